This is an optimization exercise on Yosys and OpenROAD, whose aim is small area, not a production implementation.
At most, simulation tests tie the RTL to the original design; equivalence was not proved.
The runs stand in the order in which they began. Some may have run side by side, so a run need not build on the results above it, and the first need not be the original design.
Not every run is shown, and edits may drop behaviour that the tests do not exercise.
Only the layout flow was run in runs 3 to 5; the RTL was not checked for function there.
Power is estimated from default activity; no workload was simulated.

==> flow/design.v <==
module AND_gate(A, B, Out);  
  input logic [31:0] A;
  input logic [31:0] B;
  output logic [31:0] Out;
  assign Out = (A & B);
endmodule
module OR_gate(A, B, Out);  
  input logic [31:0] A;
  input logic [31:0] B;
  output logic [31:0] Out;
  assign Out = (A | B);
endmodule
module XOR_gate(A, B, Out);  
  input logic [31:0] A;
  input logic [31:0] B;
  output logic [31:0] Out;
  assign Out = (A ^ B);
endmodule
module NOT_gate(A, Out);  
  input logic [31:0] A;
  output logic [31:0] Out;
  assign Out = ~A;
endmodule
module NAND_gate(A, B, Out);  
  input logic [31:0] A;
  input logic [31:0] B;
  output logic [31:0] Out;
  assign Out = ~(A & B);
endmodule
module NOR_gate(A, B, Out);  
  input logic [31:0] A;
  input logic [31:0] B;
  output logic [31:0] Out;
  assign Out = ~(A | B);
endmodule
module XNOR_gate(A, B, Out);  
  input logic [31:0] A;
  input logic [31:0] B;
  output logic [31:0] Out;
  assign Out = ~(A ^ B);
endmodule
module ADD_er(A, B, SUM, Cout);  
  input logic [31:0] A;
  input logic [31:0] B;
  output logic Cout;
  output logic [31:0] SUM;
  logic [32:0] SUM_local;
  always @(*) begin
    SUM_local = A + B;
  end
  assign SUM = SUM_local[31:0];  
  assign Cout = SUM_local[32];   
endmodule
module SUB_er(A, B, Out);  
  input logic [31:0] A;
  input logic [31:0] B;
  output logic [31:0] Out;
  logic [31:0] SUB_local;
  always @(*) begin
    SUB_local = A - B;
  end
  assign Out = SUB_local[31:0];
endmodule
module MUL_er(A, B, Out);  
  input logic [31:0] A;
  input logic [31:0] B;
  output logic [31:0] Out;
  logic [31:0] MUL_local;
  always @(*) begin
    MUL_local = A * B;
  end
  assign Out = MUL_local[31:0];
endmodule
module DIV_er(A, B, Out, Remainder);  
  input logic [31:0] A;
  input logic [31:0] B;
  output logic [31:0] Out;
  output logic [31:0] Remainder;
  logic [31:0] DIV_local;
  logic [31:0] REMAIN_local;
  always @(*) begin
    if (B == 32'b0) begin  
      DIV_local = 32'hFFFFFFFF;
      REMAIN_local = A;
    end else begin
      DIV_local = A / B;
      REMAIN_local = A % B;
    end
  end
  assign Out = DIV_local[31:0];
  assign Remainder = REMAIN_local[31:0];
endmodule
module SHL_Logic(A, Out);  
  input logic [31:0] A;
  output logic [31:0] Out;
  logic [31:0] SHL_local;
  always @(*) begin
    SHL_local = (A << 1);
  end
  assign Out = SHL_local[31:0];
endmodule
module SHR_Logic(A, Out);  
  input logic [31:0] A;
  output logic [31:0] Out;
  logic [31:0] SHR_local;
  always @(*) begin
    SHR_local = (A >> 1);
  end
  assign Out = SHR_local[31:0];
endmodule
module DFF(input logic clk, input logic inputA, output logic Out);  
  always @(posedge clk) begin
    Out = inputA;
  end
endmodule
module DFF_register(input logic clk, input logic reset, input logic [31:0] inputA, output logic [31:0] Out);  
  logic [31:0] rst;
  always @(posedge clk) begin
    if (reset == 1) begin
      rst = 0;
    end else begin
      rst = inputA;
    end
  end
  assign Out = rst;
endmodule
module ERROR_Check(input logic clk, input logic rst, input logic add_of, output logic LED);  
  wire Overflow_ERR;
  assign Overflow_ERR = add_of;
  wire ERROR_wire;
  logic ERROR_value;
  DFF ERROR_CHECKER(clk, Overflow_ERR, ERROR_wire);
  always @(*) begin
    ERROR_value = ERROR_wire;
    if (rst == 0) begin
      ERROR_value = 0;
    end
  end
  assign LED = ERROR_wire;
endmodule
module MUX(input logic [511:0] channels, input logic [3:0] select, output logic [31:0] Out);  
  assign Out = channels[select*32 +: 32];
endmodule
module breadboard(input logic clk, input logic reset, input logic [31:0] A, input logic [31:0] B, input logic [3:0] opcode, output logic [31:0] C, output logic ERR_out);  
  logic [31:0] curA;
  logic [31:0] curB;
  logic [31:0] curC;
  logic curERROR;
  logic [31:0] nextA;
  logic [31:0] nextB;
  logic [31:0] nextC;
  logic nextERROR;
  logic [31:0] zeros_wire;
  assign zeros_wire = 32'b0;
  logic [31:0] ADD_out_wire;
  logic carry_error_wire;
  logic [31:0] SUB_out_wire;
  logic [31:0] MUL_out_wire;
  logic [31:0] DIV_out_wire;
  logic [31:0] remainder_wire;
  logic [31:0] AND_out_wire;
  logic [31:0] OR_out_wire;
  logic [31:0] XOR_out_wire;
  logic [31:0] NOT_out_wire;
  logic [31:0] NAND_out_wire;
  logic [31:0] NOR_out_wire;
  logic [31:0] XNOR_out_wire;
  logic [31:0] SHL_out_wire;
  logic [31:0] SHR_out_wire;
  logic [511:0] MUX_channels;
  assign MUX_channels[0*32 +: 32] = curC;
  assign MUX_channels[1*32 +: 32] = ADD_out_wire;
  assign MUX_channels[2*32 +: 32] = SUB_out_wire;
  assign MUX_channels[3*32 +: 32] = MUL_out_wire;
  assign MUX_channels[4*32 +: 32] = DIV_out_wire;
  assign MUX_channels[5*32 +: 32] = remainder_wire;
  assign MUX_channels[6*32 +: 32] = AND_out_wire;
  assign MUX_channels[7*32 +: 32] = OR_out_wire;
  assign MUX_channels[8*32 +: 32] = XOR_out_wire;
  assign MUX_channels[9*32 +: 32] = NOT_out_wire;
  assign MUX_channels[10*32 +: 32] = NAND_out_wire;
  assign MUX_channels[11*32 +: 32] = NOR_out_wire;
  assign MUX_channels[12*32 +: 32] = XNOR_out_wire;
  assign MUX_channels[13*32 +: 32] = SHL_out_wire;
  assign MUX_channels[14*32 +: 32] = SHR_out_wire;
  assign MUX_channels[15*32 +: 32] = zeros_wire;
  logic [31:0] MUX_out_wire;
  logic ERROR_result;
  ADD_er ADD1(A, B, ADD_out_wire, carry_error_wire);
  SUB_er SUB1(A, B, SUB_out_wire);
  MUL_er MUL1(A, B, MUL_out_wire);
  DIV_er DIV1(A, B, DIV_out_wire, remainder_wire);
  AND_gate AND1(A, B, AND_out_wire);
  OR_gate OR1(A, B, OR_out_wire);
  XOR_gate XOR1(A, B, XOR_out_wire);
  NOT_gate NOT1(B, NOT_out_wire);   
  NAND_gate NAND1(A, B, NAND_out_wire);
  NOR_gate NOR1(A, B, NOR_out_wire);
  XNOR_gate XNOR1(A, B, XNOR_out_wire);
  SHL_Logic SHL1(A, SHL_out_wire);
  SHR_Logic SHR1(A, SHR_out_wire);
  MUX MUX1(MUX_channels, opcode, MUX_out_wire);
  DFF_register DFF_ACC(clk, reset, MUX_out_wire, curC);
  ERROR_Check ERR1(clk, reset, carry_error_wire, ERROR_result);
  always @(*) begin
    nextA = A;
    nextB = B;
    nextC = MUX_out_wire;
    nextERROR = carry_error_wire;
  end
  assign C = curC;
  assign ERR_out = ERROR_result;
endmodule
==> flow/run.sh <==
#!/bin/bash
# synth_recipe.tcl (not shown) runs the flow's synth.tcl, then flattens the netlist and writes it again
# the make line also repeats each setting of config.mk as NAME=value (left out here)
make -C /OpenROAD-flow-scripts/flow DESIGN_CONFIG=/design/flow/config.mk WORK_HOME=/design/flow/orfs CLKGATE_MAP_FILE= SYNTH_SCRIPT=/design/flow/synth_recipe.tcl finish
==> flow/config.mk <==
export PLATFORM = sky130hd
export DESIGN_NAME = breadboard
export DESIGN_NICKNAME = breadboard
export VERILOG_FILES = /design/flow/design.v
export SDC_FILE = /design/flow/constraint.sdc
export NUM_CORES = 4
export LEC_CHECK = 0
export CAP_MARGIN = 20
export CORE_MARGIN = 2
export CORE_UTILIZATION = 40
export SLEW_MARGIN = 20
==> flow/constraint.sdc <==
create_clock -name core_clock -period 150.0 [get_ports {clk}]
set_input_delay 30.0000 -clock core_clock [delete_from_list [all_inputs] [get_ports {clk}]]
set_output_delay 30.0000 -clock core_clock [all_outputs]
set_load 0.01 [all_outputs]
==> results.cfg, run 1 <==
[run_status]
status = no timing/DRC/antenna violations

[power]
share_seq_of_total_power = 0.015
p_leak_nw = 27.4
p_sw_uw = 701
p_per_area_nw_per_um2 = 19.7
power.share.clock = 0.011
p_comb_frac = 0.973
switching_share = 0.601
ir_worst_vdd_uv = 60.7
p_int_uw = 465

[clock_network]
clock_latency_ns = 0.30
cts_hold_buf = 0
htreeDepth = 2
post_cts_resized = 0
cts.reportedPaths.clkPinSlew_ns = 0.06
clockBufferDepth = 2
clock_sinks = 33
cts_tree = built
root_buffer = clkbuf_16
cts_inserted_buffers = 5
cts_setup_buffers = 0

[synth]
synth-edff-count = 0
ys_top_cells_by_count = 1027 x nand2_1, 749 x ha_1, 732 x nor2_1
synth_compound_area_frac = 0.285
ys.flop_type = dfxtp_1
yosysTopAreaCellShare = 0.169
ys_seq_elements = 33
ys_types = 98
synthesis.area_um2 = 55600
ys_top_cells_by_area = ha_1 17%, fa_1 15%, nand2_1 6.9%
async_reset_ff_frac = 0
synthMuxAreaShare = 0.0215
synth_xor_area_frac = 0.0698
synth_simple_gate_area_frac = 0.219
avgSynthCellArea_um2 = 7.00
synth_top_family_by_area = adder cells
ys_warn_count = 10
synthAdderAreaFrac = 0.317
synth_largest_area_cell = ha_1
ys_seq_area_frac = 0.0119
yosysMostFrequentCell = nand2_1
syn_inst = 7943

[route]
first_iter_violations = 8972
drtAntennaViolNets = 0
wirelength_um = 288000
drt_pass1_iterations = 9
drc = 0
vias_per_cell = 6.62
avgRoutedWirePerCell_um = 29.8
vias = 63982

[cells_and_area]
fillCellCount = 14408
stdcell_count = 9658
seqCellArea_um2 = 661
postLayoutCoreUtil = 0.429
nets = 9084
layout-drive-gt1-share = 0.0554
areaGrowthSynthToFinish_pct = 6.21
multi_input_area_um2 = 50800

[setup_path]
required_ns = 150.18
crit_path_max_incr_delay_ns = 0.86
reg2regPathDepth = 4
critPathBufInv = 20
path_max_fanout = 36
cp.arrival_ns = 118.95
critPathTopFamily = compound AO/OA/AOI/OAI gates
slowest_stage = a2111oi_0
worstSetupPathType = input pin to register
rrSetupSlack_ns = 147.86
critPathCaptureType = register
crit_path_frequent_cell = ha_1
path_depth = 278
start_kind = input pin

[hold_path]
min_path_type = register to register
hold_depth = 2

[floorplan]
dieWidth_um = 377
start_util = 0.404
num_io_pins = 103
die_y_um = 377
num_rows = 136
dieArea_um2 = 142000
coreArea_um2 = 138000

[sta]
period_share = 0.792
slew-limit-headroom = 0.175
rsz0062_at_grt = no
finalSetupViolations = 0
fin_ws_ns = 31.23
slew_viol_final = 0
worst_pin_slew_ns = 1.23
final-hold-violation-count = 0
fmax_ghz = 0.00842
period_needed_ns = 118.77
fin_skew_ns = 0
setup_tns_ns = 0
whs_ns = 0.525

[global_route]
antenna_found_initial = 20
grt_max_degree = 77
grt_pass1_wl_um = 412000
grt_pass1_vias = 59937
grt_overflow_total = 0
grt_usage = 0.391

[placement]
hpwlAfterDp_um = 228000
place_inst = 9641
gp_congestion = 1.09
dp_slack_ns = 34.14
port_buffers = 102

[job]
maxCapViolCount = 0
==> per-stage QoR <==
step | power [mW] | instance area (µm²)
after floorplan | 0.795 | 55600
after detailed placement | 1.11 | 58800
after CTS | 1.13 | 59000
final | 1.17 | 59000
after global placement | 1.11 | 58800
after global routing | 1.27 | 59000
==> tightest hold or removal path: stages (launching register included) <==
cell and delay [ns]:
dfxtp_1 0.32, nor2_1 0.10, a311oi_1 0.06
==> logic make-up after synthesis <==
| kind of cell | Yosys count |
|---|---|
| muxes | 109 |
| DFF | 33 |
| xor gates and xnor gates | 443 |
| and+or+nand+nor | 2678 |
| AOI/OAI and AO/OA | 2398 |
| buffers and inverters | 1122 |
| adders and majority gates | 1160 |
==> per-layer routing <==
metal	part of all wire	track usage
met1	0.39	0.512
met2	0.41	0.574
met3	0.12	0.0957
met4	0.076	0.242
met5	0.00078	0.00515
==> cell type report <==
cell class,count,area share
Multi-Input combinational cell,6788,0.861
Inverter,735,0.0468
Timing Repair Buffer,291,0.0401
Tap cell,1794,0.0380
Sequential cell,33,0.0112
Clock buffer,7,0.00242
Clock inverter,1,0.000509
Antenna cell,9,0.000382
==> how the worst max path moves through the flow <==
stage,end,start
floorplan,register,B[0]
global placement,register,B[26]
detailed placement,register,B[26]
CTS,register,B[26]
global route,register,B[26]
finish,register,B[26]
==> placed cells by master (no fill, tap or decap), drive strengths merged, types with 29 or more instances in the layout <==
cell type | synthesis | layout
a21boi | 45 | 45
xor2 | 173 | 173
o221ai | 39 | 39
or3 | 65 | 65
xnor2 | 270 | 270
nor2 | 732 | 732
o21bai | 63 | 63
a22oi | 32 | 32
a211oi | 114 | 114
nor4 | 41 | 41
and2 | 71 | 71
a21o | 196 | 196
a31oi | 128 | 128
o21a | 140 | 140
mux2 | 61 | 61
a221o | 33 | 33
a211o | 29 | 29
nor2b | 45 | 45
clkdlybuf4s50 | 0 | 86
o211ai | 90 | 90
nand3 | 176 | 176
fa | 411 | 411
buf | 78 | 205
o31ai | 58 | 58
a21oi | 573 | 573
o22ai | 36 | 36
a221oi | 36 | 36
dfxtp | 33 | 33
inv | 729 | 727
nand2b | 79 | 79
nand4 | 77 | 77
o21ai | 503 | 503
mux2i | 46 | 46
nor3 | 168 | 168
or2 | 51 | 51
ha | 749 | 749
nand2 | 1027 | 1027
and3 | 51 | 51
==> power groups by stage <==
stage                     Clock, mW  Sequential, mW  Combinational [mW]
final                        0.0133          0.0178                1.13
after global routing         0.0136          0.0172                1.24
after CTS                    0.0132          0.0170                1.10
after detailed placement          0          0.0171                1.09
after global placement            0          0.0173                1.09
after floorplan                   0          0.0140               0.781
==> run 2: changes to the inputs <==
==> flow/design.v (replaced) <==
module g_nand2(input logic a, input logic b, output logic y);
  assign y = ~(a & b);
endmodule
module g_nor2(input logic a, input logic b, output logic y);
  assign y = ~(a | b);
endmodule
module g_xor2(input logic a, input logic b, output logic y);
  assign y = a ^ b;
endmodule
module g_xnor2(input logic a, input logic b, output logic y);
  assign y = ~(a ^ b);
endmodule
module g_aoi21(input logic a1, input logic a2, input logic b1, output logic y);
  assign y = ~((a1 & a2) | b1);
endmodule
module g_oai21(input logic a1, input logic a2, input logic b1, output logic y);
  assign y = ~((a1 | a2) & b1);
endmodule
module cell_p(input logic xn, input logic yn, input logic c, input logic sel,
              output logic nco, output logic m);
  logic g, p, h, u;
  g_nor2  u_g(.a(xn), .b(yn), .y(g));             
  g_nand2 u_p(.a(xn), .b(yn), .y(p));             
  g_aoi21 u_c(.a1(p), .a2(c), .b1(g), .y(nco));   
  g_xnor2 u_h(.a(yn), .b(c), .y(h));              
  g_nand2 u_u(.a(sel), .b(h), .y(u));
  g_xor2  u_m(.a(xn), .b(u), .y(m));              
endmodule
module cell_n(input logic x, input logic y, input logic nc, input logic sel,
              output logic co, output logic mn);
  logic gn, pn, h, u;
  g_nand2 u_g(.a(x), .b(y), .y(gn));              
  g_nor2  u_p(.a(x), .b(y), .y(pn));              
  g_oai21 u_c(.a1(pn), .a2(nc), .b1(gn), .y(co));  
  g_xnor2 u_h(.a(y), .b(nc), .y(h));              
  g_nand2 u_u(.a(sel), .b(h), .y(u));
  g_xor2  u_m(.a(x), .b(u), .y(mn));              
endmodule
module breadboard(input logic clk, input logic reset, input logic [31:0] A, input logic [31:0] B,
                  input logic [3:0] opcode, output logic [31:0] C, output logic ERR_out);
  logic op_hold, op_add, op_sub, op_mul, op_quo, op_rem, op_div, op_shl, op_shr;
  assign op_hold = opcode == 4'h0;
  assign op_add  = opcode == 4'h1;
  assign op_sub  = opcode == 4'h2;
  assign op_mul  = opcode == 4'h3;
  assign op_quo  = opcode == 4'h4;
  assign op_rem  = opcode == 4'h5;
  assign op_div  = op_quo | op_rem;
  assign op_shl  = opcode == 4'hD;
  assign op_shr  = opcode == 4'hE;
  logic [3:0] tt;   
  always_comb begin
    case (opcode)
      4'h1, 4'h2, 4'h4, 4'h5, 4'hD: tt = 4'b1100;  
      4'h6: tt = 4'b1000;   
      4'h7: tt = 4'b1110;   
      4'h8: tt = 4'b0110;   
      4'h9: tt = 4'b0101;   
      4'hA: tt = 4'b0111;   
      4'hB: tt = 4'b0001;   
      4'hC: tt = 4'b1001;   
      default: tt = 4'b0000;
    endcase
  end
  logic [31:0] A_hi;
  assign A_hi = {1'b0, A[31:1]};
  logic [31:0] x0n;
  always_comb begin
    for (int i = 0; i < 32; i++)
      x0n[i] = ~(tt[{A[i], B[i]}] | (op_shr & A_hi[i]) | (op_hold & C[i]));
  end
  logic [31:0] Y, Yv;
  logic cin;
  assign Y   = (op_mul | op_shl) ? A : (B ^ {32{op_div | op_sub}});
  assign Yv  = Y ^ 32'h55555555;
  assign cin = op_div | op_sub;
  logic [31:0] bz;
  assign bz[0] = 1'b1;
  genvar k, i;
  generate
    for (k = 1; k < 32; k++) begin : g_bz
      assign bz[k] = bz[k-1] & ~B[32-k];
    end
  endgenerate
  logic [31:0] r [0:32];
  logic [31:0] sel;
  assign r[32] = x0n;
  generate
    for (k = 31; k >= 0; k--) begin : g_row
      localparam int W = 32 - k;
      logic [W:0] c;      
      logic co;
      assign c[0] = cin;
      for (i = 0; i < W; i++) begin : g_bit
        if (i % 2 == 0) begin : g_e
          cell_p u(.xn(r[k+1][k+i]), .yn(Yv[i]), .c(c[i]), .sel(sel[k]), .nco(c[i+1]), .m(r[k][k+i]));
        end else begin : g_o
          cell_n u(.x(r[k+1][k+i]), .y(Yv[i]), .nc(c[i]), .sel(sel[k]), .co(c[i+1]), .mn(r[k][k+i]));
        end
      end
      if (W % 2 == 0) begin : g_ce
        assign co = c[W];
      end else begin : g_co
        assign co = ~c[W];
      end
      if (k == 0) begin : g_last
        assign sel[k] = (op_mul & B[k]) | (op_div & co) | op_add | op_sub | op_shl;
      end else begin : g_mid
        assign sel[k] = (op_mul & B[k]) | (op_div & bz[k] & co);
      end
      if (k > 0) begin : g_low
        assign r[k][k-1:0] = r[k+1][k-1:0];
      end
    end
  endgenerate
  logic [31:0] rem;
  assign rem = r[0] ^ 32'hAAAAAAAA;
  logic [31:0] result;
  assign result = op_quo ? sel : rem;
  logic [32:0] ec;
  assign ec[0] = 1'b0;
  generate
    for (i = 0; i < 32; i++) begin : g_err
      assign ec[i+1] = (A[i] & B[i]) | (A[i] & ec[i]) | (B[i] & ec[i]);
    end
  endgenerate
  always_ff @(posedge clk) begin
    if (reset) C <= 32'b0;
    else       C <= result;
    ERR_out <= ec[32];
  end
endmodule
--- a/flow/config.mk
+++ b/flow/config.mk
@@ -10,2 +10,3 @@
 export CORE_UTILIZATION = 40
 export SLEW_MARGIN = 20
+export SYNTH_HIERARCHICAL = 1
==> run 2 against run 1 <==
Die area is 57% lower; hold slack better by 0.36 ns; sequential share of layout area is 1.2 points higher; clock skew is 0.0067 ns higher; sequential power is 7% lower; critical path depth is 387 higher; critical path type unchanged; largest cell class unchanged; largest power group unchanged; highest routed layer unchanged.
==> results.cfg, run 2 <==
[run_status]
status = no timing/DRC/antenna violations

[global_route]
antenna_found_initial = 3
grt_overflow_total = 0
grt_usage = 0.244
grt_pass1_vias = 21984
grt_pass1_wl_um = 120000
grt_max_degree = 85

[setup_path]
reg2regPathDepth = 658
critPathLaunch = opcode[0]
cp.arrival_ns = 139.39
crit_path_max_incr_delay_ns = 0.47
start_kind = input pin
rrSetupSlack_ns = 41.81
slowest_stage = clkdlybuf4s50_1
rr_startpoint = C[31]
required_ns = 150.14
critPathBufInv = 15
critPathCaptureType = register
worstReg2RegEnd = C[16]
critPathTopFamily = compound AO/OA/AOI/OAI gates
crit_path_frequent_cell = a21oi_2
path_depth = 665
cp-endpoint = C[16]
worstSetupPathType = input pin to register
path_max_fanout = 33

[placement]
place_area_um2 = 27000
place_inst = 4720
port_buffers = 102
hpwlAfterDp_um = 57000
dp_slack_ns = 1.59
gp_congestion = 0.860

[power]
power.share.clock = 0.026
p_comb_frac = 0.938
p_int_uw = 205
p_per_area_nw_per_um2 = 16.5
p_leak_nw = 8.81
p_seq_uw = 16.6
p_comb_uw = 432
powerClk_uw = 12.1
power.total_uw = 460
power_leader = combinational logic
p_sw_uw = 255
switching_share = 0.554
ir_worst_vdd_uv = 6.51
share_seq_of_total_power = 0.036

[synth]
ys.flop_type = dfxtp_1
ys_top_cells_by_count = 1110 x nand2_1, 576 x nor2_1, 560 x xnor2_1
synthesis.area_um2 = 23500
async_reset_ff_frac = 0
syn_inst = 3727
avgSynthCellArea_um2 = 6.30
yosysTopAreaCellShare = 0.209
ys_seq_area_frac = 0.0281
ys_seq_elements = 33
ys_types = 71
ys_warn_count = 9
yosysMostFrequentCell = nand2_1
synth_largest_area_cell = xnor2_1
synth-edff-count = 0
ys_top_cells_by_area = xnor2_1 21%, xor2_1 20%, nand2_1 18%

[route]
wirelength_um = 75700
avgRoutedWirePerCell_um = 16.0
vias_per_cell = 5.21
first_iter_violations = 1586
drtAntennaViolNets = 0
drc = 0
drt_pass1_iterations = 8
vias = 24691

[cells_and_area]
largest_register_ffs = 32
fin_area_um2 = 27900
top_regs = C x32, ERR_out x1
fillCellCount = 6093
stdcell_count = 4743
multi_input_area_um2 = 23300
layout-drive-gt1-share = 0.181
nets = 4051
seqCellArea_um2 = 661
top_register = C
postLayoutCoreUtil = 0.482
areaGrowthSynthToFinish_pct = 18.8
final_common_cell = nand2_1
layout_common_cells = 1107 x nand2_1, 574 x nor2_1, 560 x xnor2_1

[clock_network]
clock_sinks = 33
cts_tree = built
clockBufferDepth = 2
cts_hold_buf = 0
clock_latency_ns = 0.30
cts_inserted_buffers = 5
root_buffer = clkbuf_16
htreeDepth = 2
cts.reportedPaths.clkPinSlew_ns = 0.06

[sta]
fmax_ghz = 0.00718
whs_ns = 0.883
finalSetupViolations = 0
fin_ws_ns = 10.75
slew-limit-headroom = 0.254
period_share = 0.928
slew_viol_final = 0
period_needed_ns = 139.25
setup_tns_ns = 0
fin_skew_ns = 0.00668
worst_pin_slew_ns = 1.12
final-hold-violation-count = 0

[hold_path]
holdCritStartpoint = C[0]
hold_depth = 4
min_path_type = register to register
holdPathEnd = C[0]

[floorplan]
die_y_um = 246
coreArea_um2 = 57900
num_io_pins = 103
start_util = 0.406
dieArea_um2 = 60700
num_rows = 88
dieWidth_um = 246

[job]
maxCapViolCount = 0
==> run 2: cell count changes after synthesis, moves of 156 or more <==
| cell | delta |
|---|---|
| a21o_1 | -191 |
| a21oi_1 | -535 |
| a21oi_2 | +272 |
| clkbuf_1 | -270 |
| fa_1 | -411 |
| ha_1 | -744 |
| inv_1 | -722 |
| nand3_1 | -167 |
| nor2_1 | -156 |
| o21ai_0 | -458 |
| o21ai_1 | +243 |
| xnor2_1 | +290 |
| xor2_1 | +355 |
==> run 2: kinds of logic after synthesis <==
| kind of cell | synth area share |
|---|---|
| XOR/XNOR | 0.406 |
| buffers and inverters | 0.0169 |
| AO/OA/AOI/OAI | 0.223 |
| flip-flops | 0.0281 |
| AND/OR/NAND/NOR | 0.292 |
| adder cells (fa/ha/maj) | 0.00309 |
| multiplexers | 0.0314 |
==> run 2: repair_timing <==
| item | CTS | global route |
|---|---|---|
| setup buffers | 0 | 12 |
| resized for setup | 0 | 142 |
| endpoints found under the setup margin | 0 | 32 |
==> run 2: layout make-up <==
| cell class | instances | share of cell area |
|---|---|---|
| repair buffers | 317 | 0.0995 |
| diodes | 1 | 0.0000897 |
| multi-input cells | 3611 | 0.836 |
| flip-flops and latches | 33 | 0.0237 |
| clock buffers | 7 | 0.00547 |
| inverters | 8 | 0.00108 |
| clock inverters | 1 | 0.000179 |
| well taps | 765 | 0.0343 |
==> run 2: Yosys stat by module, one instance, submodules excluded, a selection <==
module,flops+latches,cells,times used
g_nor2,0,1,528
g_xor2,0,1,528
breadboard,33,559,1
g_nand2,0,1,1056
g_aoi21,0,1,272
g_xnor2,0,1,528
g_oai21,0,1,256
==> run 2: per-layer routing <==
layer | vias up | share of wire | track usage
met5 | - | 0.00040 | 0
met4 | 4 | 0.017 | 0.0432
met3 | 90 | 0.059 | 0.0297
met2 | 596 | 0.47 | 0.418
met1 | 11310 | 0.46 | 0.330
li1 | 12691 | - | -
==> run 3: changes to the inputs <==
--- a/flow/design.v
+++ b/flow/design.v
@@ -11,7 +11,4 @@
   assign y = ~(a ^ b);
 endmodule
-module g_aoi21(input logic a1, input logic a2, input logic b1, output logic y);
-  assign y = ~((a1 & a2) | b1);
-endmodule
 module g_oai21(input logic a1, input logic a2, input logic b1, output logic y);
   assign y = ~((a1 | a2) & b1);
@@ -22,5 +19,5 @@
   g_nor2  u_g(.a(xn), .b(yn), .y(g));             
   g_nand2 u_p(.a(xn), .b(yn), .y(p));             
-  g_aoi21 u_c(.a1(p), .a2(c), .b1(g), .y(nco));   
+  g_oai21 u_c(.a1(c), .a2(g), .b1(p), .y(nco));   
   g_xnor2 u_h(.a(yn), .b(c), .y(h));              
   g_nand2 u_u(.a(sel), .b(h), .y(u));
==> run 3 against run 2 <==
First-iteration DRC count is essentially flat; synthesized cell count did not move; setup slack got worse by 0.11 ns; critical path type unchanged; hold slack lost 0.062 ns; highest routed layer unchanged; still clean; wire length shrank 3.5%; critical endpoint is now C[29]; clock-buffer cell count increased by 1; final cell count decreased by 2.2%; global-route usage is 0.13 points lower; register-to-register slack got worse by 0.10 ns; non-clock buffer count decreased by 85; synthesized area shrank 4.3%.
==> results.cfg, run 3 <==
[power]
p_seq_uw = 16.5
p_leak_nw = 8.42
switching_share = 0.566
p_comb_uw = 390
power_leader = combinational logic
share_seq_of_total_power = 0.039
ir_worst_vdd_uv = 5.90
p_int_uw = 181
powerClk_uw = 11.0
p_comb_frac = 0.934
power.total_uw = 418
p_sw_uw = 237
p_per_area_nw_per_um2 = 15.7
power.share.clock = 0.026

[cells_and_area]
final_common_cell = nand2_1
top_register = C
fillCellCount = 5803
largest_register_ffs = 32
areaGrowthSynthToFinish_pct = 18.8
antenna_cells = 0
fin_area_um2 = 26700
nets = 3966
layout-drive-gt1-share = 0.114
top_regs = C x32, ERR_out x1
layout_common_cells = 1107 x nand2_1, 574 x nor2_1, 560 x xnor2_1

[setup_path]
critPathTopFamily = compound AO/OA/AOI/OAI gates
slowest_stage = clkdlybuf4s50_1
worstSetupPathType = input pin to register
path_depth = 663
worstReg2RegEnd = C[29]
critPathBufInv = 18
start_kind = input pin
path_max_fanout = 32
rr_startpoint = C[31]
rrSetupSlack_ns = 41.71
crit_path_frequent_cell = o21ai_1
required_ns = 150.18
cp.arrival_ns = 139.54
reg2regPathDepth = 657
cp-endpoint = C[29]
critPathCaptureType = register
critPathLaunch = opcode[0]
crit_path_max_incr_delay_ns = 0.51

[floorplan]
coreArea_um2 = 55300
num_io_pins = 103
dieWidth_um = 241
die_y_um = 241
dieArea_um2 = 58100
start_util = 0.406
num_rows = 86

[clock_network]
cts_inserted_buffers = 5
clock_sinks = 33
clockBufferDepth = 2
htreeDepth = 2
clock_latency_ns = 0.30
cts_tree = built
cts.reportedPaths.clkPinSlew_ns = 0.06
root_buffer = clkbuf_16
cts_hold_buf = 0

[hold_path]
holdCritStartpoint = C[0]
hold_depth = 4
holdPathEnd = C[0]
min_path_type = register to register

[sta]
fin_skew_ns = 0.00442
finalSetupViolations = 0
slew-limit-headroom = 0.201
fmax_ghz = 0.00718
period_share = 0.929
period_needed_ns = 139.36
fin_ws_ns = 10.64
slew_viol_final = 0
final-hold-violation-count = 0
setup_tns_ns = 0
worst_pin_slew_ns = 1.20

[placement]
port_buffers = 102
place_area_um2 = 25200
dp_slack_ns = 1.50
hpwlAfterDp_um = 54200
gp_congestion = 0.862

[global_route]
grt_usage = 0.243
grt_max_degree = 97
grt_pass1_vias = 20846
grt_overflow_total = 0
grt_pass1_wl_um = 114000
antenna_found_initial = 2

[run_status]
status = no timing/DRC/antenna violations

[synth]
syn_inst = 3727
synthesis.area_um2 = 22500
ys_warn_count = 9
ys_seq_area_frac = 0.0294
ys_top_cells_by_area = xnor2_1 22%, xor2_1 21%, nand2_1 19%
ys_seq_elements = 33
yosysMostFrequentCell = nand2_1
yosysTopAreaCellShare = 0.218
ys_top_cells_by_count = 1110 x nand2_1, 576 x nor2_1, 560 x xnor2_1
synth-edff-count = 0
async_reset_ff_frac = 0
avgSynthCellArea_um2 = 6.03
synth_largest_area_cell = xnor2_1
ys_types = 71
ys.flop_type = dfxtp_1

[route]
wirelength_um = 73100
drt_pass1_iterations = 6
vias_per_cell = 5.21
first_iter_violations = 1585
drc = 0
avgRoutedWirePerCell_um = 15.7
vias = 24182
drtAntennaViolNets = 0

[job]
maxCapViolCount = 0
[run 3: changes by cell type in the layout (fill, tap and decap cells not counted), moves of 3 or more]
cell      change
a21oi_2     -274
buf_16        +3
buf_4        -92
clkbuf_1      +3
o21ai_1     +208
o21ai_2      +65
xor2_1       -15
xor2_2       +15
[run 3: area by class of cell]
class	instances	area (µm²)	area share
multi-input combinational	3611	22700	0.850
timing repair buffer	232	2240	0.0838
tap	748	936	0.0351
sequential	33	661	0.0247
clock buffer	8	136	0.00511
inverter	8	30.0	0.00112
[run 3: per-layer routing]
metal / vias to the layer above / track usage / wire length [µm]
met5: - / 0 / 30
met4: 4 / 0.0518 / 1290
met3: 76 / 0.0225 / 3560
met2: 535 / 0.415 / 34100
met1: 11017 / 0.330 / 34100
li1: 12550 / - / -
[run 3: stage by stage]
| stage | instances | hold WS (ns) | util |
|---|---|---|---|
| 6_report | 4640 | 0.821 | 0.483 |
| 5_1_grt | 4640 | 0.890 | 0.483 |
| 4_1_cts | 4602 | 0.805 | 0.457 |
| 3_5_place_dp | 4594 | 0.783 | 0.455 |
| 3_3_place_gp | 4594 | 0.800 | 0.455 |
| 2_1_floorplan | 3727 | 0.801 | - |
[run 3: what timing repair did]
item / in CTS / in global routing
resized for setup: 0 / 224
setup buffers: 0 / 30
hold endpoints to repair: 0 / 0
setup endpoints to repair: 0 / 32
[run 3: modules after synthesis (local to each module, per instance), excerpt]
module      flops+latches  cells inside  copies in the design
breadboard             33           559                     1
g_nand2                 0             1                  1056
g_nor2                  0             1                   528
g_oai21                 0             1                   528
g_xnor2                 0             1                   528
g_xor2                  0             1                   528
[run 3: cells by family after synthesis]
family,Yosys count,synth area share
compound gates,723,0.187
xor+xnor,1088,0.424
fa+ha+maj,6,0.00323
buf+inv,83,0.0177
flops,33,0.0294
mux,34,0.0329
simple gates,1760,0.305
==> run 4: changes to the inputs <==
--- a/flow/design.v
+++ b/flow/design.v
@@ -34,4 +34,25 @@
   g_xor2  u_m(.a(x), .b(u), .y(mn));              
 endmodule
+module col_x0(input logic a, input logic b, input logic a1, input logic c, input logic [3:0] t,
+              input logic shr, input logic hold, output logic xn);
+  assign xn = ~(t[{a, b}] | (shr & a1) | (hold & c));
+endmodule
+module col_y(input logic a, input logic b, input logic ma, input logic mb, input logic mnb,
+             output logic y);
+  assign y = (ma & a) | (mb & b) | (mnb & ~b);
+endmodule
+module col_yn(input logic a, input logic b, input logic ma, input logic mb, input logic mnb,
+              output logic yn);
+  assign yn = ~((ma & a) | (mb & b) | (mnb & ~b));
+endmodule
+module row_sel(input logic mb, input logic dz, input logic co, output logic sel);
+  assign sel = mb | (dz & co);
+endmodule
+module out_d(input logic q, input logic r, input logic qs, input logic rs, output logic d);
+  assign d = (qs & q) | (rs & r);
+endmodule
+module g_maj3(input logic a, input logic b, input logic c, output logic y);
+  assign y = (a & b) | (c & (a | b));
+endmodule
 module breadboard(input logic clk, input logic reset, input logic [31:0] A, input logic [31:0] B,
                   input logic [3:0] opcode, output logic [31:0] C, output logic ERR_out);
@@ -63,16 +84,28 @@
   assign A_hi = {1'b0, A[31:1]};
   logic [31:0] x0n;
-  always_comb begin
-    for (int i = 0; i < 32; i++)
-      x0n[i] = ~(tt[{A[i], B[i]}] | (op_shr & A_hi[i]) | (op_hold & C[i]));
-  end
-  logic [31:0] Y, Yv;
-  logic cin;
-  assign Y   = (op_mul | op_shl) ? A : (B ^ {32{op_div | op_sub}});
-  assign Yv  = Y ^ 32'h55555555;
-  assign cin = op_div | op_sub;
+  genvar k, i;
+  generate
+    for (i = 0; i < 32; i++) begin : g_x0
+      col_x0 u(.a(A[i]), .b(B[i]), .a1(A_hi[i]), .c(C[i]), .t(tt), .shr(op_shr), .hold(op_hold),
+               .xn(x0n[i]));
+    end
+  endgenerate
+  logic [31:0] Yv;
+  logic cin, y_a, y_b, y_nb;
+  assign y_a  = op_mul | op_shl;
+  assign y_nb = op_div | op_sub;
+  assign y_b  = ~y_a & ~y_nb;
+  assign cin  = y_nb;
+  generate
+    for (i = 0; i < 32; i++) begin : g_y
+      if (i % 2 == 0) begin : g_e
+        col_yn u(.a(A[i]), .b(B[i]), .ma(y_a), .mb(y_b), .mnb(y_nb), .yn(Yv[i]));
+      end else begin : g_o
+        col_y  u(.a(A[i]), .b(B[i]), .ma(y_a), .mb(y_b), .mnb(y_nb), .y(Yv[i]));
+      end
+    end
+  endgenerate
   logic [31:0] bz;
   assign bz[0] = 1'b1;
-  genvar k, i;
   generate
     for (k = 1; k < 32; k++) begin : g_bz
@@ -102,7 +135,7 @@
       end
       if (k == 0) begin : g_last
-        assign sel[k] = (op_mul & B[k]) | (op_div & co) | op_add | op_sub | op_shl;
+        row_sel u_sel(.mb((op_mul & B[k]) | op_add | op_sub | op_shl), .dz(op_div), .co(co), .sel(sel[k]));
       end else begin : g_mid
-        assign sel[k] = (op_mul & B[k]) | (op_div & bz[k] & co);
+        row_sel u_sel(.mb(op_mul & B[k]), .dz(op_div & bz[k]), .co(co), .sel(sel[k]));
       end
       if (k > 0) begin : g_low
@@ -113,16 +146,22 @@
   logic [31:0] rem;
   assign rem = r[0] ^ 32'hAAAAAAAA;
-  logic [31:0] result;
-  assign result = op_quo ? sel : rem;
+  logic [31:0] d;
+  logic q_s, r_s;
+  assign q_s = op_quo & ~reset;
+  assign r_s = ~op_quo & ~reset;
+  generate
+    for (i = 0; i < 32; i++) begin : g_d
+      out_d u(.q(sel[i]), .r(rem[i]), .qs(q_s), .rs(r_s), .d(d[i]));
+    end
+  endgenerate
   logic [32:0] ec;
   assign ec[0] = 1'b0;
   generate
     for (i = 0; i < 32; i++) begin : g_err
-      assign ec[i+1] = (A[i] & B[i]) | (A[i] & ec[i]) | (B[i] & ec[i]);
+      g_maj3 u(.a(A[i]), .b(B[i]), .c(ec[i]), .y(ec[i+1]));
     end
   endgenerate
   always_ff @(posedge clk) begin
-    if (reset) C <= 32'b0;
-    else       C <= result;
+    C <= d;
     ERR_out <= ec[32];
   end
==> run 4 against run 3 <==
Combinational power fell by 17%; via count fell by 4.0%; synthesized area fell by 1.1%; critical endpoint is now C[15]; largest power group unchanged.
==> results.cfg, run 4 <==
[run_status]
status = no timing/DRC/antenna violations

[power]
p_sw_uw = 195
switching_share = 0.555
p_seq_uw = 15.9
p_leak_nw = 8.35
powerClk_uw = 10.8
p_comb_uw = 325
p_comb_frac = 0.924
power.share.clock = 0.031
p_per_area_nw_per_um2 = 13.6
power_leader = combinational logic
ir_worst_vdd_uv = 5.43
p_int_uw = 156
share_seq_of_total_power = 0.045

[synth]
ys_top_cells_by_area = xnor2_1 21%, xor2_1 21%, nand2_1 18%
syn_inst = 3593
synthesis.area_um2 = 22200
yosysTopAreaCellShare = 0.208
avgSynthCellArea_um2 = 6.19
ys.flop_type = dfxtp_1
ys_warn_count = 9
ys_types = 46
synth_largest_area_cell = xnor2_1
yosysMostFrequentCell = nand2_1
ys_seq_area_frac = 0.0297
synth-edff-count = 0
ys_top_cells_by_count = 1061 x nand2_1, 541 x nor2_1, 528 x o21ai_1, 528 x xnor2_1, 528 x xor2_1
async_reset_ff_frac = 0
ys_seq_elements = 33

[cells_and_area]
nets = 3873
final_common_cell = nand2_1
stdcell_count = 4545
postLayoutCoreUtil = 0.470
areaGrowthSynthToFinish_pct = 16.3
top_register = C
layout-drive-gt1-share = 0.0906
top_regs = C x32, ERR_out x1
largest_register_ffs = 32
layout_common_cells = 1060 x nand2_1, 540 x nor2_1, 528 x xnor2_1
fin_area_um2 = 25800

[global_route]
grt_usage = 0.237
grt_pass1_wl_um = 112000
antenna_found_initial = 0
grt_overflow_total = 0
grt_pass1_vias = 20388
grt_max_degree = 79

[clock_network]
htreeDepth = 2
cts_inserted_buffers = 5
clock_latency_ns = 0.30
clockBufferDepth = 2
cts_tree = built
clock_sinks = 33
root_buffer = clkbuf_16
cts.reportedPaths.clkPinSlew_ns = 0.06

[sta]
final-hold-violation-count = 0
fin_skew_ns = 0.0112
finalSetupViolations = 0
slew-limit-headroom = 0.326
worst_pin_slew_ns = 1.01
fin_ws_ns = 12.03
period_share = 0.920
fmax_ghz = 0.00725
period_needed_ns = 137.97
slew_viol_final = 0
whs_ns = 0.748

[setup_path]
worstSetupPathType = input pin to register
critPathLaunch = opcode[0]
crit_path_max_incr_delay_ns = 0.55
critPathBufInv = 28
cp-endpoint = C[15]
worstReg2RegEnd = C[15]
cp.arrival_ns = 138.16
path_max_fanout = 32
start_kind = input pin
rrSetupSlack_ns = 43.59
required_ns = 150.19
slowest_stage = clkdlybuf4s50_1
path_depth = 658
critPathCaptureType = register
critPathTopFamily = compound AO/OA/AOI/OAI gates
reg2regPathDepth = 650
crit_path_frequent_cell = o21ai_1
rr_startpoint = C[31]

[floorplan]
num_io_pins = 103
start_util = 0.404
dieArea_um2 = 57500
num_rows = 86
die_y_um = 240
coreArea_um2 = 55000
dieWidth_um = 240

[route]
first_iter_violations = 1414
avgRoutedWirePerCell_um = 15.3
wirelength_um = 69700
vias = 23223
vias_per_cell = 5.11
drtAntennaViolNets = 0
drc = 0
drt_pass1_iterations = 5

[job]
maxCapViolCount = 0

[hold_path]
holdCritStartpoint = C[0]
holdPathEnd = C[0]
min_path_type = register to register
hold_depth = 3

[placement]
place_inst = 4536
place_area_um2 = 25200
dp_slack_ns = 6.17
gp_congestion = 0.877
hpwlAfterDp_um = 52400
port_buffers = 102
run 4: cell count changes in the layout (fill, tap and decap cells not counted), moves of 23 or more:
cell and delta:
o21ai_1 +95, maj3_2 +32, nor2_1 -34, inv_1 +31, nor2b_1 +31, xnor2_1 -32, a22o_1 +27, o21ai_2 -100
a21oi_1 -23, nand2_1 -47, and2_1 +31
run 4: cell type report:
cell class	count	area, µm²
fillers	5683	29100
flip-flops and latches	33	661
clock inverters	1	5.00
well taps	748	936
clock buffers	5	125
diodes	1	2.50
multi-input cells	3514	22100
repair buffers	206	1870
inverters	37	139
run 4: through the flow:
step | TNS [ns] | total power [mW]
global placement | 0 | 0.331
floorplan | 0 | 0.266
finish | 0 | 0.351
global route | -6.40 | 0.390
detailed placement | 0 | 0.332
CTS | 0 | 0.345
run 4: kinds of logic (layout without fill, tap and decap cells):
logic type / Yosys count / in the layout / share of synthesized area
xor gates and xnor gates: 1056 / 1056 / 0.416
other: 1 / 3 / 0.000169
buffers and inverters: 47 / 249 / 0.00833
DFF: 33 / 33 / 0.0297
muxes: 33 / 33 / 0.0329
adders and majority gates: 38 / 38 / 0.0196
and+or+nand+nor: 1718 / 1718 / 0.308
AOI/OAI and AO/OA: 667 / 667 / 0.185
run 4: modules after synthesis (local to each module, per instance), excerpt:
module / flip-flops and latches / copies in the design / cells inside
row_sel: 0 / 32 / 1
col_x0: 0 / 32 / 2
g_xor2: 0 / 528 / 1
g_nand2: 0 / 1056 / 1
col_y: 0 / 16 / 2
g_nor2: 0 / 528 / 1
g_oai21: 0 / 528 / 1
breadboard: 33 / 1 / 201
col_yn: 0 / 16 / 2
g_xnor2: 0 / 528 / 1
run 4: timing repair:
action / CTS / global route
endpoints found under the setup margin: 0 / 32
hold buffers: 0 / 0
resized for setup: 0 / 110
setup buffers: 0 / 1
run 4: per-layer routing:
layer	track usage	vias to the layer above	share of wire
li1	-	12227	-
met1	0.326	10480	0.48
met2	0.402	447	0.46
met3	0.0179	69	0.046
met4	0.0491	0	0.020
met5	0	-	0
==> run 5: changes to the inputs <==
--- a/flow/config.mk
+++ b/flow/config.mk
@@ -8,5 +8,6 @@
 export CAP_MARGIN = 20
 export CORE_MARGIN = 2
-export CORE_UTILIZATION = 40
+export CORE_UTILIZATION = 65
+export PLACE_DENSITY = 0.75
 export SLEW_MARGIN = 20
 export SYNTH_HIERARCHICAL = 1
==> run 5 against run 4 <==
Synthesized area is the same; combinational power grew 4%; cell area grew 0.65%; first-iteration DRC count grew 65%; flip-flop and latch count is the same; clock power grew 5%; critical endpoint is now C[18]; largest cell class unchanged; highest routed layer unchanged.
==> results.cfg, run 5 <==
[setup_path]
worstReg2RegEnd = C[18]
rrSetupSlack_ns = 41.03
reg2regPathDepth = 651
crit_path_max_incr_delay_ns = 0.58
critPathLaunch = opcode[1]
required_ns = 150.24
cp-endpoint = C[18]
critPathTopFamily = compound AO/OA/AOI/OAI gates
critPathBufInv = 28
path_depth = 659
path_max_fanout = 32
worstSetupPathType = input pin to register
slowest_stage = clkdlybuf4s50_1
crit_path_frequent_cell = o21ai_1
critPathCaptureType = register
rr_startpoint = C[31]
cp.arrival_ns = 140.87
start_kind = input pin

[power]
ir_worst_vdd_uv = 7.83
p_int_uw = 162
p_comb_frac = 0.928
p_per_area_nw_per_um2 = 14.0
share_seq_of_total_power = 0.041
p_leak_nw = 8.64
p_sw_uw = 202
p_comb_uw = 338
switching_share = 0.555
powerClk_uw = 11.3
power_leader = combinational logic
p_seq_uw = 15.0
power.share.clock = 0.031

[synth]
synth-edff-count = 0
yosysTopAreaCellShare = 0.208
ys_seq_elements = 33
ys_top_cells_by_area = xnor2_1 21%, xor2_1 21%, nand2_1 18%
syn_inst = 3593
ys_seq_area_frac = 0.0297
synthesis.area_um2 = 22200
avgSynthCellArea_um2 = 6.19
synth_largest_area_cell = xnor2_1
ys_types = 46
ys.flop_type = dfxtp_1
ys_warn_count = 9
async_reset_ff_frac = 0
yosysMostFrequentCell = nand2_1
ys_top_cells_by_count = 1061 x nand2_1, 541 x nor2_1, 528 x o21ai_1, 528 x xnor2_1, 528 x xor2_1

[placement]
place_area_um2 = 25000
hpwlAfterDp_um = 53700
gp_congestion = 0.996
port_buffers = 102
dp_slack_ns = 1.75

[sta]
worst_pin_slew_ns = 1.04
period_needed_ns = 140.63
final-hold-violation-count = 0
fin_ws_ns = 9.37
fin_skew_ns = 0.00589
slew-limit-headroom = 0.310
fmax_ghz = 0.00711
setup_tns_ns = 0
whs_ns = 0.725
finalSetupViolations = 0
slew_viol_final = 0
period_share = 0.938

[global_route]
grt_max_degree = 55
grt_pass1_wl_um = 114000
antenna_found_initial = 0
grt_usage = 0.387
grt_overflow_total = 0
grt_pass1_vias = 23285

[floorplan]
num_io_pins = 103
dieArea_um2 = 35700
dieWidth_um = 189
die_y_um = 189
coreArea_um2 = 33600
num_rows = 67
start_util = 0.661

[cells_and_area]
seqCellArea_um2 = 661
multi_input_area_um2 = 22300
largest_register_ffs = 32
top_regs = C x32, ERR_out x1
antenna_cells = 0
layout_common_cells = 1060 x nand2_1, 540 x nor2_1, 528 x xnor2_1
nets = 3917
fillCellCount = 2541
fin_area_um2 = 26000
areaGrowthSynthToFinish_pct = 17.0
final_common_cell = nand2_1
top_register = C
layout-drive-gt1-share = 0.115

[hold_path]
holdPathEnd = C[0]
holdCritStartpoint = C[0]
hold_depth = 3
min_path_type = register to register

[clock_network]
cts.reportedPaths.clkPinSlew_ns = 0.06
clock_sinks = 33
cts_inserted_buffers = 5
htreeDepth = 2
root_buffer = clkbuf_16
cts_hold_buf = 0
clockBufferDepth = 2
cts_tree = built
clock_latency_ns = 0.30

[route]
first_iter_violations = 2337
drc = 0
vias = 25456
drt_pass1_iterations = 6
drtAntennaViolNets = 0
wirelength_um = 73300
vias_per_cell = 5.94
avgRoutedWirePerCell_um = 17.1

[run_status]
status = no timing/DRC/antenna violations

[job]
maxCapViolCount = 0
run 5: cell type report:
type / instances / area share
sequential: 33 / 0.0254
multi-input combinational: 3517 / 0.858
timing repair buffer: 247 / 0.0841
clock buffer: 7 / 0.00548
inverter: 37 / 0.00534
tap: 448 / 0.0215
run 5: stage by stage:
step                total power [mW]  utilization  std cells
floorplan                      0.266            -       3594
global placement               0.326        0.743       4264
detailed placement             0.337        0.743       4264
CTS                            0.350        0.747       4271
global route                   0.398        0.774       4289
finish                         0.364        0.774       4289
run 5: kinds of logic after synthesis:
kind of cell               after synthesis  share of synthesized area
muxes                                   33                     0.0329
other                                    1                   0.000169
AOI/OAI and AO/OA                      667                      0.185
xor gates and xnor gates              1056                      0.416
and+or+nand+nor                       1718                      0.308
buffers and inverters                   47                    0.00833
DFF                                     33                     0.0297
adders and majority gates               38                     0.0196
run 5: timing repair:
item	in CTS	in global routing
setup buffers	0	15
endpoints found under the setup margin	0	32
gates resized for setup	0	174
run 5: modules after synthesis, one instance, submodules excluded, excerpt:
| module | flops+latches | times used | cell area, µm² |
|---|---|---|---|
| col_x0 | 0 | 32 | 37.5 |
| g_xor2 | 0 | 528 | 8.76 |
| breadboard | 33 | 1 | 1710 |
| g_nand2 | 0 | 1056 | 3.75 |
| row_sel | 0 | 32 | 7.51 |
| g_maj3 | 0 | 32 | 11.3 |
| out_d | 0 | 32 | 8.76 |
| col_y | 0 | 16 | 16.3 |
| col_yn | 0 | 16 | 21.3 |
| g_xnor2 | 0 | 528 | 8.76 |
| g_oai21 | 0 | 528 | 5.00 |
| g_nor2 | 0 | 528 | 3.75 |
run 5: layer usage:
metal	up-vias	GRT usage	part of all wire
li1	12289	-	-
met1	11832	0.462	0.40
met2	1121	0.669	0.46
met4	0	0.202	0.055
met5	-	0	0
met3	214	0.0575	0.087
==> run 6: changes to the inputs <==
--- a/flow/design.v
+++ b/flow/design.v
@@ -34,18 +34,30 @@
   g_xor2  u_m(.a(x), .b(u), .y(mn));              
 endmodule
-module col_x0(input logic a, input logic b, input logic a1, input logic c, input logic [3:0] t,
-              input logic shr, input logic hold, output logic xn);
-  assign xn = ~(t[{a, b}] | (shr & a1) | (hold & c));
+module col_x0(input logic a, input logic b, input logic [3:0] tn, output logic xn);
+  assign xn = tn[{a, b}];
 endmodule
-module col_y(input logic a, input logic b, input logic ma, input logic mb, input logic mnb,
-             output logic y);
-  assign y = (ma & a) | (mb & b) | (mnb & ~b);
+module col_y(input logic a, input logic a1, input logic b, input logic c, input logic ma,
+             input logic ms, input logic mc, input logic mnbn, output logic y);
+  logic h1, h2;
+  assign h1 = ~((ma & a) | (ms & a1));
+  assign h2 = ~((mc & c) | (~b & ~mnbn));
+  assign y  = ~(h1 & h2);
 endmodule
-module col_yn(input logic a, input logic b, input logic ma, input logic mb, input logic mnb,
-              output logic yn);
-  assign yn = ~((ma & a) | (mb & b) | (mnb & ~b));
+module col_yn(input logic a, input logic a1, input logic b, input logic c, input logic ma,
+              input logic ms, input logic mc, input logic mnbn, output logic yn);
+  logic q1, q2, q3;
+  g_a22o u_1(.a1(ma), .a2(a), .b1(ms), .b2(a1), .y(q1));
+  g_a21o u_2(.a1(mc), .a2(c), .b1(q1), .y(q2));
+  g_nor2 u_3(.a(mnbn), .b(b), .y(q3));             
+  g_nor2 u_4(.a(q2), .b(q3), .y(yn));
 endmodule
-module row_sel(input logic mb, input logic dz, input logic co, output logic sel);
-  assign sel = mb | (dz & co);
+module g_a22o(input logic a1, input logic a2, input logic b1, input logic b2, output logic y);
+  assign y = (a1 & a2) | (b1 & b2);
+endmodule
+module g_a21o(input logic a1, input logic a2, input logic b1, output logic y);
+  assign y = (a1 & a2) | b1;
+endmodule
+module row_sel_p(input logic m, input logic b, input logic dz, input logic co, output logic sel);
+  assign sel = (m & b) | (dz & co);
 endmodule
 module out_d(input logic q, input logic r, input logic qs, input logic rs, output logic d);
@@ -67,8 +79,11 @@
   assign op_shl  = opcode == 4'hD;
   assign op_shr  = opcode == 4'hE;
-  logic [3:0] tt;   
+  logic op_ass;   
+  assign op_ass  = op_add | op_sub | op_shl | op_hold | op_shr;
+  logic [3:0] tt, tn;   
   always_comb begin
     case (opcode)
-      4'h1, 4'h2, 4'h4, 4'h5, 4'hD: tt = 4'b1100;  
+      4'h2, 4'h4, 4'h5, 4'hD: tt = 4'b1100;  
+      4'h1: tt = 4'b1010;   
       4'h6: tt = 4'b1000;   
       4'h7: tt = 4'b1110;   
@@ -81,34 +96,37 @@
     endcase
   end
-  logic [31:0] A_hi;
-  assign A_hi = {1'b0, A[31:1]};
+  assign tn = ~tt;
   logic [31:0] x0n;
   genvar k, i;
   generate
     for (i = 0; i < 32; i++) begin : g_x0
-      col_x0 u(.a(A[i]), .b(B[i]), .a1(A_hi[i]), .c(C[i]), .t(tt), .shr(op_shr), .hold(op_hold),
-               .xn(x0n[i]));
+      col_x0 u(.a(A[i]), .b(B[i]), .tn(tn), .xn(x0n[i]));
     end
   endgenerate
+  logic [31:0] A_hi;
+  assign A_hi = {1'b0, A[31:1]};
   logic [31:0] Yv;
-  logic cin, y_a, y_b, y_nb;
-  assign y_a  = op_mul | op_shl;
+  logic cin, y_a, y_nb, y_c, y_s;
+  assign y_a  = op_mul | op_add | op_shl;
   assign y_nb = op_div | op_sub;
-  assign y_b  = ~y_a & ~y_nb;
+  assign y_c  = op_hold;
+  assign y_s  = op_shr;
   assign cin  = y_nb;
   generate
     for (i = 0; i < 32; i++) begin : g_y
       if (i % 2 == 0) begin : g_e
-        col_yn u(.a(A[i]), .b(B[i]), .ma(y_a), .mb(y_b), .mnb(y_nb), .yn(Yv[i]));
+        col_yn u(.a(A[i]), .a1(A_hi[i]), .b(B[i]), .c(C[i]), .ma(y_a), .ms(y_s), .mc(y_c),
+                 .mnbn(~y_nb), .yn(Yv[i]));
       end else begin : g_o
-        col_y  u(.a(A[i]), .b(B[i]), .ma(y_a), .mb(y_b), .mnb(y_nb), .y(Yv[i]));
+        col_y  u(.a(A[i]), .a1(A_hi[i]), .b(B[i]), .c(C[i]), .ma(y_a), .ms(y_s), .mc(y_c),
+                 .mnbn(~y_nb), .y(Yv[i]));
       end
     end
   endgenerate
-  logic [31:0] bz;
-  assign bz[0] = 1'b1;
+  logic [31:0] dz;
+  assign dz[0] = op_div;
   generate
-    for (k = 1; k < 32; k++) begin : g_bz
-      assign bz[k] = bz[k-1] & ~B[32-k];
+    for (k = 1; k < 32; k++) begin : g_dz
+      assign dz[k] = dz[k-1] & ~B[32-k];
     end
   endgenerate
@@ -120,5 +138,4 @@
       localparam int W = 32 - k;
       logic [W:0] c;      
-      logic co;
       assign c[0] = cin;
       for (i = 0; i < W; i++) begin : g_bit
@@ -130,12 +147,13 @@
       end
       if (W % 2 == 0) begin : g_ce
-        assign co = c[W];
+        if (k == 0) begin : g_last
+          row_sel_p u_sel(.m(op_mul | op_ass), .b(B[k] | op_ass), .dz(dz[k]), .co(c[W]), .sel(sel[k]));
+        end else begin : g_mid
+          row_sel_p u_sel(.m(op_mul), .b(B[k]), .dz(dz[k]), .co(c[W]), .sel(sel[k]));
+        end
       end else begin : g_co
-        assign co = ~c[W];
-      end
-      if (k == 0) begin : g_last
-        row_sel u_sel(.mb((op_mul & B[k]) | op_add | op_sub | op_shl), .dz(op_div), .co(co), .sel(sel[k]));
-      end else begin : g_mid
-        row_sel u_sel(.mb(op_mul & B[k]), .dz(op_div & bz[k]), .co(co), .sel(sel[k]));
+        logic co;
+        g_nor2 u_co(.a(~dz[k]), .b(c[W]), .y(co));      
+        g_a21o u_sel(.a1(op_mul), .a2(B[k]), .b1(co), .y(sel[k]));
       end
       if (k > 0) begin : g_low
@@ -144,6 +162,4 @@
     end
   endgenerate
-  logic [31:0] rem;
-  assign rem = r[0] ^ 32'hAAAAAAAA;
   logic [31:0] d;
   logic q_s, r_s;
@@ -152,5 +168,11 @@
   generate
     for (i = 0; i < 32; i++) begin : g_d
-      out_d u(.q(sel[i]), .r(rem[i]), .qs(q_s), .rs(r_s), .d(d[i]));
+      if (i % 2 == 0) begin : g_e
+        out_d  u(.q(sel[i]), .r(r[0][i]), .qs(q_s), .rs(r_s), .d(d[i]));
+      end else begin : g_o
+        logic rs;
+        g_nor2 u_r(.a(~r_s), .b(r[0][i]), .y(rs));
+        g_a21o u(.a1(q_s), .a2(sel[i]), .b1(rs), .y(d[i]));
+      end
     end
   endgenerate
--- a/flow/config.mk
+++ b/flow/config.mk
@@ -8,6 +8,5 @@
 export CAP_MARGIN = 20
 export CORE_MARGIN = 2
-export CORE_UTILIZATION = 65
-export PLACE_DENSITY = 0.75
+export CORE_UTILIZATION = 40
 export SLEW_MARGIN = 20
 export SYNTH_HIERARCHICAL = 1
==> run 6 against run 5 <==
Utilization is 30 points lower; setup slack better by 2.4 ns; combinational power is 47% lower; critical path type unchanged; synthesized cell count is 0.19% lower; largest power group unchanged; still clean on timing, DRC and antenna; cell area is 1.8% lower; sequential share of layout area hardly changed; largest cell class unchanged; via count is 7.4% lower; flip-flop and latch count stayed put; final cell count is 5.2% higher; sequential power is 13% lower.
==> results.cfg, run 6 <==
[synth]
ys_top_cells_by_area = xnor2_1 21%, xor2_1 21%, nand2_1 19%
ys_seq_area_frac = 0.0306
yosysMostFrequentCell = nand2_1
synthesis.area_um2 = 21600
async_reset_ff_frac = 0
yosysTopAreaCellShare = 0.214
synth_largest_area_cell = xnor2_1
avgSynthCellArea_um2 = 6.01
ys_top_cells_by_count = 1081 x nand2_1, 608 x nor2_1, 528 x o21ai_1, 528 x xnor2_1, 528 x xor2_1
ys_warn_count = 9
syn_inst = 3586
ys_types = 40
synth-edff-count = 0
ys.flop_type = dfxtp_1
ys_seq_elements = 33

[clock_network]
cts.reportedPaths.clkPinSlew_ns = 0.06
clock_sinks = 33
cts_inserted_buffers = 5
clock_latency_ns = 0.29
clockBufferDepth = 2
root_buffer = clkbuf_16
cts_hold_buf = 0
cts_tree = built
htreeDepth = 2

[sta]
finalSetupViolations = 0
period_needed_ns = 138.21
worst_pin_slew_ns = 1.36
final-hold-violation-count = 0
slew_viol_final = 0
fin_skew_ns = 0.00589
slew-limit-headroom = 0.0874
whs_ns = 1.00
fmax_ghz = 0.00724
period_share = 0.921

[placement]
gp_congestion = 0.919
port_buffers = 102
place_area_um2 = 24400
hpwlAfterDp_um = 53500

[setup_path]
critPathCaptureType = register
slowest_stage = clkdlybuf4s50_1
worstReg2RegEnd = C[3]
crit_path_frequent_cell = o21ai_1
path_depth = 658
start_kind = input pin
required_ns = 150.19
cp-endpoint = C[3]
path_max_fanout = 32
reg2regPathDepth = 651
critPathBufInv = 9
worstSetupPathType = input pin to register
cp.arrival_ns = 138.40
rr_startpoint = C[0]
crit_path_max_incr_delay_ns = 0.58
critPathLaunch = opcode[1]
critPathTopFamily = compound AO/OA/AOI/OAI gates
rrSetupSlack_ns = 42.98

[cells_and_area]
top_register = C
layout-drive-gt1-share = 0.0994
largest_register_ffs = 32
layout_common_cells = 1081 x nand2_1, 590 x nor2_1, 528 x xnor2_1
antenna_cells = 0
fin_area_um2 = 25500
areaGrowthSynthToFinish_pct = 18.4
postLayoutCoreUtil = 0.476
final_common_cell = nand2_1
top_regs = C x32, ERR_out x1
nets = 3888

[power]
p_leak_nw = 8.19
powerClk_uw = 11.0
p_comb_uw = 180
power_leader = combinational logic
ir_worst_vdd_uv = 4.55
p_sw_uw = 115
share_seq_of_total_power = 0.064
power.share.clock = 0.054
p_comb_frac = 0.882
power.total_uw = 204
switching_share = 0.565
p_per_area_nw_per_um2 = 7.98
p_seq_uw = 13.1
p_int_uw = 88.6

[hold_path]
min_path_type = register to register
holdPathEnd = C[31]
holdCritStartpoint = C[31]
hold_depth = 7

[global_route]
grt_overflow_total = 0
grt_pass1_wl_um = 113000
grt_max_degree = 80
antenna_found_initial = 1
grt_pass1_vias = 20767
grt_usage = 0.245

[route]
drt_pass1_iterations = 6
drtAntennaViolNets = 0
vias_per_cell = 5.23
avgRoutedWirePerCell_um = 15.9
wirelength_um = 71500
first_iter_violations = 1622
vias = 23568
drc = 0

[floorplan]
dieArea_um2 = 55800
start_util = 0.402
num_rows = 85
coreArea_um2 = 53600
num_io_pins = 103
die_y_um = 236
dieWidth_um = 236

[run_status]
status = no timing/DRC/antenna violations

[job]
maxCapViolCount = 0
[run 6: cell types whose count changed after synthesis, moves of 10 or more]
cell | previous run | this run
and2_1 | 33 | 2
a21o_1 | 33 | 49
inv_1 | 37 | 3
o211ai_1 | 1 | 17
nor2b_1 | 33 | 1
a22oi_1 | 0 | 16
nor2_1 | 541 | 608
nand2_1 | 1061 | 1081
a221oi_2 | 48 | 0
a221o_1 | 16 | 0
a22o_1 | 33 | 48
nor4_2 | 10 | 0
[run 6: cell families (layout without fill, tap and decap cells)]
| kind of cell | after synthesis | in the layout | synth area share |
|---|---|---|---|
| and+or+nand+nor | 1747 | 1747 | 0.312 |
| adders and majority gates | 37 | 37 | 0.0196 |
| DFF | 33 | 33 | 0.0306 |
| buffers and inverters | 11 | 235 | 0.00191 |
| AOI/OAI and AO/OA | 669 | 672 | 0.174 |
| other | 1 | 2 | 0.000174 |
| xor gates and xnor gates | 1056 | 1056 | 0.429 |
| muxes | 32 | 32 | 0.0334 |
[run 6: area by class of cell]
class	count	area (µm²)
fillers	5694	28100
multi-input cells	3546	21800
repair buffers	223	2040
well taps	696	871
flip-flops and latches	33	661
clock buffers	8	136
inverters	4	15.0
[run 6: through the flow]
step	instances	TNS, ns	worst slack [ns]
global placement	4484	0	0.908
global route	4510	-7.51	-0.300
CTS	4492	0	0.454
finish	4510	0	11.79
floorplan	3587	0	5.85
detailed placement	4484	0	0.594
[run 6: metal layers]
| layer | part of all wire | up-vias | GRT usage |
|---|---|---|---|
| met3 | 0.053 | 79 | 0.0191 |
| met4 | 0.020 | 0 | 0.0495 |
| li1 | - | 12203 | - |
| met1 | 0.47 | 10690 | 0.336 |
| met5 | 0 | - | 0 |
| met2 | 0.46 | 596 | 0.419 |
[run 6: what timing repair did]
| action | 4_1_cts | 5_1_grt |
|---|---|---|
| gates resized for setup | 0 | 191 |
| buffers inserted | 0 | 13 |
| setup endpoints to repair | 0 | 32 |
[run 6: Yosys stat by module (local to each module, per instance), excerpt]
| module | cells inside | cell area [µm²] | times used |
|---|---|---|---|
| g_maj3 | 1 | 11.3 | 32 |
| g_a21o | 1 | 7.51 | 48 |
| g_nand2 | 1 | 3.75 | 1056 |
| g_nor2 | 1 | 3.75 | 592 |
| g_xnor2 | 1 | 8.76 | 528 |
| g_a22o | 1 | 8.76 | 16 |
| breadboard | 146 | 1330 | 1 |
==> run 7: changes to the inputs <==
==> flow/flow/run.sh (new file) <==
#!/bin/bash
# Standard layout, with the timing repair limited to resizing and buffering
# (no pin swaps, no gate cloning), single-drive port buffers, and downsizing
# of gates off the critical paths after global routing.
export SKIP_PIN_SWAP=1
export SKIP_GATE_CLONING=1
export BUFFER_PORTS_ARGS="-buffer_cell sky130_fd_sc_hd__buf_1"
export RECOVER_POWER=100
bash standard.sh > standard.log 2>&1
==> flow/standard.sh (new file) <==
#!/bin/bash
# synth_recipe.tcl (not shown) runs the flow's synth.tcl, then flattens the netlist and writes it again
# the make line also repeats each setting of config.mk as NAME=value (left out here)
make -C /OpenROAD-flow-scripts/flow DESIGN_CONFIG=/design/flow/config.mk WORK_HOME=/design/flow/orfs CLKGATE_MAP_FILE= SYNTH_SCRIPT=/design/flow/synth_recipe.tcl "${@:-finish}"
removed: flow/run.sh
==> run 7 against run 6 <==
Still clean on timing, DRC and antenna; clock skew decreased by 0.0022 ns; critical path depth increased by 3; final cell count decreased by 0.55%; critical path type unchanged; largest cell class unchanged; largest power group unchanged.
==> results.cfg, run 7 <==
[power]
ir_worst_vdd_uv = 5.29
p_leak_nw = 7.78
p_sw_uw = 113
switching_share = 0.571
powerClk_uw = 12.9
p_comb_frac = 0.868
p_comb_uw = 171
share_seq_of_total_power = 0.067
power_leader = combinational logic
p_per_area_nw_per_um2 = 8.02
p_int_uw = 84.6
power.share.clock = 0.065
p_seq_uw = 13.2

[sta]
finalSetupViolations = 0
fmax_ghz = 0.00724
worst_pin_slew_ns = 0.890
slew_viol_final = 0
period_share = 0.921
whs_ns = 0.984
fin_skew_ns = 0.00373
period_needed_ns = 138.12
final-hold-violation-count = 0
slew-limit-headroom = 0.405

[setup_path]
start_kind = input pin
required_ns = 150.15
critPathBufInv = 14
reg2regPathDepth = 654
critPathLaunch = opcode[1]
crit_path_max_incr_delay_ns = 0.31
path_depth = 661
cp.arrival_ns = 138.27
cp-endpoint = C[7]
crit_path_frequent_cell = o21ai_1
worstReg2RegEnd = C[7]
path_max_fanout = 32
rr_startpoint = C[0]
rrSetupSlack_ns = 42.72
slowest_stage = ha_1
critPathCaptureType = register
critPathTopFamily = compound AO/OA/AOI/OAI gates
worstSetupPathType = input pin to register

[synth]
yosysMostFrequentCell = nand2_1
ys_top_cells_by_count = 1081 x nand2_1, 608 x nor2_1, 528 x o21ai_1, 528 x xnor2_1, 528 x xor2_1
synth-edff-count = 0
ys_types = 40
yosysTopAreaCellShare = 0.214
ys_seq_elements = 33
synth_largest_area_cell = xnor2_1
ys_seq_area_frac = 0.0306
ys.flop_type = dfxtp_1
syn_inst = 3586
ys_top_cells_by_area = xnor2_1 21%, xor2_1 21%, nand2_1 19%
ys_warn_count = 9
async_reset_ff_frac = 0
synthesis.area_um2 = 21600
avgSynthCellArea_um2 = 6.01

[clock_network]
clockBufferDepth = 2
cts_tree = built
cts_hold_buf = 0
clock_sinks = 33
clock_latency_ns = 0.28
root_buffer = clkbuf_16
cts_inserted_buffers = 5
cts.reportedPaths.clkPinSlew_ns = 0.06
htreeDepth = 2

[placement]
hpwlAfterDp_um = 52900
gp_congestion = 0.917
place_inst = 4465
port_buffers = 102

[global_route]
grt_max_degree = 63
grt_overflow_total = 0
grt_pass1_wl_um = 112000
grt_pass1_vias = 20709
grt_usage = 0.244
antenna_found_initial = 1

[cells_and_area]
multi_input_area_um2 = 21600
seqCellArea_um2 = 661
fillCellCount = 5744
layout_common_cells = 1081 x nand2_1, 591 x nor2_1, 528 x xnor2_1
largest_register_ffs = 32
nets = 3863
top_regs = C x32, ERR_out x1
stdcell_count = 4485
top_register = C
final_common_cell = nand2_1
areaGrowthSynthToFinish_pct = 14.1
antenna_cells = 0
layout-drive-gt1-share = 0.0852

[run_status]
status = no timing/DRC/antenna violations

[hold_path]
holdPathEnd = C[31]
min_path_type = register to register
hold_depth = 7
holdCritStartpoint = C[31]

[floorplan]
num_io_pins = 103
dieWidth_um = 236
start_util = 0.402
die_y_um = 236
num_rows = 85
dieArea_um2 = 55800
coreArea_um2 = 53600

[route]
drtAntennaViolNets = 0
vias = 23339
avgRoutedWirePerCell_um = 15.6
drt_pass1_iterations = 6
wirelength_um = 70100
vias_per_cell = 5.20
first_iter_violations = 1689
drc = 0

[job]
maxCapViolCount = 0
==> run 7: per-stage QoR <==
| step | cell area, µm² | power [mW] | worst slack, ns | TNS (ns) | utilization |
|---|---|---|---|---|---|
| after floorplan | 21600 | 0.147 | 5.85 | 0 | - |
| after global placement | 23600 | 0.178 | 5.10 | 0 | 0.440 |
| after detailed placement | 23600 | 0.178 | 4.31 | 0 | 0.440 |
| after CTS | 23800 | 0.192 | 4.07 | 0 | 0.443 |
| after global routing | 24600 | 0.217 | -0.252 | -4.83 | 0.459 |
| final | 24600 | 0.197 | 11.89 | 0 | 0.459 |
==> run 7: cell type report <==
cell class	instances	area share
Clock buffer	7	0.00580
Clock inverter	1	0.00122
Inverter	4	0.000610
Multi-Input combinational cell	3543	0.880
Sequential cell	33	0.0269
Tap cell	696	0.0354
Timing Repair Buffer	201	0.0500
==> run 7: repair_timing <==
item / in CTS / in global routing
endpoints found under the setup margin: 0 / 32
buffers inserted: 0 / 11
gates resized for setup: 0 / 160
==> run 7: layer usage <==
layer | track usage | vias to the layer above | wire length, µm
met5 | 0 | - | 19
met4 | 0.0497 | 2 | 1610
met3 | 0.0171 | 86 | 3690
met2 | 0.418 | 612 | 31900
met1 | 0.334 | 10517 | 32900
li1 | - | 12122 | -
==> run 7: cells by family (layout without fill, tap and decap cells) <==
kind of cell,after synthesis,count (layout),synth area share
muxes,32,32,0.0334
adders and majority gates,37,37,0.0196
buffers and inverters,11,213,0.00191
other,1,2,0.000174
and+or+nand+nor,1747,1747,0.312
DFF,33,33,0.0306
xor gates and xnor gates,1056,1056,0.429
AOI/OAI and AO/OA,669,669,0.174
==> run 7: per-module statistics from Yosys, one instance, submodules excluded, a selection <==
module / cells / area, µm² / times used
g_maj3: 1 / 11.3 / 32
g_nor2: 1 / 3.75 / 592
g_xor2: 1 / 8.76 / 528
breadboard: 146 / 1330 / 1
g_nand2: 1 / 3.75 / 1056
col_y: 3 / 18.8 / 16
g_a21o: 1 / 7.51 / 48
==> run 8: changes to the inputs <==
==> flow/flow/run.sh (replaced) <==
#!/bin/bash
# Standard layout, with the timing repair limited to resizing and buffering
# (no pin swaps, no gate cloning).
cp standard.sh standard_sh.txt
export SKIP_PIN_SWAP=1
export SKIP_GATE_CLONING=1
bash standard.sh > standard.log 2>&1
==> run 8 against run 7 <==
Still clean on timing, DRC and antenna; synthesized area stayed put; fmax about the same; register-to-register slack improved by 0.35 ns; die area did not move; utilization up 1.6 points; cell area grew 3.6%; sequential share of layout area decreased by 0.092 points; clock power down 14%; critical path depth is 4 lower; clock skew is 0.0043 ns higher.
==> results.cfg, run 8 <==
[setup_path]
slowest_stage = mux4_2
worstSetupPathType = input pin to register
rr_startpoint = C[0]
required_ns = 150.19
reg2regPathDepth = 651
critPathTopFamily = compound AO/OA/AOI/OAI gates
crit_path_max_incr_delay_ns = 0.57
critPathLaunch = opcode[0]
path_max_fanout = 32
crit_path_frequent_cell = o21ai_1
worstReg2RegEnd = C[3]
cp-endpoint = C[3]
rrSetupSlack_ns = 43.07
cp.arrival_ns = 138.38
start_kind = input pin
path_depth = 657
critPathCaptureType = register
critPathBufInv = 9

[clock_network]
cts_hold_buf = 0
clock_sinks = 33
cts_inserted_buffers = 5
clock_latency_ns = 0.29
cts.reportedPaths.clkPinSlew_ns = 0.07
cts_tree = built
htreeDepth = 2
clockBufferDepth = 2
root_buffer = clkbuf_16

[power]
powerClk_uw = 11.1
p_seq_uw = 13.1
p_comb_uw = 179
power.total_uw = 203
p_int_uw = 88.5
p_leak_nw = 8.17
power.share.clock = 0.054
switching_share = 0.565
share_seq_of_total_power = 0.064
p_comb_frac = 0.881
p_sw_uw = 115
p_per_area_nw_per_um2 = 7.98
ir_worst_vdd_uv = 4.57
power_leader = combinational logic

[route]
drt_pass1_iterations = 6
vias = 23451
first_iter_violations = 1757
drtAntennaViolNets = 0
avgRoutedWirePerCell_um = 15.8
vias_per_cell = 5.20
wirelength_um = 71000
drc = 0

[sta]
whs_ns = 0.998
period_needed_ns = 138.20
period_share = 0.921
slew_viol_final = 0
fin_skew_ns = 0.00799
fin_ws_ns = 11.80
final-hold-violation-count = 0
worst_pin_slew_ns = 1.03
finalSetupViolations = 0
fmax_ghz = 0.00724
slew-limit-headroom = 0.311

[cells_and_area]
layout_common_cells = 1081 x nand2_1, 591 x nor2_1, 528 x xnor2_1
final_common_cell = nand2_1
nets = 3886
areaGrowthSynthToFinish_pct = 18.1
largest_register_ffs = 32
stdcell_count = 4508
top_regs = C x32, ERR_out x1
antenna_cells = 0
top_register = C
layout-drive-gt1-share = 0.0968

[placement]
hpwlAfterDp_um = 53500
dp_slack_ns = 0.594
port_buffers = 102
gp_congestion = 0.919
place_inst = 4484

[synth]
yosysMostFrequentCell = nand2_1
ys.flop_type = dfxtp_1
ys_seq_elements = 33
async_reset_ff_frac = 0
ys_seq_area_frac = 0.0306
synth-edff-count = 0
synth_largest_area_cell = xnor2_1
ys_top_cells_by_count = 1081 x nand2_1, 608 x nor2_1, 528 x o21ai_1, 528 x xnor2_1, 528 x xor2_1
ys_warn_count = 9
ys_top_cells_by_area = xnor2_1 21%, xor2_1 21%, nand2_1 19%
ys_types = 40
syn_inst = 3586
synthesis.area_um2 = 21600
yosysTopAreaCellShare = 0.214
avgSynthCellArea_um2 = 6.01

[global_route]
grt_max_degree = 80
grt_pass1_wl_um = 113000
grt_pass1_vias = 20767
grt_usage = 0.245
use_met1 = 0.336
use_met2 = 0.419
top_usage_layer = met2
antenna_found_initial = 1
use_met3 = 0.0191
grt_overflow_total = 0

[floorplan]
num_io_pins = 103
start_util = 0.402
dieArea_um2 = 55800
dieWidth_um = 236
num_rows = 85
coreArea_um2 = 53600
die_y_um = 236

[hold_path]
min_path_type = register to register
holdCritStartpoint = C[31]
holdPathEnd = C[31]
hold_depth = 7

[job]
maxCapViolCount = 0

[run_status]
status = no timing/DRC/antenna violations
[run 8: cell counts after synthesis]
Identical to the previous run, type by type.
[run 8: per-module statistics from Yosys (local to each module, per instance), excerpt]
module / flip-flops and latches / copies in the design / cells inside / cell area, µm²
g_nand2: 0 / 1056 / 1 / 3.75
col_x0: 0 / 32 / 1 / 22.5
row_sel_p: 0 / 16 / 1 / 8.76
g_nor2: 0 / 592 / 1 / 3.75
col_y: 0 / 16 / 3 / 18.8
g_xnor2: 0 / 528 / 1 / 8.76
g_a22o: 0 / 16 / 1 / 8.76
out_d: 0 / 16 / 1 / 8.76
breadboard: 33 / 1 / 146 / 1330
g_maj3: 0 / 32 / 1 / 11.3
g_xor2: 0 / 528 / 1 / 8.76
g_a21o: 0 / 48 / 1 / 7.51
g_oai21: 0 / 528 / 1 / 5.00
[run 8: final cells by class]
cell class | instances | area, µm²
Clock buffer | 8 | 136
Tap cell | 696 | 871
Inverter | 4 | 15.0
Fill cell | 5686 | 28100
Timing Repair Buffer | 224 | 2050
Multi-Input combinational cell | 3543 | 21700
Sequential cell | 33 | 661
[run 8: logic make-up (layout without fill, tap and decap cells)]
group	Yosys count	after routing	share of synthesized area
and+or+nand+nor	1747	1747	0.312
xor gates and xnor gates	1056	1056	0.429
AOI/OAI and AO/OA	669	669	0.174
adders and majority gates	37	37	0.0196
DFF	33	33	0.0306
muxes	32	32	0.0334
buffers and inverters	11	236	0.00191
other	1	2	0.000174
[run 8: what timing repair did]
action / in CTS / in global routing
setup endpoints to repair: 0 / 32
buffers inserted: 0 / 15
endpoints found under the hold margin: 0 / 0
gates resized for setup: 0 / 183
[run 8: per-stage QoR]
step,util,instance area [µm²],setup TNS [ns]
after floorplan,-,21600,0
after global routing,0.475,25500,-6.82
after detailed placement,0.455,24400,0
final,0.475,25500,0
after CTS,0.458,24500,0
after global placement,0.455,24400,0
[run 8: layer usage]
metal,share of wire,up-vias
met5,0,-
met4,0.020,0
met3,0.054,77
met2,0.46,598
met1,0.47,10588
li1,-,12188
==> run 9: changes to the inputs <==
--- a/flow/design.v
+++ b/flow/design.v
@@ -24,4 +24,13 @@
   g_xor2  u_m(.a(xn), .b(u), .y(m));              
 endmodule
+module cell_p0(input logic xn, input logic yn, input logic c, input logic h, input logic sel,
+               output logic nco, output logic m);
+  logic g, p, u;
+  g_nor2  u_g(.a(xn), .b(yn), .y(g));             
+  g_nand2 u_p(.a(xn), .b(yn), .y(p));             
+  g_oai21 u_c(.a1(c), .a2(g), .b1(p), .y(nco));   
+  g_nand2 u_u(.a(sel), .b(h), .y(u));
+  g_xor2  u_m(.a(xn), .b(u), .y(m));              
+endmodule
 module cell_n(input logic x, input logic y, input logic nc, input logic sel,
               output logic co, output logic mn);
@@ -33,4 +42,14 @@
   g_nand2 u_u(.a(sel), .b(h), .y(u));
   g_xor2  u_m(.a(x), .b(u), .y(mn));              
+endmodule
+module cell_nt(input logic x, input logic y, input logic nc, input logic sel,
+               output logic co, output logic m);
+  logic gn, pn, h, u;
+  g_nand2 u_g(.a(x), .b(y), .y(gn));              
+  g_nor2  u_p(.a(x), .b(y), .y(pn));              
+  g_oai21 u_c(.a1(pn), .a2(nc), .b1(gn), .y(co));  
+  g_xnor2 u_h(.a(y), .b(nc), .y(h));              
+  g_nand2 u_u(.a(sel), .b(h), .y(u));
+  g_xnor2 u_m(.a(x), .b(u), .y(m));               
 endmodule
 module col_x0(input logic a, input logic b, input logic [3:0] tn, output logic xn);
@@ -132,4 +151,6 @@
   endgenerate
   logic [31:0] r [0:32];
+  logic h0;   
+  g_xnor2 u_h0(.a(Yv[0]), .b(cin), .y(h0));
   logic [31:0] sel;
   assign r[32] = x0n;
@@ -140,8 +161,12 @@
       assign c[0] = cin;
       for (i = 0; i < W; i++) begin : g_bit
-        if (i % 2 == 0) begin : g_e
+        if (i == 0) begin : g_0
+          cell_p0 u(.xn(r[k+1][k+i]), .yn(Yv[i]), .c(c[i]), .h(h0), .sel(sel[k]), .nco(c[i+1]), .m(r[k][k+i]));
+        end else if (i % 2 == 0) begin : g_e
           cell_p u(.xn(r[k+1][k+i]), .yn(Yv[i]), .c(c[i]), .sel(sel[k]), .nco(c[i+1]), .m(r[k][k+i]));
-        end else begin : g_o
+        end else if (k > 0) begin : g_o
           cell_n u(.x(r[k+1][k+i]), .y(Yv[i]), .nc(c[i]), .sel(sel[k]), .co(c[i+1]), .mn(r[k][k+i]));
+        end else begin : g_ot
+          cell_nt u(.x(r[k+1][k+i]), .y(Yv[i]), .nc(c[i]), .sel(sel[k]), .co(c[i+1]), .m(r[k][k+i]));
         end
       end
@@ -168,11 +193,5 @@
   generate
     for (i = 0; i < 32; i++) begin : g_d
-      if (i % 2 == 0) begin : g_e
-        out_d  u(.q(sel[i]), .r(r[0][i]), .qs(q_s), .rs(r_s), .d(d[i]));
-      end else begin : g_o
-        logic rs;
-        g_nor2 u_r(.a(~r_s), .b(r[0][i]), .y(rs));
-        g_a21o u(.a1(q_s), .a2(sel[i]), .b1(rs), .y(d[i]));
-      end
+      out_d u(.q(sel[i]), .r(r[0][i]), .qs(q_s), .rs(r_s), .d(d[i]));
     end
   endgenerate
==> flow/flow/run.sh (replaced) <==
#!/bin/bash
export SKIP_PIN_SWAP=1
export SKIP_GATE_CLONING=1
export BUFFER_PORTS_ARGS="-buffer_cell sky130_fd_sc_hd__buf_1"
export SETUP_SLACK_MARGIN=-5
bash standard.sh > standard.log 2>&1
==> run 9 against run 8 <==
Cell area is 7.6% lower; wire length is 1.9% lower; global-route usage increased by 0.10 points; highest routed layer is now met5.
==> results.cfg, run 9 <==
[power]
p_per_area_nw_per_um2 = 8.06
switching_share = 0.578
p_int_uw = 80.1
p_sw_uw = 110
power.total_uw = 190
p_comb_frac = 0.873
p_seq_uw = 12.9
powerClk_uw = 11.1
ir_worst_vdd_uv = 4.44
p_comb_uw = 166
power.share.clock = 0.058
p_leak_nw = 7.28
share_seq_of_total_power = 0.068
power_leader = combinational logic

[cells_and_area]
nets = 3791
multi_input_area_um2 = 20900
top_register = C
layout_common_cells = 1081 x nand2_1, 577 x nor2_1, 526 x o21ai_1
layout-drive-gt1-share = 0.0546
seqCellArea_um2 = 661
top_regs = C x32, ERR_out x1
fillCellCount = 5636
areaGrowthSynthToFinish_pct = 10.7
largest_register_ffs = 32
final_common_cell = nand2_1

[clock_network]
htreeDepth = 2
clock_sinks = 33
clockBufferDepth = 2
cts.reportedPaths.clkPinSlew_ns = 0.06
cts_tree = built
clock_latency_ns = 0.29
root_buffer = clkbuf_16
cts_inserted_buffers = 5

[synth]
synthesis.area_um2 = 21300
synth-edff-count = 0
ys.flop_type = dfxtp_1
avgSynthCellArea_um2 = 6.01
ys_seq_elements = 33
ys_warn_count = 9
ys_types = 41
yosysMostFrequentCell = nand2_1
async_reset_ff_frac = 0
ys_seq_area_frac = 0.0311
yosysTopAreaCellShare = 0.211
synth_largest_area_cell = xnor2_1
ys_top_cells_by_area = xnor2_1 21%, xor2_1 21%, nand2_1 19%
syn_inst = 3538
ys_top_cells_by_count = 1081 x nand2_1, 592 x nor2_1, 528 x o21ai_1

[hold_path]
holdCritStartpoint = C[31]
holdPathEnd = C[31]
hold_depth = 6
min_path_type = register to register

[sta]
finalSetupViolations = 0
fmax_ghz = 0.00704
fin_ws_ns = 7.99
slew_viol_final = 0
period_needed_ns = 142.01
worst_pin_slew_ns = 1.02
final-hold-violation-count = 0
fin_skew_ns = 0.00830
setup_tns_ns = 0
period_share = 0.947
slew-limit-headroom = 0.320

[setup_path]
cp-endpoint = C[27]
slowest_stage = mux4_2
cp.arrival_ns = 142.24
crit_path_max_incr_delay_ns = 0.54
required_ns = 150.23
worstSetupPathType = input pin to register
worstReg2RegEnd = C[27]
critPathCaptureType = register
crit_path_frequent_cell = o21ai_1
rr_startpoint = C[0]
start_kind = input pin
critPathLaunch = opcode[0]
path_max_fanout = 32
path_depth = 655
critPathBufInv = 9
reg2regPathDepth = 649
critPathTopFamily = compound AO/OA/AOI/OAI gates
rrSetupSlack_ns = 38.88

[global_route]
grt_usage = 0.246
grt_max_degree = 94
grt_pass1_vias = 19822
antenna_found_initial = 1
grt_pass1_wl_um = 109000
grt_overflow_total = 0

[run_status]
status = no timing/DRC/antenna violations

[floorplan]
num_io_pins = 103
start_util = 0.404
num_rows = 84
die_y_um = 234
dieWidth_um = 234
dieArea_um2 = 55000
coreArea_um2 = 52600

[route]
drtAntennaViolNets = 0
vias = 23026
first_iter_violations = 1823
drt_pass1_iterations = 6
vias_per_cell = 5.23
avgRoutedWirePerCell_um = 15.8
drc = 0
wirelength_um = 69700

[placement]
gp_congestion = 0.887
dp_slack_ns = 2.68
hpwlAfterDp_um = 52400
port_buffers = 102

[job]
maxCapViolCount = 0
-- run 9: cell families (layout without fill, tap and decap cells) --
kind of cell               Yosys count  after routing  share of synthesized area
and+or+nand+nor                   1731           1731                      0.314
xor gates and xnor gates          1025           1025                      0.422
AOI/OAI and AO/OA                  669            669                      0.177
adders and majority gates           37             37                     0.0199
DFF                                 33             33                     0.0311
muxes                               32             32                     0.0339
buffers and inverters               10            187                    0.00177
other                                1              3                   0.000176
-- run 9: repair_timing --
item	in CTS	in global routing
resized for setup	0	48
hold buffers	0	0
setup buffers	0	8
endpoints found under the setup margin	0	32
-- run 9: layer usage --
metal  up-vias  track usage  routed length [µm]
li1      11977            -                   -
met1     10464        0.356               34200
met2       529        0.400               30700
met3        54       0.0193                3870
met4         2       0.0411                1020
met5         -            0                  10
-- run 9: per-stage QoR --
step / hold slack [ns] / utilization / cell area [µm²] / cells
after global placement: 0.954 / 0.440 / 23100 / 4392
after detailed placement: 0.968 / 0.440 / 23100 / 4392
after CTS: 0.988 / 0.443 / 23300 / 4399
final: 0.999 / 0.448 / 23500 / 4405
after floorplan: 0.926 / - / 21300 / 3539
after global routing: 1.06 / 0.448 / 23500 / 4404
-- run 9: per-module statistics from Yosys (local to each module, per instance), a selection --
module / times used / cell area [µm²] / cells
row_sel_p: 16 / 8.76 / 1
g_xnor2: 513 / 8.76 / 1
col_y: 16 / 18.8 / 3
g_maj3: 32 / 11.3 / 1
breadboard: 1 / 1320 / 145
g_nand2: 1056 / 3.75 / 1
-- run 9: layout make-up --
type                            instances  area share
Antenna cell                            1    0.000106
Clock buffer                            7     0.00606
Inverter                                3    0.000478
Multi-Input combinational cell       3496       0.886
Sequential cell                        33      0.0281
Tap cell                              688      0.0366
Timing Repair Buffer                  177      0.0422
==> run 10: changes to the inputs <==
==> flow/flow/run.sh (replaced) <==
#!/bin/bash
export SKIP_PIN_SWAP=1
export SKIP_GATE_CLONING=1
export BUFFER_PORTS_ARGS="-buffer_cell sky130_fd_sc_hd__buf_1"
export SETUP_SLACK_MARGIN=-6
bash standard.sh > standard.log 2>&1
--- a/flow/config.mk
+++ b/flow/config.mk
@@ -6,7 +6,7 @@
 export NUM_CORES = 4
 export LEC_CHECK = 0
-export CAP_MARGIN = 20
+export CAP_MARGIN = 5
 export CORE_MARGIN = 2
 export CORE_UTILIZATION = 40
-export SLEW_MARGIN = 20
+export SLEW_MARGIN = 5
 export SYNTH_HIERARCHICAL = 1
==> run 10 against run 9 <==
Still clean; register-to-register slack got worse by 0.86 ns; sequential power barely moved; critical endpoint is now C[26]; hold slack improved by 0.0014 ns; critical path type unchanged; critical path depth rose by 1; global-route usage did not move; clock-buffer cell count did not move; wire length fell by 0.45%; cell area fell by 0.42%; via count barely moved; final cell count barely moved; die area did not move.
==> results.cfg, run 10 <==
[power]
powerClk_uw = 11.1
p_seq_uw = 12.9
p_comb_frac = 0.873
power_leader = combinational logic
p_comb_uw = 165
p_leak_nw = 7.25
ir_worst_vdd_uv = 4.45
p_int_uw = 79.9
power.total_uw = 189
p_sw_uw = 109
share_seq_of_total_power = 0.068
switching_share = 0.578
power.share.clock = 0.059
p_per_area_nw_per_um2 = 8.08

[setup_path]
critPathCaptureType = register
worstSetupPathType = input pin to register
rr_startpoint = C[0]
crit_path_frequent_cell = o21ai_1
start_kind = input pin
required_ns = 150.18
worstReg2RegEnd = C[26]
rrSetupSlack_ns = 38.02
cp.arrival_ns = 143.03
critPathTopFamily = compound AO/OA/AOI/OAI gates
path_max_fanout = 32
path_depth = 656
reg2regPathDepth = 650
critPathLaunch = opcode[0]
critPathBufInv = 10
slowest_stage = mux4_2
crit_path_max_incr_delay_ns = 0.54
cp-endpoint = C[26]

[synth]
synth_largest_area_cell = xnor2_1
avgSynthCellArea_um2 = 6.01
async_reset_ff_frac = 0
ys_seq_elements = 33
syn_inst = 3538
ys_top_cells_by_count = 1081 x nand2_1, 592 x nor2_1, 528 x o21ai_1
synth-edff-count = 0
yosysTopAreaCellShare = 0.211
yosysMostFrequentCell = nand2_1
ys.flop_type = dfxtp_1
ys_seq_area_frac = 0.0311
synthesis.area_um2 = 21300
ys_top_cells_by_area = xnor2_1 21%, xor2_1 21%, nand2_1 19%
ys_types = 41
ys_warn_count = 9

[floorplan]
coreArea_um2 = 52600
dieArea_um2 = 55000
num_io_pins = 103
die_y_um = 234
dieWidth_um = 234
num_rows = 84
start_util = 0.404

[hold_path]
holdCritStartpoint = C[31]
min_path_type = register to register
holdPathEnd = C[31]
hold_depth = 6

[cells_and_area]
top_regs = C x32, ERR_out x1
largest_register_ffs = 32
areaGrowthSynthToFinish_pct = 10.3
nets = 3789
stdcell_count = 4403
postLayoutCoreUtil = 0.446
final_common_cell = nand2_1
fillCellCount = 5647
top_register = C
layout-drive-gt1-share = 0.0522
layout_common_cells = 1081 x nand2_1, 577 x nor2_1, 527 x o21ai_1

[clock_network]
clock_sinks = 33
cts_hold_buf = 0
cts_inserted_buffers = 5
htreeDepth = 2
clock_latency_ns = 0.29
cts.reportedPaths.clkPinSlew_ns = 0.06
clockBufferDepth = 2
root_buffer = clkbuf_16
cts_tree = built

[route]
vias = 23014
avgRoutedWirePerCell_um = 15.8
wirelength_um = 69400
first_iter_violations = 1835
drt_pass1_iterations = 5
drtAntennaViolNets = 0
drc = 0
vias_per_cell = 5.23

[sta]
period_share = 0.952
worst_pin_slew_ns = 1.01
fin_skew_ns = 0.00758
fin_ws_ns = 7.15
fmax_ghz = 0.00700
finalSetupViolations = 0
period_needed_ns = 142.85
slew_viol_final = 0
final-hold-violation-count = 0
slew-limit-headroom = 0.325

[run_status]
status = no timing/DRC/antenna violations

[global_route]
antenna_found_initial = 1
grt_pass1_wl_um = 109000
grt_max_degree = 94
grt_pass1_vias = 19822
grt_usage = 0.246
grt_overflow_total = 0

[placement]
place_inst = 4392
hpwlAfterDp_um = 52400
dp_slack_ns = 2.68
port_buffers = 102
gp_congestion = 0.887

[job]
maxCapViolCount = 0
run 10: cells by family (layout without fill, tap and decap cells):
group | count (synthesis) | count (layout) | share of synthesized area
buffers and inverters | 10 | 185 | 0.00177
other | 1 | 3 | 0.000176
adders and majority gates | 37 | 37 | 0.0199
xor gates and xnor gates | 1025 | 1025 | 0.422
and+or+nand+nor | 1731 | 1731 | 0.314
muxes | 32 | 32 | 0.0339
DFF | 33 | 33 | 0.0311
AOI/OAI and AO/OA | 669 | 669 | 0.177
run 10: stage by stage:
step                      hold slack [ns]  cell area (µm²)  setup TNS (ns)
after floorplan                     0.926            21300               0
after global placement              0.954            23100               0
after detailed placement            0.968            23100               0
after CTS                           0.988            23300               0
after global routing                 1.06            23400         -192.61
final                                1.00            23400               0
run 10: timing repair:
action | CTS | global route
setup buffers | 0 | 5
setup endpoints to repair | 0 | 32
gates resized for setup | 0 | 37
run 10: layer usage:
layer	share of wire	vias to the layer above	track usage
met5	0.00014	-	0
met1	0.49	10401	0.356
li1	-	11978	-
met4	0.015	2	0.0411
met3	0.058	54	0.0193
met2	0.44	579	0.400
run 10: final cells by class:
type                            instances  area (µm²)  area share
Antenna cell                            1        2.50    0.000107
Timing Repair Buffer                  175         958      0.0409
Sequential cell                        33         661      0.0282
Clock buffer                            7         143     0.00609
Tap cell                              688         861      0.0367
Inverter                                3        11.3    0.000480
Multi-Input combinational cell       3496       20800       0.888
run 10: modules after synthesis, one instance, submodules excluded, a selection:
module | cell area [µm²] | cells inside | times used
breadboard | 1320 | 145 | 1
col_x0 | 22.5 | 1 | 32
col_y | 18.8 | 3 | 16
g_a21o | 7.51 | 1 | 32
g_a22o | 8.76 | 1 | 16
g_maj3 | 11.3 | 1 | 32
g_nand2 | 3.75 | 1 | 1056
g_nor2 | 3.75 | 1 | 576
g_oai21 | 5.00 | 1 | 528
g_xnor2 | 8.76 | 1 | 513
g_xor2 | 8.76 | 1 | 512
out_d | 8.76 | 1 | 32
row_sel_p | 8.76 | 1 | 16
==> run 11: changes to the inputs <==
--- a/flow/config.mk
+++ b/flow/config.mk
@@ -9,4 +9,5 @@
 export CORE_MARGIN = 2
 export CORE_UTILIZATION = 40
+export CTS_BUF_LIST = sky130_fd_sc_hd__clkbuf_8
 export SLEW_MARGIN = 5
 export SYNTH_HIERARCHICAL = 1
==> run 11 against run 10 <==
Still clean; clock-buffer cell count down 1; largest cell class unchanged; critical path type unchanged; clock power fell by 29%; final cell count about the same; sequential power is essentially flat; flip-flop and latch count did not move.
==> results.cfg, run 11 <==
[setup_path]
rr_startpoint = C[0]
required_ns = 150.19
crit_path_max_incr_delay_ns = 0.54
slowest_stage = mux4_2
rrSetupSlack_ns = 37.85
cp-endpoint = C[26]
path_depth = 656
crit_path_frequent_cell = o21ai_1
start_kind = input pin
critPathLaunch = opcode[0]
reg2regPathDepth = 650
path_max_fanout = 32
critPathBufInv = 10
worstSetupPathType = input pin to register
critPathTopFamily = compound AO/OA/AOI/OAI gates
cp.arrival_ns = 143.20
worstReg2RegEnd = C[26]
critPathCaptureType = register

[power]
power_leader = combinational logic
p_per_area_nw_per_um2 = 7.96
p_leak_nw = 7.23
p_comb_uw = 165
switching_share = 0.587
power.share.clock = 0.042
p_sw_uw = 109
ir_worst_vdd_uv = 3.83
p_int_uw = 76.9
powerClk_uw = 7.85
p_comb_frac = 0.888
share_seq_of_total_power = 0.069
p_seq_uw = 12.9
power.total_uw = 186

[sta]
period_share = 0.953
fmax_ghz = 0.00699
slew-limit-headroom = 0.324
fin_skew_ns = 0.0101
setup_tns_ns = 0
slew_viol_final = 0
period_needed_ns = 143.00
fin_ws_ns = 7.00
worst_pin_slew_ns = 1.01
final-hold-violation-count = 0
finalSetupViolations = 0

[global_route]
top_usage_layer = met2
use_met1 = 0.356
grt_max_degree = 94
grt_pass1_wl_um = 109000
use_met2 = 0.400
grt_usage = 0.246
antenna_found_initial = 1
use_met3 = 0.0196
grt_overflow_total = 0
grt_pass1_vias = 19842

[synth]
yosysTopAreaCellShare = 0.211
syn_inst = 3538
avgSynthCellArea_um2 = 6.01
ys_top_cells_by_count = 1081 x nand2_1, 592 x nor2_1, 528 x o21ai_1
yosysMostFrequentCell = nand2_1
async_reset_ff_frac = 0
ys_top_cells_by_area = xnor2_1 21%, xor2_1 21%, nand2_1 19%
synthesis.area_um2 = 21300
ys_seq_elements = 33
ys_seq_area_frac = 0.0311
ys_warn_count = 9
synth_largest_area_cell = xnor2_1
ys_types = 41
synth-edff-count = 0
ys.flop_type = dfxtp_1

[route]
drt_pass1_iterations = 5
drtAntennaViolNets = 0
vias_per_cell = 5.21
first_iter_violations = 1825
vias = 22966
wirelength_um = 69500
avgRoutedWirePerCell_um = 15.8
drc = 0

[placement]
gp_congestion = 0.887
port_buffers = 102
place_inst = 4392
hpwlAfterDp_um = 52400
dp_slack_ns = 2.68

[cells_and_area]
areaGrowthSynthToFinish_pct = 10.0
layout-drive-gt1-share = 0.0522
top_register = C
largest_register_ffs = 32
stdcell_count = 4404
fillCellCount = 5654
layout_common_cells = 1081 x nand2_1, 577 x nor2_1, 527 x o21ai_1
final_common_cell = nand2_1
multi_input_area_um2 = 20800
top_regs = C x32, ERR_out x1
seqCellArea_um2 = 661
nets = 3789

[hold_path]
min_path_type = register to register
holdPathEnd = C[31]
hold_depth = 6
holdCritStartpoint = C[31]

[job]
maxCapViolCount = 0

[clock_network]
root_buffer = clkbuf_8
cts.reportedPaths.clkPinSlew_ns = 0.09
htreeDepth = 2
cts_tree = built
cts_inserted_buffers = 5
clock_latency_ns = 0.30
clock_sinks = 33
clockBufferDepth = 2

[floorplan]
num_rows = 84
coreArea_um2 = 52600
start_util = 0.404
dieWidth_um = 234
die_y_um = 234
num_io_pins = 103
dieArea_um2 = 55000

[run_status]
status = no timing/DRC/antenna violations
[run 11: what timing repair did]
action / 4_1_cts / 5_1_grt
endpoints found under the setup margin: 0 / 32
hold buffers: 0 / 0
gates resized for setup: 0 / 37
buffers inserted: 0 / 5
[run 11: logic make-up (layout without fill, tap and decap cells)]
logic type	count (synthesis)	in the layout	share of synthesized area
xor gates and xnor gates	1025	1025	0.422
AOI/OAI and AO/OA	669	669	0.177
buffers and inverters	10	185	0.00177
other	1	4	0.000176
DFF	33	33	0.0311
muxes	32	32	0.0339
and+or+nand+nor	1731	1731	0.314
adders and majority gates	37	37	0.0199
[run 11: through the flow]
step	hold slack, ns	instance area (µm²)	utilization
floorplan	0.926	21300	-
global placement	0.954	23100	0.440
detailed placement	0.968	23100	0.440
CTS	0.994	23200	0.442
global route	1.06	23400	0.445
finish	1.01	23400	0.445
[run 11: layer usage]
metal  vias up  share of wire
met4         2          0.014
met2       567           0.44
met5         -        0.00014
li1      11972              -
met1     10381           0.49
met3        44          0.058
[run 11: layout make-up]
cell class                 instances  share of cell area
tap                              688              0.0368
timing repair buffer             175              0.0410
clock buffer                       6             0.00353
clock inverter                     1            0.000161
sequential                        33              0.0283
inverter                           3            0.000482
multi-input combinational       3496               0.890
antenna                            2            0.000214
[run 11: Yosys stat by module, one instance, submodules excluded, a selection]
module	copies in the design	area (µm²)
g_nor2	576	3.75
col_y	16	18.8
g_oai21	528	5.00
g_nand2	1056	3.75
g_xnor2	513	8.76
g_a22o	16	8.76
g_a21o	32	7.51
col_x0	32	22.5
out_d	32	8.76
g_maj3	32	11.3
==> run 12: changes to the inputs <==
--- a/flow/config.mk
+++ b/flow/config.mk
@@ -8,5 +8,5 @@
 export CAP_MARGIN = 5
 export CORE_MARGIN = 2
-export CORE_UTILIZATION = 40
+export CORE_UTILIZATION = 50
 export CTS_BUF_LIST = sky130_fd_sc_hd__clkbuf_8
 export SLEW_MARGIN = 5
==> run 12 against run 11 <==
Still clean; sequential power about the same; clock-buffer cell count unchanged; via count increased by 4.7%; critical endpoint unchanged; flip-flop and latch count unchanged; die area decreased by 20%; total power increased by 3.4%.
==> results.cfg, run 12 <==
[cells_and_area]
antenna_cells = 0
areaGrowthSynthToFinish_pct = 10.4
top_register = C
postLayoutCoreUtil = 0.559
largest_register_ffs = 32
fin_area_um2 = 23500
final_common_cell = nand2_1
stdcell_count = 4252
top_regs = C x32, ERR_out x1
layout_common_cells = 1081 x nand2_1, 576 x nor2_1, 519 x o21ai_1
nets = 3787
fillCellCount = 4347
layout-drive-gt1-share = 0.0598

[global_route]
antenna_found_initial = 3
grt_usage = 0.322
grt_overflow_total = 0
grt_max_degree = 94
grt_pass1_vias = 21439
grt_pass1_wl_um = 115000

[setup_path]
crit_path_frequent_cell = o21ai_1
required_ns = 150.24
worstSetupPathType = input pin to register
critPathLaunch = opcode[0]
path_depth = 652
critPathTopFamily = compound AO/OA/AOI/OAI gates
start_kind = input pin
rrSetupSlack_ns = 37.13
reg2regPathDepth = 646
crit_path_max_incr_delay_ns = 0.55
critPathCaptureType = register
rr_startpoint = C[0]
cp.arrival_ns = 143.93
critPathBufInv = 5
worstReg2RegEnd = C[26]
slowest_stage = mux4_2
cp-endpoint = C[26]
path_max_fanout = 32

[sta]
period_share = 0.958
worst_pin_slew_ns = 1.22
fin_skew_ns = 0.0112
period_needed_ns = 143.69
fin_ws_ns = 6.31
slew_viol_final = 0
slew-limit-headroom = 0.184
whs_ns = 1.06
setup_tns_ns = 0
final-hold-violation-count = 0
finalSetupViolations = 0
fmax_ghz = 0.00696

[placement]
hpwlAfterDp_um = 54200
place_inst = 4237
gp_congestion = 0.986
port_buffers = 102
dp_slack_ns = -0.914
place_area_um2 = 22900

[power]
ir_worst_vdd_uv = 4.65
p_sw_uw = 113
power_leader = combinational logic
switching_share = 0.588
p_per_area_nw_per_um2 = 8.21
p_int_uw = 79.3
p_seq_uw = 12.8
share_seq_of_total_power = 0.067
p_comb_frac = 0.881
p_leak_nw = 7.29
powerClk_uw = 10.1
p_comb_uw = 170
power.total_uw = 192
power.share.clock = 0.052

[route]
avgRoutedWirePerCell_um = 17.2
drt_pass1_iterations = 6
first_iter_violations = 2145
drtAntennaViolNets = 0
wirelength_um = 73100
drc = 0
vias_per_cell = 5.65
vias = 24037

[synth]
ys_seq_elements = 33
ys_top_cells_by_area = xnor2_1 21%, xor2_1 21%, nand2_1 19%
ys_seq_area_frac = 0.0311
yosysTopAreaCellShare = 0.211
synth_largest_area_cell = xnor2_1
async_reset_ff_frac = 0
ys_warn_count = 9
avgSynthCellArea_um2 = 6.01
synth_compound_area_frac = 0.177
syn_inst = 3538
ys_top_cells_by_count = 1081 x nand2_1, 592 x nor2_1, 528 x o21ai_1
yosysMostFrequentCell = nand2_1
ys.flop_type = dfxtp_1
synthAdderAreaFrac = 0.0199
synthesis.area_um2 = 21300
synth-edff-count = 0
synth_xor_area_frac = 0.422
synth_simple_gate_area_frac = 0.314
ys_types = 41
synthMuxAreaShare = 0.0339
synth_top_family_by_area = XOR/XNOR gates

[clock_network]
cts_hold_buf = 0
htreeDepth = 2
root_buffer = clkbuf_8
clock_latency_ns = 0.31
cts.reportedPaths.clkPinSlew_ns = 0.10
clockBufferDepth = 2
cts_inserted_buffers = 5
clock_sinks = 33
cts_tree = built

[run_status]
status = no timing/DRC/antenna violations

[job]
maxCapViolCount = 0

[floorplan]
dieWidth_um = 210
start_util = 0.507
num_io_pins = 103
dieArea_um2 = 44200
num_rows = 75
die_y_um = 210
coreArea_um2 = 41900

[hold_path]
hold_depth = 7
holdCritStartpoint = C[0]
holdPathEnd = C[31]
min_path_type = register to register
-- run 12: changes by cell type in the layout (fill, tap and decap cells not counted), moves of 3 or more --
cell,change
xor2_1,-12
xor2_2,+12
o21ai_2,+8
a21o_1,-3
buf_4,-10
o21ai_1,-8
buf_6,+5
a21o_4,+4
-- run 12: kinds of logic (layout without fill, tap and decap cells) --
| group | count (synthesis) | after routing |
|---|---|---|
| AO/OA/AOI/OAI | 669 | 669 |
| AND/OR/NAND/NOR | 1731 | 1731 |
| multiplexers | 32 | 32 |
| adder cells (fa/ha/maj) | 37 | 37 |
| other | 1 | 2 |
| flip-flops | 33 | 33 |
| buffers and inverters | 10 | 184 |
| XOR/XNOR | 1025 | 1025 |
-- run 12: cell type report --
| cell class | count | area (µm²) | share of cell area |
|---|---|---|---|
| inverter | 3 | 11.3 | 0.000480 |
| timing repair buffer | 173 | 997 | 0.0425 |
| clock buffer | 6 | 82.6 | 0.00352 |
| multi-input combinational | 3496 | 21000 | 0.895 |
| tap | 539 | 674 | 0.0288 |
| sequential | 33 | 661 | 0.0282 |
| clock inverter | 2 | 37.5 | 0.00160 |
-- run 12: routing by layer --
layer  part of all wire  global-route usage  up-vias  wire length [µm]
met4              0.027              0.0834        6              2010
met3              0.069              0.0289      123              5040
met1               0.46               0.446    11161             33600
li1                   -                   -    11971                 -
met2               0.44               0.535      776             32500
met5            0.00053                   0        -                39
-- run 12: repair_timing --
| item | CTS | global route |
|---|---|---|
| resized for setup | 0 | 74 |
| setup endpoints to repair | 0 | 32 |
| setup buffers | 0 | 12 |
-- run 12: Yosys stat by module (local to each module, per instance), a selection --
module      cells  flip-flops and latches
breadboard    145                      33
g_oai21         1                       0
g_maj3          1                       0
col_y           3                       0
out_d           1                       0
g_xnor2         1                       0
g_nand2         1                       0
g_xor2          1                       0
g_a22o          1                       0
col_x0          1                       0
row_sel_p       1                       0
g_nor2          1                       0
g_a21o          1                       0
==> run 13: changes to the inputs <==
--- a/flow/config.mk
+++ b/flow/config.mk
@@ -6,8 +6,8 @@
 export NUM_CORES = 4
 export LEC_CHECK = 0
-export CAP_MARGIN = 5
+export CAP_MARGIN = 20
 export CORE_MARGIN = 2
-export CORE_UTILIZATION = 50
+export CORE_UTILIZATION = 40
 export CTS_BUF_LIST = sky130_fd_sc_hd__clkbuf_8
-export SLEW_MARGIN = 5
+export SLEW_MARGIN = 20
 export SYNTH_HIERARCHICAL = 1
==> run 13 against run 12 <==
Critical path type unchanged; highest routed layer unchanged; hold slack got worse by 0.057 ns; via count decreased by 4.5%; setup slack improved by 0.69 ns; first-iteration DRC count decreased by 15%; final cell count increased by 3.6%; still clean on timing, DRC and antenna; sequential power about the same; non-clock buffer count increased by 2; global-route usage decreased by 7.6 points; fmax increased by 0.48%; total power decreased by 3.3%.
==> results.cfg, run 13 <==
[floorplan]
coreArea_um2 = 52600
start_util = 0.404
num_io_pins = 103
num_rows = 84
die_y_um = 234
dieArea_um2 = 55000
dieWidth_um = 234

[setup_path]
cp.arrival_ns = 143.20
crit_path_max_incr_delay_ns = 0.54
rrSetupSlack_ns = 37.85
critPathTopFamily = compound AO/OA/AOI/OAI gates
rr_startpoint = C[0]
reg2regPathDepth = 650
worstSetupPathType = input pin to register
crit_path_frequent_cell = o21ai_1
critPathCaptureType = register
worstReg2RegEnd = C[26]
slowest_stage = mux4_2
start_kind = input pin
path_max_fanout = 32
cp-endpoint = C[26]
required_ns = 150.19
critPathLaunch = opcode[0]
critPathBufInv = 10
path_depth = 656

[power]
p_sw_uw = 109
power_leader = combinational logic
share_seq_of_total_power = 0.069
ir_worst_vdd_uv = 3.83
p_int_uw = 76.9
p_leak_nw = 7.23
p_per_area_nw_per_um2 = 7.96
p_comb_uw = 165
power.share.clock = 0.042
p_comb_frac = 0.888
p_seq_uw = 12.9
powerClk_uw = 7.85
switching_share = 0.587

[run_status]
status = no timing/DRC/antenna violations

[route]
wirelength_um = 69500
drtAntennaViolNets = 0
avgRoutedWirePerCell_um = 15.8
drc = 0
drt_pass1_iterations = 5
first_iter_violations = 1825
vias = 22966
vias_per_cell = 5.21

[synth]
ys.flop_type = dfxtp_1
avgSynthCellArea_um2 = 6.01
synth_largest_area_cell = xnor2_1
ys_top_cells_by_area = xnor2_1 21%, xor2_1 21%, nand2_1 19%
ys_types = 41
ys_seq_area_frac = 0.0311
ys_top_cells_by_count = 1081 x nand2_1, 592 x nor2_1, 528 x o21ai_1
yosysTopAreaCellShare = 0.211
syn_inst = 3538
synth-edff-count = 0
yosysMostFrequentCell = nand2_1
synthesis.area_um2 = 21300
async_reset_ff_frac = 0
ys_warn_count = 9
ys_seq_elements = 33

[sta]
fmax_ghz = 0.00699
finalSetupViolations = 0
period_share = 0.953
worst_pin_slew_ns = 1.01
final-hold-violation-count = 0
fin_skew_ns = 0.0101
slew-limit-headroom = 0.324
period_needed_ns = 143.00
slew_viol_final = 0

[cells_and_area]
areaGrowthSynthToFinish_pct = 10.0
top_register = C
layout_common_cells = 1081 x nand2_1, 577 x nor2_1, 527 x o21ai_1
fin_area_um2 = 23400
postLayoutCoreUtil = 0.445
nets = 3789
final_common_cell = nand2_1
largest_register_ffs = 32
layout-drive-gt1-share = 0.0522
top_regs = C x32, ERR_out x1

[clock_network]
root_buffer = clkbuf_8
cts.reportedPaths.clkPinSlew_ns = 0.09
cts_inserted_buffers = 5
cts_tree = built
clockBufferDepth = 2
clock_latency_ns = 0.30
clock_sinks = 33
htreeDepth = 2

[placement]
place_area_um2 = 23100
hpwlAfterDp_um = 52400
port_buffers = 102
gp_congestion = 0.887

[global_route]
grt_overflow_total = 0
grt_pass1_vias = 19842
grt_pass1_wl_um = 109000
antenna_found_initial = 1
grt_usage = 0.246
grt_max_degree = 94

[job]
maxCapViolCount = 0

[hold_path]
hold_depth = 6
holdPathEnd = C[31]
holdCritStartpoint = C[31]
min_path_type = register to register
==> run 13: cell counts after synthesis <==
Identical to the previous run, type by type.
==> run 13: kinds of logic (layout without fill, tap and decap cells) <==
logic type,count (synthesis),after routing,synth area share
flops,33,33,0.0311
fa+ha+maj,37,37,0.0199
mux,32,32,0.0339
xor+xnor,1025,1025,0.422
compound gates,669,669,0.177
simple gates,1731,1731,0.314
buf+inv,10,185,0.00177
other cells,1,4,0.000176
==> run 13: layer usage <==
metal | GRT usage | share of wire
met1 | 0.356 | 0.49
met4 | 0.0413 | 0.014
met2 | 0.400 | 0.44
met5 | 0 | 0.00014
met3 | 0.0196 | 0.058
==> run 13: cell type report <==
type | instances | area [µm²]
inverter | 3 | 11.3
clock buffer | 6 | 82.6
fill | 5654 | 29200
clock inverter | 1 | 3.75
tap | 688 | 861
multi-input combinational | 3496 | 20800
timing repair buffer | 175 | 958
sequential | 33 | 661
antenna | 2 | 5.00
==> run 13: repair_timing <==
item / 4_1_cts / 5_1_grt
hold buffers: 0 / 0
endpoints found under the setup margin: 0 / 32
buffers inserted: 0 / 5
gates resized for setup: 0 / 37
==> run 13: per-module statistics from Yosys, one instance, submodules excluded, excerpt <==
module      times used  flops+latches  area (µm²)
g_a22o              16              0        8.76
out_d               32              0        8.76
breadboard           1             33        1320
g_nor2             576              0        3.75
g_maj3              32              0        11.3
g_a21o              32              0        7.51
col_x0              32              0        22.5
g_oai21            528              0        5.00
g_xor2             512              0        8.76
g_nand2           1056              0        3.75
g_xnor2            513              0        8.76
col_y               16              0        18.8
row_sel_p           16              0        8.76
==> run 13: metrics by stage <==
step / total power, mW / setup TNS (ns) / setup WS [ns] / hold WS (ns) / std cells
6_report: 0.186 / 0 / 7.00 / 1.01 / 4404
5_1_grt: 0.206 / -191.83 / -6.10 / 1.06 / 4402
4_1_cts: 0.185 / 0 / 2.60 / 0.994 / 4399
3_5_place_dp: 0.176 / 0 / 2.68 / 0.968 / 4392
3_3_place_gp: 0.175 / 0 / 3.56 / 0.954 / 4392
2_1_floorplan: 0.146 / 0 / 5.07 / 0.926 / 3539
==> run 14: changes to the inputs <==
==> flow/flow/run.sh (replaced) <==
#!/bin/bash
export SKIP_PIN_SWAP=1
export SKIP_GATE_CLONING=1
export BUFFER_PORTS_ARGS="-buffer_cell sky130_fd_sc_hd__buf_1"
export SETUP_SLACK_MARGIN=-8
bash standard.sh > standard.log 2>&1
==> run 14 against run 13 <==
Still clean; hold slack better by 0.0063 ns; combinational power hardly changed; clock skew down 0.0013 ns; clock power grew 0.6%; fmax down 0.90%; first-iteration DRC count down 2.8%; non-clock buffer count is the same; global-route usage unchanged; cell area down 0.52%; sequential share of layout area about the same; critical path depth unchanged; critical path type unchanged.
==> results.cfg, run 14 <==
[run_status]
status = no timing/DRC/antenna violations

[hold_path]
holdCritStartpoint = C[31]
holdPathEnd = C[31]
min_path_type = register to register
hold_depth = 6

[setup_path]
rrSetupSlack_ns = 36.58
worstSetupPathType = input pin to register
required_ns = 150.24
critPathTopFamily = compound AO/OA/AOI/OAI gates
cp-endpoint = C[27]
start_kind = input pin
critPathCaptureType = register
reg2regPathDepth = 650
critPathLaunch = opcode[0]
rr_startpoint = C[0]
path_max_fanout = 33
cp.arrival_ns = 144.54
critPathBufInv = 11
slowest_stage = mux4_2
crit_path_frequent_cell = o21ai_1
crit_path_max_incr_delay_ns = 0.55
worstReg2RegEnd = C[27]
path_depth = 656

[route]
wirelength_um = 69100
first_iter_violations = 1773
drt_pass1_iterations = 6
drc = 0
avgRoutedWirePerCell_um = 15.7
vias_per_cell = 5.21
drtAntennaViolNets = 0
vias = 22938

[synth]
ys_seq_area_frac = 0.0311
synth-edff-count = 0
ys_types = 41
syn_inst = 3538
avgSynthCellArea_um2 = 6.01
ys_seq_elements = 33
yosysMostFrequentCell = nand2_1
ys_top_cells_by_area = xnor2_1 21%, xor2_1 21%, nand2_1 19%
synthesis.area_um2 = 21300
ys_warn_count = 9
yosysTopAreaCellShare = 0.211
synth_largest_area_cell = xnor2_1
async_reset_ff_frac = 0
ys.flop_type = dfxtp_1
ys_top_cells_by_count = 1081 x nand2_1, 592 x nor2_1, 528 x o21ai_1

[clock_network]
cts_tree = built
root_buffer = clkbuf_8
clock_sinks = 33
cts_hold_buf = 0
clock_latency_ns = 0.30
cts.reportedPaths.clkPinSlew_ns = 0.09
htreeDepth = 2
clockBufferDepth = 2
cts_inserted_buffers = 5

[cells_and_area]
layout_common_cells = 1081 x nand2_1, 577 x nor2_1, 528 x o21ai_1
layout-drive-gt1-share = 0.0490
final_common_cell = nand2_1
fin_area_um2 = 23300
top_register = C
nets = 3789
top_regs = C x32, ERR_out x1
areaGrowthSynthToFinish_pct = 9.46
largest_register_ffs = 32

[global_route]
grt_usage = 0.246
grt_pass1_wl_um = 109000
grt_overflow_total = 0
grt_pass1_vias = 19842
grt_max_degree = 94
antenna_found_initial = 1

[sta]
fin_skew_ns = 0.00883
setup_tns_ns = 0
slew-limit-headroom = 0.324
period_share = 0.962
slew_viol_final = 0
finalSetupViolations = 0
worst_pin_slew_ns = 1.01
fmax_ghz = 0.00693
final-hold-violation-count = 0
whs_ns = 1.01
period_needed_ns = 144.30

[floorplan]
num_io_pins = 103
start_util = 0.404
num_rows = 84
die_y_um = 234
coreArea_um2 = 52600
dieArea_um2 = 55000
dieWidth_um = 234

[placement]
gp_congestion = 0.887
port_buffers = 102
place_area_um2 = 23100
hpwlAfterDp_um = 52400

[power]
ir_worst_vdd_uv = 3.84
power_leader = combinational logic
power.share.clock = 0.043
power.total_uw = 185
p_seq_uw = 12.9
share_seq_of_total_power = 0.070
p_per_area_nw_per_um2 = 7.97
p_comb_frac = 0.888
p_int_uw = 76.7
switching_share = 0.586
powerClk_uw = 7.90
p_comb_uw = 165
p_sw_uw = 109
p_leak_nw = 7.19

[job]
maxCapViolCount = 0
==> run 14: final cells by class <==
type                    instances  area [µm²]
diodes                          1        2.50
clock buffers                   6        82.6
clock inverters                 1        3.75
fillers                      5670       29300
inverters                       3        11.3
multi-input cells            3496       20700
flip-flops and latches         33         661
well taps                     688         861
repair buffers                175         947
==> run 14: what timing repair did <==
item                       4_1_cts  5_1_grt
buffers inserted                 0        3
gates resized for setup          0       15
hold endpoints to repair         0        0
setup endpoints to repair        0       32
==> run 14: kinds of logic (layout without fill, tap and decap cells) <==
| logic type | count (synthesis) | count (layout) | synth area share |
|---|---|---|---|
| flops | 33 | 33 | 0.0311 |
| other cells | 1 | 3 | 0.000176 |
| simple gates | 1731 | 1731 | 0.314 |
| compound gates | 669 | 669 | 0.177 |
| xor+xnor | 1025 | 1025 | 0.422 |
| fa+ha+maj | 37 | 37 | 0.0199 |
| buf+inv | 10 | 185 | 0.00177 |
| mux | 32 | 32 | 0.0339 |
==> run 14: routing by layer <==
| metal | track usage | share of wire |
|---|---|---|
| met5 | 0 | 0.00014 |
| met1 | 0.356 | 0.49 |
| met4 | 0.0413 | 0.015 |
| met2 | 0.400 | 0.44 |
| met3 | 0.0196 | 0.060 |
==> run 14: per-stage QoR <==
step / std cells / setup WS, ns / util
after floorplan: 3539 / 5.07 / -
after global placement: 4392 / 3.56 / 0.440
after detailed placement: 4392 / 2.68 / 0.440
after CTS: 4399 / 2.60 / 0.442
after global routing: 4402 / -7.95 / 0.443
final: 4403 / 5.70 / 0.443
==> run 14: per-module statistics from Yosys (local to each module, per instance), a selection <==
module | times used | area [µm²] | flops+latches
g_a22o | 16 | 8.76 | 0
breadboard | 1 | 1320 | 33
col_y | 16 | 18.8 | 0
g_nor2 | 576 | 3.75 | 0
out_d | 32 | 8.76 | 0
g_maj3 | 32 | 11.3 | 0
col_x0 | 32 | 22.5 | 0
g_xnor2 | 513 | 8.76 | 0
row_sel_p | 16 | 8.76 | 0
g_xor2 | 512 | 8.76 | 0
g_oai21 | 528 | 5.00 | 0
g_nand2 | 1056 | 3.75 | 0
g_a21o | 32 | 7.51 | 0
==> run 15: changes to the inputs <==
--- a/flow/design.v
+++ b/flow/design.v
@@ -18,9 +18,9 @@
   logic g, p, h, u;
   g_nor2  u_g(.a(xn), .b(yn), .y(g));             
-  g_nand2 u_p(.a(xn), .b(yn), .y(p));             
+  g_nand2 u_p(.a(yn), .b(xn), .y(p));             
   g_oai21 u_c(.a1(c), .a2(g), .b1(p), .y(nco));   
-  g_xnor2 u_h(.a(yn), .b(c), .y(h));              
-  g_nand2 u_u(.a(sel), .b(h), .y(u));
-  g_xor2  u_m(.a(xn), .b(u), .y(m));              
+  g_xnor2 u_h(.a(c), .b(yn), .y(h));              
+  g_nand2 u_u(.a(h), .b(sel), .y(u));
+  g_xor2  u_m(.a(u), .b(xn), .y(m));              
 endmodule
 module cell_p0(input logic xn, input logic yn, input logic c, input logic h, input logic sel,
@@ -28,28 +28,28 @@
   logic g, p, u;
   g_nor2  u_g(.a(xn), .b(yn), .y(g));             
-  g_nand2 u_p(.a(xn), .b(yn), .y(p));             
+  g_nand2 u_p(.a(yn), .b(xn), .y(p));             
   g_oai21 u_c(.a1(c), .a2(g), .b1(p), .y(nco));   
-  g_nand2 u_u(.a(sel), .b(h), .y(u));
-  g_xor2  u_m(.a(xn), .b(u), .y(m));              
+  g_nand2 u_u(.a(h), .b(sel), .y(u));
+  g_xor2  u_m(.a(u), .b(xn), .y(m));              
 endmodule
 module cell_n(input logic x, input logic y, input logic nc, input logic sel,
               output logic co, output logic mn);
   logic gn, pn, h, u;
-  g_nand2 u_g(.a(x), .b(y), .y(gn));              
+  g_nand2 u_g(.a(y), .b(x), .y(gn));              
   g_nor2  u_p(.a(x), .b(y), .y(pn));              
-  g_oai21 u_c(.a1(pn), .a2(nc), .b1(gn), .y(co));  
-  g_xnor2 u_h(.a(y), .b(nc), .y(h));              
-  g_nand2 u_u(.a(sel), .b(h), .y(u));
-  g_xor2  u_m(.a(x), .b(u), .y(mn));              
+  g_oai21 u_c(.a1(nc), .a2(pn), .b1(gn), .y(co));  
+  g_xnor2 u_h(.a(nc), .b(y), .y(h));              
+  g_nand2 u_u(.a(h), .b(sel), .y(u));
+  g_xor2  u_m(.a(u), .b(x), .y(mn));              
 endmodule
 module cell_nt(input logic x, input logic y, input logic nc, input logic sel,
                output logic co, output logic m);
   logic gn, pn, h, u;
-  g_nand2 u_g(.a(x), .b(y), .y(gn));              
+  g_nand2 u_g(.a(y), .b(x), .y(gn));              
   g_nor2  u_p(.a(x), .b(y), .y(pn));              
-  g_oai21 u_c(.a1(pn), .a2(nc), .b1(gn), .y(co));  
-  g_xnor2 u_h(.a(y), .b(nc), .y(h));              
-  g_nand2 u_u(.a(sel), .b(h), .y(u));
-  g_xnor2 u_m(.a(x), .b(u), .y(m));               
+  g_oai21 u_c(.a1(nc), .a2(pn), .b1(gn), .y(co));  
+  g_xnor2 u_h(.a(nc), .b(y), .y(h));              
+  g_nand2 u_u(.a(h), .b(sel), .y(u));
+  g_xnor2 u_m(.a(u), .b(x), .y(m));               
 endmodule
 module col_x0(input logic a, input logic b, input logic [3:0] tn, output logic xn);
@@ -179,5 +179,5 @@
       end else begin : g_co
         logic co;
-        g_nor2 u_co(.a(~dz[k]), .b(c[W]), .y(co));      
+        g_nor2 u_co(.a(c[W]), .b(~dz[k]), .y(co));      
         g_a21o u_sel(.a1(op_mul), .a2(B[k]), .b1(co), .y(sel[k]));
       end
--- a/flow/config.mk
+++ b/flow/config.mk
@@ -8,5 +8,5 @@
 export CAP_MARGIN = 20
 export CORE_MARGIN = 2
-export CORE_UTILIZATION = 40
+export CORE_UTILIZATION = 35
 export CTS_BUF_LIST = sky130_fd_sc_hd__clkbuf_8
 export SLEW_MARGIN = 20
==> run 15 against run 14 <==
Non-clock buffer count up 36; largest cell class unchanged; cell area up 1.6%; total power up 2.3%.
==> results.cfg, run 15 <==
[run_status]
status = no timing/DRC/antenna violations

[route]
drc = 0
avgRoutedWirePerCell_um = 15.6
drtAntennaViolNets = 0
wirelength_um = 70700
drt_pass1_iterations = 5
vias = 23094
first_iter_violations = 1902
vias_per_cell = 5.09

[placement]
dp_slack_ns = 4.54
hpwlAfterDp_um = 54700
port_buffers = 102
gp_congestion = 0.969

[synth]
ys.flop_type = dfxtp_1
synthMuxAreaShare = 0.0339
synth_compound_area_frac = 0.177
ys_top_cells_by_count = 1081 x nand2_1, 592 x nor2_1, 528 x o21ai_1
ys_seq_area_frac = 0.0311
synth_largest_area_cell = xnor2_1
synth_simple_gate_area_frac = 0.314
synth_xor_area_frac = 0.422
synth_top_family_by_area = XOR/XNOR gates
synthAdderAreaFrac = 0.0199
ys_types = 41
syn_inst = 3538
ys_top_cells_by_area = xnor2_1 21%, xor2_1 21%, nand2_1 19%
synthesis.area_um2 = 21300
yosysMostFrequentCell = nand2_1
async_reset_ff_frac = 0
ys_warn_count = 9
yosysTopAreaCellShare = 0.211
avgSynthCellArea_um2 = 6.01
synth-edff-count = 0
ys_seq_elements = 33

[cells_and_area]
layout_common_cells = 1081 x nand2_1, 577 x nor2_1, 528 x o21ai_1
postLayoutCoreUtil = 0.392
antenna_cells = 0
largest_register_ffs = 32
top_regs = C x32, ERR_out x1
final_common_cell = nand2_1
nets = 3825
layout-drive-gt1-share = 0.0568
top_register = C
areaGrowthSynthToFinish_pct = 11.2

[clock_network]
clock_sinks = 33
cts_hold_buf = 0
cts.reportedPaths.clkPinSlew_ns = 0.09
clockBufferDepth = 2
htreeDepth = 2
clock_latency_ns = 0.32
cts_inserted_buffers = 5
root_buffer = clkbuf_8
cts_tree = built

[hold_path]
holdPathEnd = C[31]
hold_depth = 7
min_path_type = register to register
holdCritStartpoint = C[0]

[power]
switching_share = 0.581
p_sw_uw = 110
p_comb_frac = 0.892
p_comb_uw = 169
p_per_area_nw_per_um2 = 8.03
p_seq_uw = 13.2
p_leak_nw = 7.82
power_leader = combinational logic
powerClk_uw = 7.32
p_int_uw = 79.5
power.share.clock = 0.039
ir_worst_vdd_uv = 3.84
share_seq_of_total_power = 0.069

[floorplan]
num_rows = 90
dieWidth_um = 250
num_io_pins = 103
die_y_um = 250
coreArea_um2 = 60200
start_util = 0.353
dieArea_um2 = 62700

[sta]
final-hold-violation-count = 0
period_needed_ns = 142.93
fin_ws_ns = 7.07
setup_tns_ns = 0
whs_ns = 1.04
period_share = 0.953
fin_skew_ns = 0.0117
fmax_ghz = 0.00700
finalSetupViolations = 0
worst_pin_slew_ns = 1.08
slew-limit-headroom = 0.276
slew_viol_final = 0

[global_route]
grt_pass1_wl_um = 112000
antenna_found_initial = 1
grt_usage = 0.219
grt_overflow_total = 0
grt_max_degree = 58
grt_pass1_vias = 19829

[setup_path]
critPathLaunch = opcode[1]
crit_path_max_incr_delay_ns = 0.40
reg2regPathDepth = 655
cp.arrival_ns = 143.15
path_max_fanout = 32
path_depth = 662
crit_path_frequent_cell = o21ai_1
critPathCaptureType = register
critPathBufInv = 19
worstSetupPathType = input pin to register
rr_startpoint = C[0]
start_kind = input pin
rrSetupSlack_ns = 37.85
worstReg2RegEnd = C[17]
required_ns = 150.22
slowest_stage = a22o_2
critPathTopFamily = compound AO/OA/AOI/OAI gates
cp-endpoint = C[17]

[job]
maxCapViolCount = 0
## run 15: cell counts after synthesis
No cell type changed its count.
## run 15: kinds of logic (layout without fill, tap and decap cells)
group,count (synthesis),after routing
adders and majority gates,37,37
buffers and inverters,10,222
DFF,33,33
and+or+nand+nor,1731,1731
AOI/OAI and AO/OA,669,669
muxes,32,32
other,1,2
xor gates and xnor gates,1025,1025
## run 15: stage by stage
| step | instances | power [mW] | area [µm²] |
|---|---|---|---|
| 2_1_floorplan | 3539 | 0.145 | 21300 |
| 3_3_place_gp | 4523 | 0.180 | 23500 |
| 3_5_place_dp | 4523 | 0.181 | 23500 |
| 4_1_cts | 4531 | 0.190 | 23600 |
| 5_1_grt | 4533 | 0.210 | 23600 |
| 6_report | 4533 | 0.190 | 23600 |
## run 15: timing repair
action,4_1_cts,5_1_grt
endpoints found under the setup margin,0,32
gates resized for setup,0,12
buffers inserted,0,2
## run 15: metal layers
metal  share of wire  up-vias  global-route usage
met5         0.00018        -                   0
met4           0.025        2              0.0522
met3           0.057       92              0.0183
met2            0.44      664               0.361
met1            0.47    10298               0.307
li1                -    12038                   -
## run 15: area by class of cell
type / instances / area [µm²]
clock buffers: 5 / 68.8
flip-flops and latches: 33 / 661
clock inverters: 3 / 11.3
fillers: 6459 / 36600
repair buffers: 211 / 1220
multi-input cells: 3496 / 20700
inverters: 3 / 11.3
well taps: 782 / 978
## run 15: per-module statistics from Yosys, one instance, submodules excluded, a selection
module / cells / flip-flops and latches
breadboard: 145 / 33
col_x0: 1 / 0
col_y: 3 / 0
g_a22o: 1 / 0
g_nor2: 1 / 0
g_oai21: 1 / 0
g_xnor2: 1 / 0
g_xor2: 1 / 0
out_d: 1 / 0
row_sel_p: 1 / 0
==> run 16: changes to the inputs <==
--- a/flow/config.mk
+++ b/flow/config.mk
@@ -8,5 +8,5 @@
 export CAP_MARGIN = 20
 export CORE_MARGIN = 2
-export CORE_UTILIZATION = 35
+export CORE_UTILIZATION = 40
 export CTS_BUF_LIST = sky130_fd_sc_hd__clkbuf_8
 export SLEW_MARGIN = 20
==> run 16 against run 15 <==
Register-to-register slack worse by 0.04 ns; utilization up 5.1 points; sequential power is 3% lower; flip-flop and latch count unchanged; synthesized cell count unchanged; wire length fell by 2.4%; critical path depth is 5 lower; clock-buffer cell count unchanged; clock power grew about 50%; largest cell class unchanged; highest routed layer is now met4.
==> results.cfg, run 16 <==
[run_status]
status = no timing/DRC/antenna violations

[sta]
period_share = 0.952
slew_viol_final = 0
slew-limit-headroom = 0.287
setup_tns_ns = 0
fmax_ghz = 0.00701
fin_skew_ns = 0.0179
final-hold-violation-count = 0
whs_ns = 1.09
fin_ws_ns = 7.27
finalSetupViolations = 0
period_needed_ns = 142.73
worst_pin_slew_ns = 1.07

[power]
p_leak_nw = 7.63
powerClk_uw = 11.0
p_comb_uw = 165
power.share.clock = 0.058
power.total_uw = 189
p_seq_uw = 12.8
share_seq_of_total_power = 0.068
p_per_area_nw_per_um2 = 8.11
switching_share = 0.579
power_leader = combinational logic
p_sw_uw = 109
ir_worst_vdd_uv = 3.80
p_comb_frac = 0.874
p_int_uw = 79.6

[route]
drtAntennaViolNets = 0
drc = 0
wirelength_um = 69000
first_iter_violations = 1978
vias_per_cell = 5.23
drt_pass1_iterations = 5
avgRoutedWirePerCell_um = 15.7
vias = 23016

[synth]
synthesis.area_um2 = 21300
ys_seq_elements = 33
ys_seq_area_frac = 0.0311
async_reset_ff_frac = 0
yosysTopAreaCellShare = 0.211
synth_largest_area_cell = xnor2_1
syn_inst = 3538
yosysMostFrequentCell = nand2_1
synth-edff-count = 0
ys_top_cells_by_count = 1081 x nand2_1, 592 x nor2_1, 528 x o21ai_1
ys_types = 41
ys_warn_count = 9
avgSynthCellArea_um2 = 6.01
ys.flop_type = dfxtp_1
ys_top_cells_by_area = xnor2_1 21%, xor2_1 21%, nand2_1 19%

[hold_path]
holdPathEnd = C[31]
hold_depth = 6
min_path_type = register to register
holdCritStartpoint = C[31]

[cells_and_area]
largest_register_ffs = 32
final_common_cell = nand2_1
multi_input_area_um2 = 20700
layout-drive-gt1-share = 0.0482
nets = 3784
areaGrowthSynthToFinish_pct = 9.57
seqCellArea_um2 = 661
layout_common_cells = 1081 x nand2_1, 577 x nor2_1, 528 x o21ai_1
top_regs = C x32, ERR_out x1
top_register = C
fillCellCount = 5679
postLayoutCoreUtil = 0.443

[clock_network]
cts.reportedPaths.clkPinSlew_ns = 0.08
root_buffer = clkbuf_8
clock_latency_ns = 0.33
clockBufferDepth = 2
cts_tree = built
clock_sinks = 33
cts_inserted_buffers = 5
htreeDepth = 2

[global_route]
grt_usage = 0.247
antenna_found_initial = 1
grt_overflow_total = 0
grt_max_degree = 55
grt_pass1_wl_um = 109000
grt_pass1_vias = 19707

[setup_path]
rr_startpoint = C[0]
critPathBufInv = 13
critPathTopFamily = compound AO/OA/AOI/OAI gates
required_ns = 150.27
critPathCaptureType = register
crit_path_max_incr_delay_ns = 0.44
worstReg2RegEnd = C[25]
cp-endpoint = C[25]
cp.arrival_ns = 143.00
slowest_stage = xnor2_1
worstSetupPathType = input pin to register
path_depth = 657
path_max_fanout = 35
reg2regPathDepth = 651
rrSetupSlack_ns = 37.81
start_kind = input pin
critPathLaunch = opcode[0]
crit_path_frequent_cell = o21ai_1

[placement]
gp_congestion = 0.971
port_buffers = 102
hpwlAfterDp_um = 52800
dp_slack_ns = 3.58

[floorplan]
num_io_pins = 103
coreArea_um2 = 52600
die_y_um = 234
start_util = 0.404
dieArea_um2 = 55000
num_rows = 84
dieWidth_um = 234

[job]
maxCapViolCount = 0
## run 16: repair_timing
action,in CTS,in global routing
buffers inserted,0,0
setup endpoints to repair,0,32
hold endpoints to repair,0,0
resized for setup,0,18
hold buffers,0,0
## run 16: cell families (layout without fill, tap and decap cells)
kind of cell | count (synthesis) | after routing | synth area share
XOR/XNOR | 1025 | 1025 | 0.422
AND/OR/NAND/NOR | 1731 | 1731 | 0.314
adder cells (fa/ha/maj) | 37 | 37 | 0.0199
flip-flops | 33 | 33 | 0.0311
AO/OA/AOI/OAI | 669 | 669 | 0.177
multiplexers | 32 | 32 | 0.0339
other | 1 | 4 | 0.000176
buffers and inverters | 10 | 181 | 0.00177
## run 16: per-stage QoR
stage / cells / area, µm²
global placement: 4390 / 23100
finish: 4400 / 23300
CTS: 4398 / 23200
detailed placement: 4390 / 23100
floorplan: 3539 / 21300
global route: 4399 / 23300
## run 16: cell type report
class	instances	area share
clock inverter	3	0.00279
clock buffer	5	0.00296
inverter	3	0.000484
tap	688	0.0370
sequential	33	0.0284
timing repair buffer	170	0.0385
antenna	2	0.000215
multi-input combinational	3496	0.890
## run 16: per-layer routing
layer	global-route usage	vias to the layer above	part of all wire
li1	-	11967	-
met1	0.345	10256	0.47
met2	0.405	691	0.44
met3	0.0178	102	0.062
met4	0.0715	0	0.029
met5	0	-	0
## run 16: per-module statistics from Yosys (local to each module, per instance), excerpt
module	cells	area [µm²]	flops+latches
g_nand2	1	3.75	0
col_x0	1	22.5	0
row_sel_p	1	8.76	0
g_xnor2	1	8.76	0
g_a21o	1	7.51	0
g_a22o	1	8.76	0
breadboard	145	1320	33
col_y	3	18.8	0
g_maj3	1	11.3	0
g_oai21	1	5.00	0

## re-timing with driven ports
The results above use ideal ports. As a check the final layouts listed here were re-extracted and re-timed, cells and wires unchanged. Step 1 sets driving cells, clkbuf_16 on the clock port and buf_2 on the other inputs (assumed; they add their load-dependent delay and slew). Step 2 adds t to the input delays and takes it off the output delays; t is the mean of the earliest and latest rising clock arrival at the registers after step 1. Input paths then give back, and output paths get back, about the clock's delay inside the block. a / b / c = no drivers / after step 1 / after step 2; a / b = the first two.
run | t, ns | setup WS [ns] | slew at the worst register clock pin (ns)
run 1 | 0.345 | 31.228 / 31.247 / 30.903 | 0.06 / 0.06
run 2 | 0.342 | 10.747 / 10.766 / 10.424 | 0.07 / 0.07
run 3 | 0.344 | 10.642 / 10.661 / 10.317 | 0.06 / 0.06
run 4 | 0.332 | 12.029 / 12.041 / 11.709 | 0.07 / 0.07
run 5 | 0.329 | 9.374 / 9.377 / 9.048 | 0.06 / 0.06
run 6 | 0.332 | 11.790 / 11.805 / 11.473 | 0.06 / 0.06
run 7 | 0.325 | 11.885 / 11.906 / 11.582 | 0.06 / 0.06
run 8 | 0.334 | 11.803 / 11.820 / 11.486 | 0.07 / 0.07
run 9 | 0.331 | 7.990 / 8.014 / 7.683 | 0.06 / 0.06
run 10 | 0.331 | 7.152 / 7.174 / 6.844 | 0.06 / 0.06
run 11 | 0.338 | 6.997 / 7.017 / 6.679 | 0.09 / 0.09
run 12 | 0.344 | 6.309 / 6.326 / 5.983 | 0.10 / 0.10
run 13 | 0.338 | 6.997 / 7.017 / 6.679 | 0.09 / 0.09
run 14 | 0.339 | 5.701 / 5.721 / 5.382 | 0.09 / 0.09
run 15 | 0.347 | 7.073 / 7.082 / 6.735 | 0.09 / 0.09
run 16 | 0.366 | 7.272 / 7.287 / 6.921 | 0.09 / 0.09
After both steps every run listed still meets setup and hold. The setup slack of run 16, which loses most, moves by +0.015 ns with the drivers and by -0.351 ns with both steps.
